What follows belongs to an exercise in optimizing a design on an open flow for small area; a production flow would make more cautious choices.
At most, simulation tests tie the RTL to the original design; equivalence was not proved.
The runs stand in the order in which they began. Some may have run side by side, so a run need not build on the results above it, and the first need not be the original design.
The series may have gaps, and a smaller design here may also do less where the tests do not look.
Function not checked in run 4: the RTL went through the layout flow alone.

<file path="design/flow/run.sh">
#!/bin/bash
# synth_recipe.tcl (not shown) runs the flow's synth.tcl, then flattens the netlist and writes it again
# the make line also repeats each setting of config.mk as NAME=value (left out here)
make -C /OpenROAD-flow-scripts/flow DESIGN_CONFIG=/design/flow/config.mk WORK_HOME=/design/flow/orfs CLKGATE_MAP_FILE= SYNTH_SCRIPT=/design/flow/synth_recipe.tcl finish
</file>
<file path="design/flow/config.mk">
export PLATFORM = sky130hd
export DESIGN_NAME = ElevatorController
export DESIGN_NICKNAME = ElevatorController
export VERILOG_FILES = /design/flow/design.v
export SDC_FILE = /design/flow/constraint.sdc
export NUM_CORES = 4
export LEC_CHECK = 0
export CAP_MARGIN = 20
export CORE_MARGIN = 2
export CORE_UTILIZATION = 45
export PLACE_DENSITY = 0.6
export SETUP_SLACK_MARGIN = 1.5
export SLEW_MARGIN = 20
</file>
<file path="design/flow/constraint.sdc">
create_clock -name core_clock -period 32.0 [get_ports {clk}]
set_input_delay 6.4000 -clock core_clock [delete_from_list [all_inputs] [get_ports {clk}]]
set_output_delay 6.4000 -clock core_clock [all_outputs]
set_load 0.01 [all_outputs]
</file>
<file path="design/flow/design.v">
`timescale 1ns / 1ps
module ElevatorController#(parameter CLK_PER_OPEN = 5, CLK_PER_MOVE = 10, CLK_PER_HOLD = 10)
   (
    input         clk,
    input         reset,
    input [11:0]  newRealFloorButton,
    input [9:1]   newInternalButton1,
    input [9:1]   newInternalButton2,
    input [9:1]   newInternalButton3,
    output [2:0]  currentFloor1,
    output [2:0]  currentFloor2,
    output [2:0]  currentFloor3,
    output [1:0]  currentDirection1,
    output [1:0]  currentDirection2,
    output [1:0]  currentDirection3,
    output [11:0] currentRealFloorButton,
    output [9:1]  currentInternalButton1,
    output [9:1]  currentInternalButton2,
    output [9:1]  currentInternalButton3,
    output        doorState1,
    output        doorState2,
    output        doorState3
    );
   reg [13:0]     unusedFloorButtonIn;
   wire [13:0]    newExtendedFloorButton = {1'b0, newRealFloorButton, 1'b0};
   wire [13:0]    currentFloorButton1;
   wire [13:0]    currentFloorButton2;
   wire [13:0]    currentFloorButton3;
   wire [13:0]    nextFloorButton1;
   wire [13:0]    nextFloorButton2;
   wire [13:0]    nextFloorButton3;
   wire [13:0]    unusedFloorButtonOut;
   wire [13:0]    currentExtendedFloorButton =
                  currentFloorButton1 |
                  currentFloorButton2 |
                  currentFloorButton3 |
                  unusedFloorButtonIn;
   assign currentRealFloorButton = currentExtendedFloorButton[12:1];
   wire [9:1]     nextInternalButton1;
   wire [9:1]     nextInternalButton2;
   wire [9:1]     nextInternalButton3;
   assign currentInternalButton1 = nextInternalButton1 | newInternalButton1;
   assign currentInternalButton2 = nextInternalButton2 | newInternalButton2;
   assign currentInternalButton3 = nextInternalButton3 | newInternalButton3;
   GiveFloorButton
     gFB(clk, reset,
         currentFloor1, currentFloor2, currentFloor3, newExtendedFloorButton,
         nextFloorButton1, nextFloorButton2, nextFloorButton3, unusedFloorButtonIn,
         currentDirection1, currentDirection2, currentDirection3,
         currentFloorButton1, currentFloorButton2, currentFloorButton3,
         unusedFloorButtonOut);
   Elevator#(CLK_PER_OPEN, CLK_PER_MOVE, CLK_PER_HOLD)
   ele1(clk, reset, currentFloorButton1, currentInternalButton1, currentFloor1,
        currentDirection1, nextFloorButton1, nextInternalButton1, doorState1);
   Elevator#(CLK_PER_OPEN, CLK_PER_MOVE, CLK_PER_HOLD)
   ele2(clk, reset, currentFloorButton2, currentInternalButton2, currentFloor2,
        currentDirection2, nextFloorButton2, nextInternalButton2, doorState2);
   Elevator#(CLK_PER_OPEN, CLK_PER_MOVE, CLK_PER_HOLD)
   ele3(clk, reset, currentFloorButton3, currentInternalButton3, currentFloor3,
        currentDirection3, nextFloorButton3, nextInternalButton3, doorState3);
   always @(posedge clk)
     begin
        unusedFloorButtonIn <= unusedFloorButtonOut;
     end
endmodule  
`timescale 1ns / 1ps
module GiveFloorButton
  (
   input         clk,
   input         reset,
   input [2:0]   currentFloor1,
   input [2:0]   currentFloor2,
   input [2:0]   currentFloor3,
   input [13:0]  newFloorButton,
   input [13:0]  currentFloorButton1,
   input [13:0]  currentFloorButton2,
   input [13:0]  currentFloorButton3,
   input [13:0]  unusedFloorButtonIn,
   input [1:0]   direction1,
   input [1:0]   direction2,
   input [1:0]   direction3,
   output [13:0] nextFloorButton1,
   output [13:0] nextFloorButton2,
   output [13:0] nextFloorButton3,
   output [13:0] unusedFloorButtonOut
   );
   reg [6:1]     LRU;
   wire [6:1]    LRUwire[8:1];
   assign LRUwire[1] = LRU;
   genvar        i;
   generate
      for (i = 0; i < 7; i = i + 1)
        begin : subgen
           SubGive sub(clk, reset, LRUwire[i+1], LRUwire[i+2], i+1,
                       currentFloor1, currentFloor2, currentFloor3,
                       newFloorButton[2*i+1:2*i],
                       currentFloorButton1[2*i+1:2*i],
                       currentFloorButton2[2*i+1:2*i],
                       currentFloorButton3[2*i+1:2*i],
                       unusedFloorButtonIn[2*i+1:2*i],
                       direction1, direction2, direction3,
                       nextFloorButton1[2*i+1:2*i],
                       nextFloorButton2[2*i+1:2*i],
                       nextFloorButton3[2*i+1:2*i],
                       unusedFloorButtonOut[2*i+1:2*i]);
        end  
   endgenerate
   always @(posedge clk)
     begin
        if (reset)
          LRU <= {2'd1, 2'd2, 2'd3};
        else
          LRU <= LRUwire[8];
     end
endmodule  
module SubGive
  (
   input        clk,
   input        reset,
   input [6:1]  LRUIn,
   output [6:1] LRUOut,
   input [2:0]  buttonFloor,
   input [2:0]  currentFloor1,
   input [2:0]  currentFloor2,
   input [2:0]  currentFloor3,
   input [1:0]  newFloorButton,
   input [1:0]  currentFloorButton1,
   input [1:0]  currentFloorButton2,
   input [1:0]  currentFloorButton3,
   input [1:0]  unusedFloorButtonIn,
   input [1:0]  direction1,
   input [1:0]  direction2,
   input [1:0]  direction3,
   output [1:0] nextFloorButton1,
   output [1:0] nextFloorButton2,
   output [1:0] nextFloorButton3,
   output [1:0] unusedFloorButtonOut
   );
   localparam STOP = 2'b00, UP = 2'b10, DOWN = 2'b01, UPDOWN = 2'b11,
     ON = 1'b1, OFF = 1'b0;
   wire [1:0] wholeButton = newFloorButton |
              currentFloorButton1 |
              currentFloorButton2 |
              currentFloorButton3 |
              unusedFloorButtonIn;
   wire [1:0] getButton1, getButton2, getButton3;
   wire       isUp, isDown;
   wire [1:0] upClosest, downClosest;
   wire       upStill, downStill;
   wire [1:0] freeButton = unusedFloorButtonIn | newFloorButton;
   assign LRUOut = LRUControl(LRUIn, getButton1, getButton2, getButton3);
   assign {upClosest, upStill} =
          ToUpClosest(LRUIn,
                      buttonFloor, currentFloor1, currentFloor2, currentFloor3);
   assign isUp = (upStill? wholeButton[1] : freeButton[1]);
   assign {downClosest, downStill} =
          ToDownClosest(LRUIn,
                        buttonFloor, currentFloor1, currentFloor2, currentFloor3);
   assign isDown = isUp? 1'b0 :
                   (downStill? wholeButton[0] : freeButton[0]);
   assign getButton1[1] = (upClosest == 1) & isUp;
   assign getButton2[1] = (upClosest == 2) & isUp;
   assign getButton3[1] = (upClosest == 3) & isUp;
   assign getButton1[0] = (downClosest == 1) & isDown;
   assign getButton2[0] = (downClosest == 2) & isDown;
   assign getButton3[0] = (downClosest == 3) & isDown;
   assign nextFloorButton1 = reset?2'b0:
                             ((currentFloorButton1 | getButton1) &
                              ~(getButton2 | getButton3));
   assign nextFloorButton2 = reset?2'b0:
                             ((currentFloorButton2 | getButton2) &
                              ~(getButton1 | getButton3));
   assign nextFloorButton3 = reset?2'b0:
                             ((currentFloorButton3 | getButton3) &
                              ~(getButton1 | getButton2));
   assign unusedFloorButtonOut = reset?2'b0:
                                 (wholeButton &
                                  ~(nextFloorButton1 |
                                    nextFloorButton2 |
                                    nextFloorButton3));
   function [2:0] ToUpClosest;
      input [6:1] LRU;
      input [2:0] buttonFloor;
      input [2:0] currentFloor1;
      input [2:0] currentFloor2;
      input [2:0] currentFloor3;
      reg [1:0]   closestNum;
      reg         still;
      begin
         case ({currentFloor1 > buttonFloor,
                currentFloor2 > buttonFloor,
                currentFloor3 > buttonFloor,
                currentFloor1 > currentFloor2,
                currentFloor2 > currentFloor3,
                currentFloor3 > currentFloor1,
                currentFloor1 == currentFloor2,
                currentFloor2 == currentFloor3,
                currentFloor3 == currentFloor1})
           9'b000_000_111 : closestNum = (LRU[6:5] == 1 ? 1 :
                                     LRU[4:3] == 1 ? 2 : 3);
           9'b000_001_100, 9'b000_101_000, 9'b010_011_000, 9'b100_100_000,
             9'b110_010_000, 9'b110_010_100, 9'b110_110_000 :
             closestNum = 3;
           9'b000_010_001, 9'b000_011_000, 9'b001_001_000, 9'b100_110_000,
             9'b101_100_000, 9'b101_100_001, 9'b101_101_000 :
             closestNum = 2;
           9'b000_100_010, 9'b000_110_000, 9'b001_101_000, 9'b010_010_000,
             9'b011_001_000, 9'b011_001_010, 9'b011_011_000:
             closestNum = 1;
           9'b000_010_100, 9'b001_001_100 :
             closestNum = (LRU[6:5] < LRU[4:3] ? 1 : 2);
           9'b000_100_001, 9'b010_010_001 :
             closestNum = (LRU[6:5] < LRU[2:1] ? 1 : 3);
           9'b000_001_010, 9'b100_100_010 :
             closestNum = (LRU[4:3] < LRU[2:1] ? 2 : 3);
           default :
             closestNum = 1;
         endcase  
         still = (closestNum == 1? buttonFloor == currentFloor1 :
                  (closestNum == 2? buttonFloor == currentFloor2 :
                   buttonFloor == currentFloor3));
         ToUpClosest = {closestNum, still};
      end
   endfunction  
   function [2:0] ToDownClosest;
      input [6:1] LRU;
      input [2:0] buttonFloor;
      input [2:0] currentFloor1;
      input [2:0] currentFloor2;
      input [2:0] currentFloor3;
      reg [1:0]   closestNum;
      reg         still;
      begin
         case ({currentFloor1 < buttonFloor,
                currentFloor2 < buttonFloor,
                currentFloor3 < buttonFloor,
                currentFloor1 < currentFloor2,
                currentFloor2 < currentFloor3,
                currentFloor3 < currentFloor1,
                currentFloor1 == currentFloor2,
                currentFloor2 == currentFloor3,
                currentFloor3 == currentFloor1})
           9'b000_000_111 : closestNum = (LRU[6:5] == 1 ? 1 :
                                     LRU[4:3] == 1 ? 2 : 3);
           9'b000_001_100, 9'b000_101_000, 9'b010_011_000, 9'b100_100_000,
             9'b110_010_000, 9'b110_010_100, 9'b110_110_000 :
             closestNum = 3;
           9'b000_010_001, 9'b000_011_000, 9'b001_001_000, 9'b100_110_000,
             9'b101_100_000, 9'b101_100_001, 9'b101_101_000 :
             closestNum = 2;
           9'b000_100_010, 9'b000_110_000, 9'b001_101_000, 9'b010_010_000,
             9'b011_001_000, 9'b011_001_010, 9'b011_011_000:
             closestNum = 1;
           9'b000_010_100, 9'b001_001_100 :
             closestNum = (LRU[6:5] < LRU[4:3] ? 1 : 2);
           9'b000_100_001, 9'b010_010_001 :
             closestNum = (LRU[6:5] < LRU[2:1] ? 1 : 3);
           9'b000_001_010, 9'b100_100_010 :
             closestNum = (LRU[4:3] < LRU[2:1] ? 2 : 3);
           default :
             closestNum = 1;
         endcase  
         still = (closestNum == 1? buttonFloor == currentFloor1 :
                  (closestNum == 2? buttonFloor == currentFloor2 :
                   buttonFloor == currentFloor3));
         ToDownClosest = {closestNum, still};
      end
   endfunction  
   function [6:1] LRUControl;
      input [6:1] LRUIn;
      input [1:0] getButton1, getButton2, getButton3;
      begin
         case (LRUIn)
           {2'd1, 2'd2, 2'd3} :
             if (getButton1)
               LRUControl = {2'd3, 2'd1, 2'd2};
             else if (getButton2)
               LRUControl = {2'd1, 2'd3, 2'd2};
             else
               LRUControl = LRUIn;
           {2'd1, 2'd3, 2'd2} :
             if (getButton1)
               LRUControl = {2'd3, 2'd2, 2'd1};
             else if (getButton3)
               LRUControl = {2'd1, 2'd2, 2'd3};
             else
               LRUControl = LRUIn;
           {2'd2, 2'd1, 2'd3} :
             if (getButton1)
               LRUControl = {2'd3, 2'd1, 2'd2};
             else if (getButton2)
               LRUControl = {2'd1, 2'd3, 2'd2};
             else
               LRUControl = LRUIn;
           {2'd2, 2'd3, 2'd1} :
             if (getButton1)
               LRUControl = {2'd3, 2'd2, 2'd1};
             else if (getButton3)
               LRUControl = {2'd1, 2'd2, 2'd3};
             else
               LRUControl = LRUIn;
           {2'd3, 2'd1, 2'd2} :
             if (getButton2)
               LRUControl = {2'd2, 2'd3, 2'd1};
             else if (getButton3)
               LRUControl = {2'd2, 2'd1, 2'd3};
             else
               LRUControl = LRUIn;
           {2'd3, 2'd2, 2'd1} :
             if (getButton2)
               LRUControl = {2'd2, 2'd3, 2'd1};
             else if (getButton3)
               LRUControl = {2'd2, 2'd1, 2'd3};
             else
               LRUControl = LRUIn;
           default :
             LRUControl = LRUIn;
         endcase  
      end
   endfunction  
endmodule  
`timescale 1ns / 1ps
module Elevator#(parameter CLK_PER_OPEN = 5, CLK_PER_MOVE = 10, CLK_PER_HOLD = 10)
   (
    input         clk,
    input         reset,
    input [13:0]  floorButton,
    input [9:1]   internalButton,
    output [2:0]  nextFloor,
    output [1:0]  nextDirection,
    output [13:0] nextFloorButton,
    output [9:1]  nextInternalButton,
    output        doorState
    );
   localparam ON = 1'b1, OFF = 1'b0,
     STOP = 2'b00, UP = 2'b10, DOWN = 2'b01, UPDOWN = 2'b11,
     OPEN = 1'b1, CLOSE = 1'b0,
     MOVE = 1'b1, HOLD = 1'b0,
     DIREC_STAGE = 2'b00, DOOR_STAGE = 2'b01, BUTTON_STAGE = 2'b10, LIFT_STAGE = 2'b11;
   reg [1:0]      sequenceChecker;
   wire           move;
   Director
     director(clk, (sequenceChecker == DIREC_STAGE), reset,
              nextFloor, nextDirection, floorButton, internalButton[7:1],
              doorState, move,
              nextDirection);
   Door#(CLK_PER_OPEN)
   door(clk, (sequenceChecker == DOOR_STAGE), reset, move,
        nextFloor, nextDirection,
        getCurrent(floorButton, nextFloor), internalButton,
        doorState);
   Button
     button(clk, (sequenceChecker == BUTTON_STAGE), reset,
            nextFloor, nextDirection,
            floorButton, internalButton, doorState, move,
            nextFloorButton, nextInternalButton);
   Lift#(CLK_PER_MOVE, CLK_PER_HOLD)
   lift(clk, (sequenceChecker == LIFT_STAGE), reset,
        doorState, nextFloor, nextDirection,
        nextFloor, move);
   always @(posedge clk or posedge reset)
     begin
        if (reset == ON)
          begin
             sequenceChecker <= DIREC_STAGE;
          end
        else
          begin
             sequenceChecker <= sequenceChecker + 1;
          end
     end  
   function [1:0] getCurrent;
      input [13:0] floorButton;
      input [2:0]  currentFloor;
      begin
         getCurrent = (currentFloor == 1) ? floorButton[1:0] :
                      (currentFloor == 2) ? floorButton[3:2] :
                      (currentFloor == 3) ? floorButton[5:4] :
                      (currentFloor == 4) ? floorButton[7:6] :
                      (currentFloor == 5) ? floorButton[9:8] :
                      (currentFloor == 6) ? floorButton[11:10] :
                      (currentFloor == 7) ? floorButton[13:12] : 2'b00;
      end
   endfunction  
endmodule
`timescale 1ns / 1ps
module Director
  (  
    input            clk,
    input            enable,
    input            reset,
    input [2:0]      currentFloor,
    input [1:0]      currentDirection,
    input [13:0]     floorButton,
    input [7:1]      internalButton,
    input            doorState,
    input            move,
    output reg [1:0] nextDirection
    );
   localparam ON = 1'b1, OFF = 1'b0,
     MOVE = 1'b1, HOLD = 1'b0,
     OPEN = 1'b1, CLOSE = 1'b0,
     STOP = 2'b00, UP = 2'b10, DOWN = 2'b01, UPDOWN = 2'b11;
   wire              anyUpper = upper(currentFloor, floorButton, internalButton);
   wire              anyLower = lower(currentFloor, floorButton, internalButton);
   always @(posedge clk or posedge reset)
     begin
        if (reset == ON)
          begin
             nextDirection <= STOP;
          end
        else if (enable == ON)
          begin
             if (move == HOLD)
               begin
                  if (doorState == CLOSE)
                    case (currentDirection)
                      STOP :
                        begin
                           if (anyUpper == ON)
                             nextDirection <= UP;
                           else if (anyLower == ON)
                             nextDirection <= DOWN;
                        end
                      UP :
                        begin
                           if (anyUpper == OFF)
                             begin
                                if (anyLower == ON)
                                  nextDirection <= DOWN;
                                else
                                  nextDirection <= STOP;
                             end
                        end
                      DOWN :
                        begin
                           if (anyLower == OFF)
                             begin
                                if (anyUpper == ON)
                                  nextDirection <= UP;
                                else
                                  nextDirection <= STOP;
                             end
                        end
                      UPDOWN :
                        $display("ERROR in Director\n");
                    endcase  
               end  
          end  
        else
          begin
             nextDirection <= currentDirection;
          end  
     end  
   function upper;
      input [2:0]  currentFloor;
      input [13:0] floorButton;
      input [9:1]  internalButton;
      begin
         upper = (currentFloor < 2 &&
                  (internalButton[2] == ON ||
                   !isIn(STOP, floorButton[3:2]))) ||
                 (currentFloor < 3 &&
                  (internalButton[3] == ON ||
                   !isIn(STOP, floorButton[5:4]))) ||
                 (currentFloor < 4 &&
                  (internalButton[4] == ON ||
                   !isIn(STOP, floorButton[7:6]))) ||
                 (currentFloor < 5 &&
                  (internalButton[5] == ON ||
                   !isIn(STOP, floorButton[9:8]))) ||
                 (currentFloor < 6 &&
                  (internalButton[6] == ON ||
                   !isIn(STOP, floorButton[11:10]))) ||
                 (currentFloor < 7 &&
                  (internalButton[7] == ON ||
                   !isIn(STOP, floorButton[13:12])));
      end
   endfunction  
   function lower;
      input [2:0]  currentFloor;
      input [13:0] floorButton;
      input [9:1]  internalButton;
      begin
         lower = (currentFloor > 1 &&
                  (internalButton[1] == ON ||
                   !isIn(STOP, floorButton[1:0]))) ||
                 (currentFloor > 2 &&
                  (internalButton[2] == ON ||
                   !isIn(STOP, floorButton[3:2]))) ||
                 (currentFloor > 3 &&
                  (internalButton[3] == ON ||
                   !isIn(STOP, floorButton[5:4]))) ||
                 (currentFloor > 4 &&
                  (internalButton[4] == ON ||
                   !isIn(STOP, floorButton[7:6]))) ||
                 (currentFloor > 5 &&
                  (internalButton[5] == ON ||
                   !isIn(STOP, floorButton[9:8]))) ||
                 (currentFloor > 6 &&
                  (internalButton[6] == ON ||
                   !isIn(STOP, floorButton[11:10])));
      end
   endfunction  
   function isIn;
      input [1:0] currentDirection;
      input [1:0] currentFloorButton;
      begin
         case (currentDirection)
           STOP   : isIn = (currentFloorButton == STOP);
           UP     : isIn = (currentFloorButton == UP
                            || currentFloorButton == UPDOWN);
           DOWN   : isIn = (currentFloorButton == DOWN
                            || currentFloorButton == UPDOWN);
           UPDOWN : $display("ERROR in Door!");
         endcase  
      end
   endfunction  
endmodule  
`timescale 1ns / 1ps
module Door#(parameter CLK_PER_OPEN=5)
   (  
     input       clk,
     input       enable,
     input       reset,
     input       hold,
     input [2:0] currentFloor,
     input [1:0] currentDirection,
     input [1:0] currentFloorButton,
     input [9:1] internalButton,
     output reg  doorState
     );
   localparam OPEN_B = 9, CLOSE_B = 8,
     ON = 1'b1, OFF = 1'b0,
     OPEN = 1'b1, CLOSE = 1'b0,
     INIT = 32'b0,
     STOP = 2'b00, UP = 2'b10, DOWN = 2'b01, UPDOWN = 2'b11;
   reg [31:0]    counter;
   always @(posedge clk or posedge reset)
     begin
        if (reset == ON)
          begin
             doorState <= CLOSE;
             counter  <= INIT;
          end
        else if (hold == ON)
          begin
             doorState <= CLOSE;
             counter  <= INIT;
          end
        else if (enable == ON)
          begin
             if (internalButton[currentFloor] == ON ||
                 (currentDirection != STOP &&
                  isIn(currentDirection, currentFloorButton)) ||
                 (currentDirection == STOP &&
                  !isIn(STOP, currentFloorButton)))
               begin
                  doorState <= OPEN;
                  counter <= CLK_PER_OPEN;
               end
             else if (counter == INIT)
               begin
                  if (doorState == OPEN)
                    doorState <= CLOSE;
               end
             else
               begin
                  if (internalButton[OPEN_B] == ON)
                    counter <= CLK_PER_OPEN;
                  else if (internalButton[CLOSE_B] == ON)
                    counter <= INIT;
                  else
                    counter <= counter - 1;
               end  
          end  
     end  
   function isIn;
      input [1:0] currentDirection;
      input [1:0] currentFloorButton;
      begin
         case (currentDirection)
           STOP   : isIn = (currentFloorButton == STOP);
           UP     : isIn = (currentFloorButton == UP
                            || currentFloorButton == UPDOWN);
           DOWN   : isIn = (currentFloorButton == DOWN
                            || currentFloorButton == UPDOWN);
           UPDOWN :
             begin
                isIn = 0;
                $display("ERROR in Door!");
             end
         endcase  
      end
   endfunction  
endmodule  
`timescale 1ns / 1ps
module Button
  (  
    input wire        clk,
    input wire        enable,
    input wire        reset,
    input wire [2:0]  currentFloor,
    input wire [1:0]  currentDirection,
    input wire [13:0] currentFloorButton,
    input wire [9:1]  internalButton,
    input wire        doorState,
    input wire        move,
    output reg [13:0] nextFloorButton,
    output reg [9:1]  nextInternalButton
    );
   localparam NO_FB = 14'b0, NO_B = 9'b0,
     OPEN = 1'b1, CLOSE = 1'b0,
     ON = 1'b1, OFF = 1'b0,
     MOVE = 1'b1, HOLD = 1'b0,
     STOP = 2'b00, UP = 2'b10, DOWN = 2'b01, UPDOWN = 2'b11;
   integer            ind0, ind1, ind2;
   always @(posedge clk or posedge reset)
     begin
        if (reset == ON)
          begin
             nextFloorButton <= NO_FB;
             nextInternalButton <= NO_B;
          end
        else if (enable == ON)
          begin
             if (doorState == OPEN)
               begin
                  if (currentDirection & UPDOWN)
                    begin
                       for (ind0 = 0; ind0 < 14; ind0 = ind0 + 1)
                        begin
                           nextFloorButton[ind0] <= (ind0/2 == currentFloor-1)?
                                   currentFloorButton[ind0] &
                                   ~currentDirection[ind0-ind0/2*2] :
                                   currentFloorButton[ind0];
                        end
                    end
                  else
                    begin
                       for (ind0 = 0; ind0 < 14; ind0 = ind0 + 1)
                         begin
                            nextFloorButton[ind0] <= (ind0/2 == currentFloor-1)?
                                   currentFloorButton[ind0] &
                                   ((ind0-ind0/2*2)?
                                    currentFloorButton[ind0-1]:
                                    OFF):
                                   currentFloorButton[ind0];
                         end
                    end  
                  for (ind1 = 1; ind1 < 10; ind1 = ind1 + 1)
                    begin
                       nextInternalButton[ind1] <= (ind1 == currentFloor ||
                                                    ind1 == 9)?
                              OFF : internalButton[ind1];
                    end
               end  
             else if (move == HOLD)
               begin
                  nextFloorButton <= currentFloorButton;
                  for (ind2 = 1; ind2 < 10; ind2 = ind2 + 1)
                    begin
                       nextInternalButton[ind2] <= (ind2 == currentFloor ||
                                                    ind2 == 8)?
                              OFF : internalButton[ind2];
                    end
               end
             else
               begin
                  nextFloorButton <= currentFloorButton;
                  nextInternalButton[7:1] <= internalButton[7:1];
                  nextInternalButton[9:8] <= 0;
               end  
          end  
        else
          begin
             nextFloorButton <= currentFloorButton;
             nextInternalButton <= internalButton;
          end  
     end  
endmodule  
`timescale 1ns / 1ps
module Lift#(parameter CLK_PER_MOVE = 10, CLK_PER_HOLD = 10)
   (  
     input            clk,
     input            enable,
     input            reset,
     input            doorState,
     input [2:0]      currentFloor,
     input [1:0]      currentDirection,
     output reg [2:0] nextFloor,
     output reg       move
     );
   localparam ON = 1'b1, OFF = 1'b0,
     STOP = 2'b00, UP = 2'b10, DOWN = 2'b01, UPDOWN = 2'b11,
     MOVE = 1'b1, HOLD = 1'b0,
     INIT = 32'b0,
     F_FST = 3'b1;
   reg [31:0]         counter;
   always @(posedge clk or posedge reset)
     begin
        if (reset == ON)
          begin
             nextFloor <= F_FST;
             move <= OFF;
             counter <= INIT;
          end
        else if (enable == ON)
          begin
             if (counter == INIT)
               begin
                  if (doorState == ON || move == MOVE)
                    begin
                       nextFloor <= currentFloor;
                       move <= HOLD;
                       counter <= CLK_PER_HOLD;
                    end
                  else
                    begin
                       case (currentDirection)
                         STOP :
                           begin
                              nextFloor <= currentFloor;
                              move <= HOLD;
                           end
                         UP :
                           begin
                              if (currentFloor < 7)
                                begin
                                   nextFloor <= currentFloor + 1;
                                   move <= MOVE;
                                   counter <= CLK_PER_MOVE;
                                end
                              else
                                $display("ERROR in Lift!(UP)\n");
                           end  
                         DOWN :
                           begin
                              if (currentFloor > 1)
                                begin
                                   nextFloor <= currentFloor - 1;
                                   move <= MOVE;
                                   counter <= CLK_PER_MOVE;
                                end
                              else
                                $display("ERROR in Lift!(DOWN)\n");
                           end  
                         UPDOWN :
                           begin
                              $display("ERROR in Lift!(UPDOWN)\n");
                           end
                       endcase  
                    end  
               end  
             else
               begin
                  counter <= counter - 1;
               end  
          end  
        else
          begin
             nextFloor <= currentFloor;
          end  
     end  
endmodule  
</file>
==> flow_summary.ini, run 1 <==
[drt]
finalWirelength_um = 120000
ant_nets = 0
vias = 29700
drc = 0
vias_per_cell = 6.92
first_pass_iters = 9
avgRoutedWirePerCell_um = 27.9
drt-initial-drc-count = 3753

[synth]
synth_edf_count = 0
synth.avg_cell_area_sq_um = 7.81
async_flop_share_pct = 93.5
synth_flop_cell = dfrtp_1
yosys_register_bits = 308
yosys.area_share.xor_xnor_pct = 2.17
netlist-cell-type-count = 124
syn-cell-area_sq_mm = 0.0262
synth_mux_area_share_pct = 2.03
yosysWarnings = 8
synth-compound-area-share_pct = 29.8
ys_seq_area_share_pct = 29.0
synth_cells = 3359
synth-simple-area-share_pct = 28.6
synth-adder-area-share_pct = 4.15
synth_top_family_by_area = compound AO/OA/AOI/OAI gates

[critical_path]
crit_family = compound AO/OA/AOI/OAI gates
r2r_cells = 85
path_buf_inv = 9
path_class = input port to output pin
slowest_stage = a311oi_4
critPathMaxStageDelay_ps = 550
cpMostUsedCell = nor2_1
worstSetupStartpointType = input port
r2r_end = ele3.director.nextDirection[0]
regToRegSetupSlack_ps = 9850
arrival_ps = 23510
path_max_fanout = 9
timing.rr.start = ele2.lift.nextFloor[2]
cp-end-kind = output pin
worstPathRequired_ps = 25600

[clock_tree]
ctsHoldBuffers = 0
ctsHtreeMaxLevel = 2
cts_tree = yes
clkTransAtPathRegs_ps = 50
clock_sinks = 308
root_buffer = clkbuf_16
cts_buffer_depth = 3
clk_latency_ps = 590
cts_inserted_buffers = 39

[floorplanning]
die_area_sq_mm = 0.0603
rows = 88
die_height_um = 246
core-area_sq_mm = 0.0577
initial_utilization_pct = 45.5
die_w_um = 246
io_pins = 98

[global_routing]
grt_max_degree = 150
grt_pass1_wl_um = 177000
antenna_found_initial = 5
grt_pass1_vias = 28100
grtUsageTotal_pct = 38.6
grt-ovfl-total = 0

[sta]
slew_viol_final = 0
setup_slack_ps = 2090
finClkSkew_ps = 31.0
rsz0062_at_grt = no
slew-limit-headroom_pct = 20.0
hold_viol_final = 0
fin_setup_tns_ps = 0
worst_pin_slew_ps = 1190
max_freq_ghz = 0.0334
period_needed_ps = 29910
layout_worst_path_cycle_share_pct = 93.5
setup_viol = 0

[min_path]
hp-class = flip-flop to flip-flop
min_to = ele3.door.counter[31]
whs_path_depth = 1
hp-start = ele3.door.counter[31]

[final_layout]
final_layout_size_suffix_gt1_share_pct = 12.1
final_cell_mix = 402 x nor2_1, 294 x nand2_1, 285 x dfrtp_1, 195 x o21ai_0, 188 x a21oi_1
area.growth.synth_to_final_pct = 16.9
nNetsFinal = 3633
final_common_cell = nor2_1

[outcome]
status = finished clean

[placement]
pre_cts_slack_ps = 24.2
port_buffers = 97
place_hpwl_um = 90200
gp_congestion = 1.11

[job]
drv_cap = 0
-- per-stage QoR --
stage | std cells | hold WS [ps] | utilization [%] | cell area [sq um]
after detailed placement | 4167 | 461 | 49.0 | 28200
after CTS | 4251 | 469 | 51.8 | 29900
after global placement | 4167 | 453 | 49.0 | 28200
after floorplan | 3365 | 441 | - | 26300
after global routing | 4299 | 503 | 53.2 | 30700
final | 4300 | 471 | 53.2 | 30700
-- sequential cells by signal, indices dropped and copies added, names as in the netlist, 32 cells and up --
signal and flops:
ele1.lift.counter 32, ele3.door.counter 32, ele2.lift.counter 32, ele2.door.counter 32
ele3.lift.counter 32, ele1.door.counter 32
-- per-layer routing --
layer,wire (um),track usage (%),part of all wire [%],vias to the layer above
met5,8,0,0.0067,-
met4,8290,21.9,6.9,2
met3,12900,9.91,11,463
met2,51600,58.5,43,1775
met1,47200,50.0,39,14500
li1,-,-,-,13000
-- cell type report --
| class | instances | area (sq um) |
|---|---|---|
| timing repair buffer | 229 | 1980 |
| inverter | 148 | 563 |
| antenna | 1 | 2.50 |
| multi-input combinational | 2779 | 18200 |
| clock inverter | 16 | 265 |
| tap | 765 | 957 |
| sequential | 308 | 7610 |
| clock buffer | 54 | 1070 |
| fill | 5497 | 27000 |
-- cell families after synthesis --
| logic type | count (synthesis) |
|---|---|
| and+or+nand+nor | 1487 |
| DFF | 308 |
| AOI/OAI and AO/OA | 1089 |
| muxes | 43 |
| xor gates and xnor gates | 65 |
| adders and majority gates | 87 |
| other | 1 |
| buffers and inverters | 279 |
-- worst max path at each step --
stage                     slack, ps  cells after the start                  start                          to
after floorplan                2900                     75  newRealFloorButton[0]  currentRealFloorButton[11]
after global placement          650                     75  newRealFloorButton[0]  currentRealFloorButton[11]
after detailed placement         20                     76  newRealFloorButton[0]  currentRealFloorButton[11]
after CTS                      1510                     76  newRealFloorButton[0]  currentRealFloorButton[11]
after global routing           1410                     79  newRealFloorButton[0]  currentRealFloorButton[11]
final                          2090                     78  newRealFloorButton[0]  currentRealFloorButton[11]
-- cells in the mapped netlist (13+ instances only) --
master    instances  area share, %
nor2_1          407            5.8
nand2_1         294            4.2
dfrtp_1         285             27
o21ai_0         200            3.8
a21oi_1         194            3.7
nor3_1          177            3.4
inv_1           140            2.0
nand3_1         100            1.9
clkbuf_1         93            1.3
ha_1             87            4.1
or3_1            87            2.1
nor4_1           69            1.6
nand2b_1         59            1.4
a31oi_1          58            1.4
or4_1            57            1.6
xnor2_1          52            1.7
a211oi_1         47            1.3
o211ai_1         44            1.3
o31ai_1          44            1.3
a21o_1           42            1.2
a22oi_1          40            1.1
nand4_1          37           0.88
or2_2            36           0.86
and2_1           32           0.76
and3_1           30           0.72
o21ai_1          28           0.53
o22ai_1          27           0.64
mux2i_1          25           0.95
a21boi_0         24           0.69
nor2b_1          23           0.55
a32o_1           21           0.80
buf_2            21           0.40
o21a_1           21           0.60
a22o_1           20           0.67
dfxtp_1          20            1.5
o221ai_1         17           0.57
nand3b_1         13           0.37
xor2_1           13           0.43
-- what timing repair did --
item	4_1_cts	5_1_grt
buffers inserted	14	46
resized for setup	39	78
pin swaps	10	37
setup endpoints to repair	1	2
gates cloned	0	1
Power of run 1 is not shown: the default activity estimate is doubtful for this run.
==> inputs of run 2 (changes only) <==
==> design/flow/design.v (replaced) <==
`timescale 1ns / 1ps
module ElevatorController
  (
   input         clk,
   input         reset,
   input [11:0]  newRealFloorButton,
   input [9:1]   newInternalButton1,
   input [9:1]   newInternalButton2,
   input [9:1]   newInternalButton3,
   output [2:0]  currentFloor1,
   output [2:0]  currentFloor2,
   output [2:0]  currentFloor3,
   output [1:0]  currentDirection1,
   output [1:0]  currentDirection2,
   output [1:0]  currentDirection3,
   output [11:0] currentRealFloorButton,
   output [9:1]  currentInternalButton1,
   output [9:1]  currentInternalButton2,
   output [9:1]  currentInternalButton3,
   output        doorState1,
   output        doorState2,
   output        doorState3
   );
   reg [1:0]     stage;
   always @(posedge clk or posedge reset)
     if (reset) stage <= 2'd0;
     else       stage <= stage + 2'd1;
   wire          enDir  = (stage == 2'd0);
   wire          enDoor = (stage == 2'd1);
   wire          enBtn  = (stage == 2'd2);
   wire          enLift = (stage == 2'd3);
   reg [12:1]    unused;
   reg           p12, p13, p23;
   wire [13:0]   B1, B2, B3;
   wire [2:0]    F1 = currentFloor1, F2 = currentFloor2, F3 = currentFloor3;
   wire [13:0]   newExt = {1'b0, newRealFloorButton, 1'b0};
   wire [13:0]   U = {1'b0, unused, 1'b0};
   wire          gt12 = F1 > F2, gt23 = F2 > F3, gt31 = F3 > F1;
   wire          eq12 = F1 == F2, eq23 = F2 == F3, eq31 = F3 == F1;
   wire          gt21 = ~gt12 & ~eq12, gt32 = ~gt23 & ~eq23, gt13 = ~gt31 & ~eq31;
   wire          distinct = ~eq12 & ~eq23 & ~eq31;
   wire          cyc = distinct & (gt12 ^ gt23 ^ gt31);
   reg [13:0]    n1, n2, n3, uo;
   reg           q12, q13, q23;
   reg           c1, c2, c3, w1u, w2u, w3u, w1d, w2d, w3d;
   reg           aU, aD, g1u, g2u, g3u, g1d, g2d, g3d, g1, g2, g3;
   reg           sU, sD, wh, fr;
   integer       b;
   always @* begin
      q12 = p12; q13 = p13; q23 = p23;
      n1 = 14'b0; n2 = 14'b0; n3 = 14'b0; uo = 14'b0;
      for (b = 1; b <= 7; b = b + 1) begin
         c1 = F1 <= b; c2 = F2 <= b; c3 = F3 <= b;
         w1u = c1 & (~c2 | gt12 | (eq12 & q12)) & (~c3 | gt13 | (eq31 & q13));
         w2u = c2 & (~c1 | gt21 | (eq12 & ~q12)) & (~c3 | gt23 | (eq23 & q23));
         w3u = c3 & (~c1 | gt31 | (eq31 & ~q13)) & (~c2 | gt32 | (eq23 & ~q23));
         if ((~c1 & ~c2 & ~c3) | (cyc & c1 & c2 & c3)) begin
            w1u = 1'b1; w2u = 1'b0; w3u = 1'b0;
         end
         c1 = F1 >= b; c2 = F2 >= b; c3 = F3 >= b;
         w1d = c1 & (~c2 | gt21 | (eq12 & q12)) & (~c3 | gt31 | (eq31 & q13));
         w2d = c2 & (~c1 | gt12 | (eq12 & ~q12)) & (~c3 | gt32 | (eq23 & q23));
         w3d = c3 & (~c1 | gt13 | (eq31 & ~q13)) & (~c2 | gt23 | (eq23 & ~q23));
         if ((~c1 & ~c2 & ~c3) | (~cyc & distinct & c1 & c2 & c3)) begin
            w1d = 1'b1; w2d = 1'b0; w3d = 1'b0;
         end
         sU = (w1u & (F1 == b)) | (w2u & (F2 == b)) | (w3u & (F3 == b));
         sD = (w1d & (F1 == b)) | (w2d & (F2 == b)) | (w3d & (F3 == b));
         aU = 1'b0;
         if (b < 7) begin
            wh = newExt[2*b-1] | B1[2*b-1] | B2[2*b-1] | B3[2*b-1] | U[2*b-1];
            fr = newExt[2*b-1] | U[2*b-1];
            aU = sU ? wh : fr;
         end
         g1u = w1u & aU; g2u = w2u & aU; g3u = w3u & aU;
         aD = 1'b0;
         if (b > 1) begin
            wh = newExt[2*b-2] | B1[2*b-2] | B2[2*b-2] | B3[2*b-2] | U[2*b-2];
            fr = newExt[2*b-2] | U[2*b-2];
            aD = ~aU & (sD ? wh : fr);
         end
         g1d = w1d & aD; g2d = w2d & aD; g3d = w3d & aD;
         if (b < 7) begin
            n1[2*b-1] = (B1[2*b-1] | g1u) & ~(g2u | g3u);
            n2[2*b-1] = (B2[2*b-1] | g2u) & ~(g1u | g3u);
            n3[2*b-1] = (B3[2*b-1] | g3u) & ~(g1u | g2u);
            uo[2*b-1] = (newExt[2*b-1] | U[2*b-1] | B1[2*b-1] | B2[2*b-1] | B3[2*b-1]) &
                        ~(n1[2*b-1] | n2[2*b-1] | n3[2*b-1]);
         end
         if (b > 1) begin
            n1[2*b-2] = (B1[2*b-2] | g1d) & ~(g2d | g3d);
            n2[2*b-2] = (B2[2*b-2] | g2d) & ~(g1d | g3d);
            n3[2*b-2] = (B3[2*b-2] | g3d) & ~(g1d | g2d);
            uo[2*b-2] = (newExt[2*b-2] | U[2*b-2] | B1[2*b-2] | B2[2*b-2] | B3[2*b-2]) &
                        ~(n1[2*b-2] | n2[2*b-2] | n3[2*b-2]);
         end
         g1 = g1u | g1d; g2 = g2u | g2d; g3 = g3u | g3d;
         q12 = g1 ? 1'b0 : (g2 ? 1'b1 : q12);
         q13 = g1 ? 1'b0 : (g3 ? 1'b1 : q13);
         q23 = g2 ? 1'b0 : (g3 ? 1'b1 : q23);
      end
   end
   always @(posedge clk) begin
      if (reset) begin
         unused <= 12'b0;
         p12 <= 1'b1; p13 <= 1'b1; p23 <= 1'b1;
      end else begin
         unused <= uo[12:1];
         p12 <= q12; p13 <= q13; p23 <= q23;
      end
   end
   assign currentRealFloorButton = n1[12:1] | n2[12:1] | n3[12:1] | unused;
   Car car1(clk, reset, enDir, enDoor, enBtn, enLift, n1, newInternalButton1,
            currentFloor1, currentDirection1, doorState1, B1, currentInternalButton1);
   Car car2(clk, reset, enDir, enDoor, enBtn, enLift, n2, newInternalButton2,
            currentFloor2, currentDirection2, doorState2, B2, currentInternalButton2);
   Car car3(clk, reset, enDir, enDoor, enBtn, enLift, n3, newInternalButton3,
            currentFloor3, currentDirection3, doorState3, B3, currentInternalButton3);
endmodule  
module Car
  (
   input             clk,
   input             reset,
   input             enDir,
   input             enDoor,
   input             enBtn,
   input             enLift,
   input [13:0]      fb,         
   input [9:1]       newInt,
   output reg [2:0]  floor,
   output reg [1:0]  dir,        
   output reg        door,
   output [13:0]     hallReg,
   output [9:1]      ibCur
   );
   reg [12:1]        hall;
   reg [9:1]         ib;
   reg [2:0]         dcnt;
   reg [3:0]         lcnt;
   reg               move;
   assign hallReg = {1'b0, hall, 1'b0};
   assign ibCur = ib | newInt;
   wire [7:1]        fbUp = {1'b0, fb[11], fb[9], fb[7], fb[5], fb[3], fb[1]};
   wire [7:1]        fbDn = {fb[12], fb[10], fb[8], fb[6], fb[4], fb[2], 1'b0};
   wire [7:1]        calls = ibCur[7:1] | fbUp | fbDn;
   reg [7:1]         here, above, below;
   integer           f;
   always @* begin
      for (f = 1; f <= 7; f = f + 1) begin
         here[f] = floor == f;
         above[f] = floor < f;
         below[f] = floor > f;
      end
   end
   wire              upper = |(calls & above);
   wire              lower = |(calls & below);
   wire              hUp = |(fbUp & here);
   wire              hDn = |(fbDn & here);
   wire              ibHere = |(ibCur[7:1] & here);
   always @(posedge clk or posedge reset)
     if (reset)
       dir <= 2'b00;
     else if (enDir & ~move & ~door)
       dir <= {upper & ~(dir[0] & lower), lower & (dir[0] | ~upper)};
   wire              openReq = ibHere | (hUp & ~dir[0]) | (hDn & ~dir[1]);
   always @(posedge clk or posedge reset)
     if (reset) begin
        door <= 1'b0;
        dcnt <= 3'd0;
     end else if (move) begin
        door <= 1'b0;
        dcnt <= 3'd0;
     end else if (enDoor) begin
        if (openReq) begin
           door <= 1'b1;
           dcnt <= 3'd5;
        end else if (dcnt == 3'd0)
          door <= 1'b0;
        else if (ibCur[9])
          dcnt <= 3'd5;
        else if (ibCur[8])
          dcnt <= 3'd0;
        else
          dcnt <= dcnt - 3'd1;
     end
   wire              bOpen = enBtn & door;
   wire [7:1]        clrDn = {7{bOpen & ~dir[1]}} & here;
   wire [7:1]        clrUp = {7{bOpen}} & here & ({7{dir[1]}} | ({7{~dir[0]}} & ~fbDn));
   wire [7:1]        clrI = {7{enBtn & (door | ~move)}} & here;
   wire [12:1]       clrH = {clrDn[7], clrUp[6], clrDn[6], clrUp[5], clrDn[5], clrUp[4],
                             clrDn[4], clrUp[3], clrDn[3], clrUp[2], clrDn[2], clrUp[1]};
   always @(posedge clk or posedge reset)
     if (reset) begin
        hall <= 12'b0;
        ib <= 9'b0;
     end else begin
        hall <= fb[12:1] & ~clrH;
        ib <= ibCur & ~{enBtn & (door | move), enBtn & ~door, clrI};
     end
   always @(posedge clk or posedge reset)
     if (reset) begin
        floor <= 3'd1;
        move <= 1'b0;
        lcnt <= 4'd0;
     end else if (enLift) begin
        if (lcnt == 4'd0) begin
           if (door | move) begin
              move <= 1'b0;
              lcnt <= 4'd10;
           end else if (dir[1] & (floor != 3'd7)) begin
              floor <= floor + 3'd1;
              move <= 1'b1;
              lcnt <= 4'd10;
           end else if (dir[0] & (floor != 3'd1)) begin
              floor <= floor - 3'd1;
              move <= 1'b1;
              lcnt <= 4'd10;
           end
        end else
          lcnt <= lcnt - 4'd1;
     end
endmodule  
==> flow_summary.ini, run 2 <==
[floorplanning]
die_w_um = 159
die_height_um = 159
initial_utilization_pct = 45.9
die_area_sq_mm = 0.0252
rows = 56
io_pins = 98
core-area_sq_mm = 0.0235

[global_routing]
antenna_found_initial = 0
grt_pass1_vias = 11800
grt-ovfl-total = 0
grt_max_degree = 59
grt_pass1_wl_um = 72400
grtUsageTotal_pct = 37.5

[final_layout]
final_layout_size_suffix_gt1_share_pct = 10.9
final_common_cell = nor2_1
final_cell_mix = 167 x nor2_1, 143 x nand2_1, 119 x a21oi_1, 104 x dfrtp_1, 97 x clkdlybuf4s50_1
nFillCells = 2277
fin_area_sq_mm = 0.0127
n_antenna_cell = 0
area.growth.synth_to_final_pct = 18.2
nNetsFinal = 1568
final_util_pct = 54.3

[drt]
first_pass_iters = 6
drc = 0
ant_nets = 0
vias = 12400
avgRoutedWirePerCell_um = 26.4
drt-initial-drc-count = 1600
vias_per_cell = 6.81
finalWirelength_um = 48100

[sta]
setup_viol = 0
hold_viol_final = 0
finClkSkew_ps = 22.7
max_freq_ghz = 0.0416
layout_worst_path_cycle_share_pct = 75.1
period_needed_ps = 24050
worst_pin_slew_ps = 1190
fin_setup_tns_ps = 0
slew_viol_final = 0
rsz0062_at_grt = no
slew-limit-headroom_pct = 20.7

[synth]
syn-cell-area_sq_mm = 0.0108
synth_cells = 1388
yosys.area_share.xor_xnor_pct = 0.975
synth-adder-area-share_pct = 4.64
synth_mux_area_share_pct = 0.232
synth-simple-area-share_pct = 25.1
synth.top_cells.by_area = dfrtp_1 24%, nor2_1 5.8%, a21oi_1 5.5%, nand2_1 5.0%, ha_1 4.6%
synth_flop_cell = dfrtp_1
synth_common_cells = 167 x nor2_1, 143 x nand2_1, 119 x a21oi_1
yosys_register_bits = 122
synth_edf_count = 0
yosysWarnings = 2
ys_seq_area_share_pct = 27.7
synth_top_area_share_pct = 24.1
synth_top_area_cell = dfrtp_1
async_flop_share_pct = 87.7
synth-compound-area-share_pct = 36.7
synth.avg_cell_area_sq_um = 7.77
synth_top_family_by_area = compound AO/OA/AOI/OAI gates
netlist-cell-type-count = 112
synth_most_common_cell = nor2_1

[job]
drv_cap = 0

[min_path]
hp-class = flip-flop to flip-flop

[clock_tree]
root_buffer = clkbuf_16
ctsHoldBuffers = 0
clkTransAtPathRegs_ps = 60
cts_setup_buffers = 0
clk_latency_ps = 450
cts_buffer_depth = 2
cts_tree = yes
ctsHtreeMaxLevel = 4
clock_sinks = 122
cts_resized = 0
cts_inserted_buffers = 17

[critical_path]
cp-end-kind = output pin
path_class = input port to output pin
critPathMaxStageDelay_ps = 610
worstPathRequired_ps = 25600
path_max_fanout = 8
slowest_stage = o31ai_2
arrival_ps = 17650
worstSetupStartpointType = input port

[placement]
gp_congestion = 1.04
place_hpwl_um = 36400
placement.cell_area_sq_mm = 0.0122
port_buffers = 97

[outcome]
status = finished clean
## run 2: logic make-up after synthesis
group / count (synthesis)
AO/OA/AOI/OAI: 537
multiplexers: 2
buffers and inverters: 127
adder cells (fa/ha/maj): 40
XOR/XNOR: 9
AND/OR/NAND/NOR: 551
flip-flops: 122
## run 2: layout make-up
class | count | area [sq um] | area share (%)
flip-flops and latches | 122 | 2980 | 23.4
inverters | 84 | 318 | 2.49
well taps | 319 | 399 | 3.13
clock buffers | 19 | 443 | 3.48
repair buffers | 123 | 1170 | 9.15
multi-input cells | 1139 | 7290 | 57.2
clock inverters | 13 | 144 | 1.13
## run 2: per-stage QoR
step,setup slack [ps],std cells,hold slack [ps]
3_5_place_dp,8330,1787,493
4_1_cts,8240,1819,508
5_1_grt,7210,1819,534
3_3_place_gp,8330,1787,482
6_report,7950,1819,505
2_1_floorplan,10600,1388,465
## run 2: worst max-delay path, delay by kind of cell
family                 cells  cell delay [ps]
AO/OA/AOI/OAI             26             8100
buffers and inverters      2              920
AND/OR/NAND/NOR            7             2220
## run 2: routing by layer
metal	GRT usage (%)	vias to the layer above	wire length, um
met5	0	-	0
met4	20.6	0	3020
met3	9.04	162	5280
met2	55.8	816	20100
met1	50.1	5975	19600
li1	-	5439	-
## run 2: worst paths after layout
| path | slack (ps) | depth (start not counted) | endpoint | startpoint |
|---|---|---|---|---|
| max in group asynchronous | 24020 | 4 | car1.hall[6] | reset |
| worst min-delay path | 500 | 2 | car3.lcnt[1] | car3.lcnt[1] |
| min in group asynchronous | 6690 | 3 | car3.ib[2] | reset |
| worst min register to register | 500 | 2 | car3.lcnt[1] | car3.lcnt[1] |
| worst max-delay path | 7950 | 35 | currentRealFloorButton[11] | newRealFloorButton[0] |
| worst max register to register | 18760 | 38 | car1.dcnt[0] | car2.floor[0] |
Power of run 2 is not shown: the default activity estimate is doubtful for this run.
==> inputs of run 3 (changes only) <==
--- a/design/flow/design.v
+++ b/design/flow/design.v
@@ -24,77 +24,89 @@
    reg [1:0]     stage;
    always @(posedge clk or posedge reset)
      if (reset) stage <= 2'd0;
-     else       stage <= stage + 2'd1;
+     else       stage <= {stage[1] ^ stage[0], ~stage[0]};
    wire          enDir  = (stage == 2'd0);
    wire          enDoor = (stage == 2'd1);
    wire          enBtn  = (stage == 2'd2);
    wire          enLift = (stage == 2'd3);
-   reg [12:1]    unused;
+   function fgt(input [2:0] a, input [2:0] c);
+      fgt = (a[2] & ~c[2]) |
+            (~(a[2] ^ c[2]) & ((a[1] & ~c[1]) | (~(a[1] ^ c[1]) & a[0] & ~c[0])));
+   endfunction
+   function fle(input [2:0] a, input integer k);
+      reg [2:0] kk;
+      begin
+         kk = k;
+         fle = (k >= 7) | ~fgt(a, kk);
+      end
+   endfunction
+   function feq(input [2:0] a, input integer k);
+      reg [2:0] kk;
+      begin
+         kk = k;
+         feq = &(a ~^ kk);
+      end
+   endfunction
+   reg [6:2]     ud;
    reg           p12, p13, p23;
    wire [13:0]   B1, B2, B3;
    wire [2:0]    F1 = currentFloor1, F2 = currentFloor2, F3 = currentFloor3;
    wire [13:0]   newExt = {1'b0, newRealFloorButton, 1'b0};
-   wire [13:0]   U = {1'b0, unused, 1'b0};
-   wire          gt12 = F1 > F2, gt23 = F2 > F3, gt31 = F3 > F1;
-   wire          eq12 = F1 == F2, eq23 = F2 == F3, eq31 = F3 == F1;
+   wire          gt12 = fgt(F1, F2), gt23 = fgt(F2, F3), gt31 = fgt(F3, F1);
+   wire          eq12 = &(F1 ~^ F2), eq23 = &(F2 ~^ F3), eq31 = &(F3 ~^ F1);
    wire          gt21 = ~gt12 & ~eq12, gt32 = ~gt23 & ~eq23, gt13 = ~gt31 & ~eq31;
    wire          distinct = ~eq12 & ~eq23 & ~eq31;
    wire          cyc = distinct & (gt12 ^ gt23 ^ gt31);
-   reg [13:0]    n1, n2, n3, uo;
+   reg [13:0]    n1, n2, n3;
+   reg [6:2]     udn;
    reg           q12, q13, q23;
    reg           c1, c2, c3, w1u, w2u, w3u, w1d, w2d, w3d;
-   reg           aU, aD, g1u, g2u, g3u, g1d, g2d, g3d, g1, g2, g3;
-   reg           sU, sD, wh, fr;
+   reg           aU, aD, g1, g2, g3;
+   reg           sU, sD, qU, qD, at, ub;
    integer       b;
    always @* begin
       q12 = p12; q13 = p13; q23 = p23;
-      n1 = 14'b0; n2 = 14'b0; n3 = 14'b0; uo = 14'b0;
+      n1 = 14'b0; n2 = 14'b0; n3 = 14'b0; udn = 5'b0;
       for (b = 1; b <= 7; b = b + 1) begin
-         c1 = F1 <= b; c2 = F2 <= b; c3 = F3 <= b;
+         c1 = fle(F1, b); c2 = fle(F2, b); c3 = fle(F3, b);
          w1u = c1 & (~c2 | gt12 | (eq12 & q12)) & (~c3 | gt13 | (eq31 & q13));
          w2u = c2 & (~c1 | gt21 | (eq12 & ~q12)) & (~c3 | gt23 | (eq23 & q23));
          w3u = c3 & (~c1 | gt31 | (eq31 & ~q13)) & (~c2 | gt32 | (eq23 & ~q23));
-         if ((~c1 & ~c2 & ~c3) | (cyc & c1 & c2 & c3)) begin
+         qU = cyc & ~gt12 & c1 & c2 & c3;
+         if ((~c1 & ~c2 & ~c3) | qU) begin
             w1u = 1'b1; w2u = 1'b0; w3u = 1'b0;
          end
-         c1 = F1 >= b; c2 = F2 >= b; c3 = F3 >= b;
+         c1 = ~fle(F1, b-1); c2 = ~fle(F2, b-1); c3 = ~fle(F3, b-1);
          w1d = c1 & (~c2 | gt21 | (eq12 & q12)) & (~c3 | gt31 | (eq31 & q13));
          w2d = c2 & (~c1 | gt12 | (eq12 & ~q12)) & (~c3 | gt32 | (eq23 & q23));
          w3d = c3 & (~c1 | gt13 | (eq31 & ~q13)) & (~c2 | gt23 | (eq23 & ~q23));
-         if ((~c1 & ~c2 & ~c3) | (~cyc & distinct & c1 & c2 & c3)) begin
+         qD = ~cyc & distinct & gt12 & c1 & c2 & c3;
+         if ((~c1 & ~c2 & ~c3) | qD) begin
             w1d = 1'b1; w2d = 1'b0; w3d = 1'b0;
          end
-         sU = (w1u & (F1 == b)) | (w2u & (F2 == b)) | (w3u & (F3 == b));
-         sD = (w1d & (F1 == b)) | (w2d & (F2 == b)) | (w3d & (F3 == b));
+         at = feq(F1, b) | feq(F2, b) | feq(F3, b);
+         sU = at & ~qU;
+         sD = at & ~qD;
          aU = 1'b0;
          if (b < 7) begin
-            wh = newExt[2*b-1] | B1[2*b-1] | B2[2*b-1] | B3[2*b-1] | U[2*b-1];
-            fr = newExt[2*b-1] | U[2*b-1];
-            aU = sU ? wh : fr;
-         end
-         g1u = w1u & aU; g2u = w2u & aU; g3u = w3u & aU;
+            aU = newExt[2*b-1] | (sU & (B1[2*b-1] | B2[2*b-1] | B3[2*b-1]));
+            n1[2*b-1] = aU ? w1u : B1[2*b-1];
+            n2[2*b-1] = aU ? w2u : B2[2*b-1];
+            n3[2*b-1] = aU ? w3u : B3[2*b-1];
+         end
          aD = 1'b0;
          if (b > 1) begin
-            wh = newExt[2*b-2] | B1[2*b-2] | B2[2*b-2] | B3[2*b-2] | U[2*b-2];
-            fr = newExt[2*b-2] | U[2*b-2];
-            aD = ~aU & (sD ? wh : fr);
-         end
-         g1d = w1d & aD; g2d = w2d & aD; g3d = w3d & aD;
-         if (b < 7) begin
-            n1[2*b-1] = (B1[2*b-1] | g1u) & ~(g2u | g3u);
-            n2[2*b-1] = (B2[2*b-1] | g2u) & ~(g1u | g3u);
-            n3[2*b-1] = (B3[2*b-1] | g3u) & ~(g1u | g2u);
-            uo[2*b-1] = (newExt[2*b-1] | U[2*b-1] | B1[2*b-1] | B2[2*b-1] | B3[2*b-1]) &
-                        ~(n1[2*b-1] | n2[2*b-1] | n3[2*b-1]);
-         end
-         if (b > 1) begin
-            n1[2*b-2] = (B1[2*b-2] | g1d) & ~(g2d | g3d);
-            n2[2*b-2] = (B2[2*b-2] | g2d) & ~(g1d | g3d);
-            n3[2*b-2] = (B3[2*b-2] | g3d) & ~(g1d | g2d);
-            uo[2*b-2] = (newExt[2*b-2] | U[2*b-2] | B1[2*b-2] | B2[2*b-2] | B3[2*b-2]) &
-                        ~(n1[2*b-2] | n2[2*b-2] | n3[2*b-2]);
-         end
-         g1 = g1u | g1d; g2 = g2u | g2d; g3 = g3u | g3d;
+            ub = (b < 7) ? ud[b] : 1'b0;
+            aD = ~aU & (newExt[2*b-2] | ub | (sD & (B1[2*b-2] | B2[2*b-2] | B3[2*b-2])));
+            n1[2*b-2] = aD ? w1d : B1[2*b-2];
+            n2[2*b-2] = aD ? w2d : B2[2*b-2];
+            n3[2*b-2] = aD ? w3d : B3[2*b-2];
+            if (b < 7)
+              udn[b] = aU & (ub | (newExt[2*b-2] & ~(B1[2*b-2] | B2[2*b-2] | B3[2*b-2])));
+         end
+         g1 = (w1u & aU) | (w1d & aD);
+         g2 = (w2u & aU) | (w2d & aD);
+         g3 = (w3u & aU) | (w3d & aD);
          q12 = g1 ? 1'b0 : (g2 ? 1'b1 : q12);
          q13 = g1 ? 1'b0 : (g3 ? 1'b1 : q13);
          q23 = g2 ? 1'b0 : (g3 ? 1'b1 : q23);
@@ -102,14 +114,15 @@
    end
    always @(posedge clk) begin
       if (reset) begin
-         unused <= 12'b0;
+         ud <= 5'b0;
          p12 <= 1'b1; p13 <= 1'b1; p23 <= 1'b1;
       end else begin
-         unused <= uo[12:1];
+         ud <= udn;
          p12 <= q12; p13 <= q13; p23 <= q23;
       end
    end
-   assign currentRealFloorButton = n1[12:1] | n2[12:1] | n3[12:1] | unused;
+   assign currentRealFloorButton = n1[12:1] | n2[12:1] | n3[12:1] |
+                                   {2'b0, ud[6], 1'b0, ud[5], 1'b0, ud[4], 1'b0, ud[3], 1'b0, ud[2], 1'b0};
    Car car1(clk, reset, enDir, enDoor, enBtn, enLift, n1, newInternalButton1,
             currentFloor1, currentDirection1, doorState1, B1, currentInternalButton1);
    Car car2(clk, reset, enDir, enDoor, enBtn, enLift, n2, newInternalButton2,
@@ -143,13 +156,26 @@
    wire [7:1]        fbUp = {1'b0, fb[11], fb[9], fb[7], fb[5], fb[3], fb[1]};
    wire [7:1]        fbDn = {fb[12], fb[10], fb[8], fb[6], fb[4], fb[2], 1'b0};
    wire [7:1]        calls = ibCur[7:1] | fbUp | fbDn;
+   function fgt(input [2:0] a, input [2:0] c);
+      fgt = (a[2] & ~c[2]) |
+            (~(a[2] ^ c[2]) & ((a[1] & ~c[1]) | (~(a[1] ^ c[1]) & a[0] & ~c[0])));
+   endfunction
+   function [2:0] dec3(input [2:0] a);
+      dec3 = {a[2] & (a[1] | a[0]), a[1] ~^ a[0], ~a[0]};
+   endfunction
+   function [2:0] inc3(input [2:0] a);
+      inc3 = {a[2] ^ (a[1] & a[0]), a[1] ^ a[0], ~a[0]};
+   endfunction
+   function [3:0] dec4(input [3:0] a);
+      dec4 = {a[3] & (a[2] | a[1] | a[0]), a[2] ^ ~(a[1] | a[0]), a[1] ~^ a[0], ~a[0]};
+   endfunction
    reg [7:1]         here, above, below;
    integer           f;
    always @* begin
       for (f = 1; f <= 7; f = f + 1) begin
-         here[f] = floor == f;
-         above[f] = floor < f;
-         below[f] = floor > f;
+         here[f] = &(floor ~^ f[2:0]);
+         above[f] = fgt(f[2:0], floor);
+         below[f] = fgt(floor, f[2:0]);
       end
    end
    wire              upper = |(calls & above);
@@ -181,7 +207,7 @@
         else if (ibCur[8])
           dcnt <= 3'd0;
         else
-          dcnt <= dcnt - 3'd1;
+          dcnt <= dec3(dcnt);
      end
    wire              bOpen = enBtn & door;
    wire [7:1]        clrDn = {7{bOpen & ~dir[1]}} & here;
@@ -208,15 +234,15 @@
               move <= 1'b0;
               lcnt <= 4'd10;
            end else if (dir[1] & (floor != 3'd7)) begin
-              floor <= floor + 3'd1;
+              floor <= inc3(floor);
               move <= 1'b1;
               lcnt <= 4'd10;
            end else if (dir[0] & (floor != 3'd1)) begin
-              floor <= floor - 3'd1;
+              floor <= dec3(floor);
               move <= 1'b1;
               lcnt <= 4'd10;
            end
         end else
-          lcnt <= lcnt - 4'd1;
+          lcnt <= dec4(lcnt);
      end
 endmodule  
==> design/flow/flow/run.sh (new file) <==
#!/bin/bash
# Standard ORFS layout (standard.sh) with these changes:
#  - ABC maps the logic for area (deepsyn + area mapping) instead of ORFS's script
#  - no half/full-adder extraction before ABC (ABC maps that logic itself)
#  - the port buffers are the smallest buffer cell
# All tool output goes to standard.log and ORFS's own logs under orfs/logs.
set -euo pipefail
here=$(pwd)
mkdir -p scripts_area
for f in "$FLOW_HOME"/scripts/*; do ln -sf "$f" scripts_area/; done
rm -f scripts_area/abc_area.script scripts_area/abc_speed.script
cp flow/abc.script scripts_area/abc_area.script
cp flow/abc.script scripts_area/abc_speed.script
export SCRIPTS_DIR=$here/scripts_area
export ADDER_MAP_FILE=
export BUFFER_PORTS_ARGS="-buffer_cell sky130_fd_sc_hd__buf_1"
bash standard.sh > standard.log 2>&1
==> design/flow/flow/abc.script (new file) <==
strash
&get -n
&deepsyn -T 30
&put
dch -f
map -a
topo
==> design/flow/standard.sh (new file) <==
#!/bin/bash
# synth_recipe.tcl (not shown) runs the flow's synth.tcl, then flattens the netlist and writes it again
# the make line also repeats each setting of config.mk as NAME=value (left out here)
make -C /OpenROAD-flow-scripts/flow DESIGN_CONFIG=/design/flow/config.mk WORK_HOME=/design/flow/orfs CLKGATE_MAP_FILE= SYNTH_SCRIPT=/design/flow/synth_recipe.tcl "${@:-finish}"
--- a/design/flow/config.mk
+++ b/design/flow/config.mk
@@ -5,9 +5,11 @@
 export SDC_FILE = /design/flow/constraint.sdc
 export NUM_CORES = 4
 export LEC_CHECK = 0
+export ABC_AREA = 1
 export CAP_MARGIN = 20
 export CORE_MARGIN = 2
 export CORE_UTILIZATION = 45
+export CTS_BUF_LIST = sky130_fd_sc_hd__clkbuf_8
 export PLACE_DENSITY = 0.6
 export SETUP_SLACK_MARGIN = 1.5
 export SLEW_MARGIN = 20
removed: design/flow/run.sh
==> flow_summary.ini, run 3 <==
[placement]
port_buffers = 97
place_hpwl_um = 23600
gp_congestion = 1.04

[floorplanning]
die_height_um = 131
core-area_sq_mm = 0.0159
io_pins = 98
die_area_sq_mm = 0.0172
initial_utilization_pct = 45.9
die_w_um = 131
rows = 46

[clock_tree]
cts_setup_buffers = 0
clkTransAtPathRegs_ps = 70
cts_resized = 0
clk_latency_ps = 470
root_buffer = clkbuf_8
clock_sinks = 115
ctsHtreeMaxLevel = 4
cts_buffer_depth = 2
ctsHoldBuffers = 0
cts_tree = yes
cts_inserted_buffers = 17

[critical_path]
worstPathRequired_ps = 25600
worstSetupStartpointType = input port
cp-end-kind = output pin
slowest_stage = or3_2
path_max_fanout = 4
critPathMaxStageDelay_ps = 510
cpMostUsedCell = nand2_1
arrival_ps = 12900
path_class = input port to output pin

[min_path]
hp-class = flip-flop to flip-flop

[final_layout]
nFillCells = 1678
final_layout_size_suffix_gt1_share_pct = 5.77
final_cell_mix = 196 x clkinv_1, 179 x nand2_1, 165 x nor2_1, 121 x a21oi_1, 104 x dfrtp_1
nNetsFinal = 1242
regArea_sq_mm = 0.00284
largestRegisters = car1.hall: 12 flops, car2.hall: 12 flops, car3.hall: 12 flops
n_antenna_cell = 0
multi_input_area_sq_mm = 0.00371
final_common_cell = clkinv_1
area.growth.synth_to_final_pct = 15.0

[drt]
vias_per_cell = 5.83
ant_nets = 0
finalWirelength_um = 29900
drc = 0
first_pass_iters = 8
drt-initial-drc-count = 805
vias = 8331
avgRoutedWirePerCell_um = 20.9

[synth]
async_flop_share_pct = 93.0
synth_edf_count = 0
synth.avg_cell_area_sq_um = 6.78
synth_most_common_cell = clkinv_1
yosysWarnings = 2
ys_seq_area_share_pct = 39.0
synth_flop_cell = dfrtp_1
synth_common_cells = 197 x clkinv_1, 179 x nand2_1, 165 x nor2_1
synth_cells = 1075
synth.top_cells.by_area = dfrtp_1 36%, clkinv_1 10%, nand2_1 9.2%, nor2_1 8.5%, a21oi_1 8.3%
synth_top_area_share_pct = 35.7
netlist-cell-type-count = 35
syn-cell-area_sq_mm = 0.00729
yosys_register_bits = 115
synth_top_area_cell = dfrtp_1

[global_routing]
grt_pass1_wl_um = 45900
grtUsageTotal_pct = 34.9
use_met3_pct = 7.29
grt_max_degree = 63
busiest_layer = met2
antenna_found_initial = 0
met2_usage_pct = 56.0
met1_usage_pct = 46.0
grt-ovfl-total = 0
grt_pass1_vias = 7968

[sta]
layout_worst_path_cycle_share_pct = 60.3
rsz0062_at_grt = no
slew_viol_final = 0
worst_pin_slew_ps = 1320
finClkSkew_ps = 18.2
fin_setup_tns_ps = 0
setup_viol = 0
slew-limit-headroom_pct = 11.9
period_needed_ps = 19300
max_freq_ghz = 0.0518
hold_viol_final = 0

[job]
drv_cap = 0

[outcome]
status = finished clean
-- run 3: cell types whose count changed after synthesis, moves of 14 or more --
cell      before  now
clkinv_1       0  197
a211o_1       14    0
o21ai_0       85   57
clkbuf_1      32    0
nand2b_1      18    0
ha_1          40    0
nand3_1       32   55
or2_2         28    5
inv_1         82    0
a211oi_1      35    1
nand2_1      143  179
o21ai_1       19    0
-- run 3: worst paths after layout --
kind                                        from                         end  slack, ps  cells after the start
min reg2reg                         car3.lcnt[0]                car3.lcnt[0]        500                      2
min                                 car3.lcnt[0]                car3.lcnt[0]        500                      2
min in group asynchronous                  reset                car3.hall[5]       6310                      2
max reg2reg                        car2.floor[2]                car1.dcnt[1]      20920                     56
max in group asynchronous                  reset               car1.hall[11]      24450                      3
max                        newRealFloorButton[0]  currentRealFloorButton[11]      12700                     42
-- run 3: per-layer routing --
| metal | vias up | share of wire (%) |
|---|---|---|
| li1 | 3900 | - |
| met1 | 3920 | 42 |
| met2 | 425 | 45 |
| met3 | 86 | 8.0 |
| met4 | 0 | 4.7 |
| met5 | - | 0 |
-- run 3: layout make-up --
class	instances	area share, %
inverters	197	8.85
clock inverters	15	1.75
flip-flops and latches	115	33.9
clock buffers	17	2.79
repair buffers	107	5.24
well taps	216	3.22
multi-input cells	763	44.2
-- run 3: cells by family after synthesis --
group | synth area share [%]
AO/OA/AOI/OAI | 22.6
buffers and inverters | 10.1
XOR/XNOR | 0.961
AND/OR/NAND/NOR | 27.3
flip-flops | 39.0
-- run 3: critical path, delay by kind of cell --
| family | cells | cell delay [ps] |
|---|---|---|
| and+or+nand+nor | 23 | 3050 |
| AOI/OAI and AO/OA | 15 | 2950 |
| buffers and inverters | 4 | 490 |
-- run 3: stage by stage --
| step | cells | worst slack, ps | hold WS, ps | util (%) | cell area (sq um) |
|---|---|---|---|---|---|
| after floorplan | 1075 | 14090 | 454 | - | 7290 |
| after global placement | 1398 | 12890 | 470 | 50.4 | 8000 |
| after detailed placement | 1398 | 12870 | 482 | 50.4 | 8000 |
| after CTS | 1430 | 12870 | 500 | 52.8 | 8380 |
| after global routing | 1430 | 12050 | 533 | 52.8 | 8380 |
| final | 1430 | 12700 | 502 | 52.8 | 8380 |
Power of run 3 is not shown: the default activity estimate is doubtful for this run.
==> inputs of run 4 (changes only) <==
--- a/design/flow/design.v
+++ b/design/flow/design.v
@@ -142,14 +142,13 @@
    input [9:1]       newInt,
    output reg [2:0]  floor,
    output reg [1:0]  dir,        
-   output reg        door,
+   output reg        door,       
    output [13:0]     hallReg,
    output [9:1]      ibCur
    );
    reg [12:1]        hall;
    reg [9:1]         ib;
-   reg [2:0]         dcnt;
-   reg [3:0]         lcnt;
+   reg [3:0]         lcnt;       
    reg               move;
    assign hallReg = {1'b0, hall, 1'b0};
    assign ibCur = ib | newInt;
@@ -188,26 +187,25 @@
        dir <= 2'b00;
      else if (enDir & ~move & ~door)
        dir <= {upper & ~(dir[0] & lower), lower & (dir[0] | ~upper)};
+   reg [2:0]         dq;
    wire              openReq = ibHere | (hUp & ~dir[0]) | (hDn & ~dir[1]);
-   always @(posedge clk or posedge reset)
-     if (reset) begin
-        door <= 1'b0;
-        dcnt <= 3'd0;
-     end else if (move) begin
-        door <= 1'b0;
-        dcnt <= 3'd0;
-     end else if (enDoor) begin
-        if (openReq) begin
-           door <= 1'b1;
-           dcnt <= 3'd5;
-        end else if (dcnt == 3'd0)
-          door <= 1'b0;
+   always @* door = |dq;
+   always @(posedge clk or posedge reset)
+     if (reset)
+       dq <= 3'd0;
+     else if (move)
+       dq <= 3'd0;
+     else if (enDoor) begin
+        if (openReq)
+          dq <= 3'd6;
+        else if (~dq[2] & ~dq[1])
+          dq <= 3'd0;
         else if (ibCur[9])
-          dcnt <= 3'd5;
+          dq <= 3'd6;
         else if (ibCur[8])
-          dcnt <= 3'd0;
+          dq <= 3'd1;
         else
-          dcnt <= dec3(dcnt);
+          dq <= dec3(dq);
      end
    wire              bOpen = enBtn & door;
    wire [7:1]        clrDn = {7{bOpen & ~dir[1]}} & here;
@@ -232,17 +230,17 @@
         if (lcnt == 4'd0) begin
            if (door | move) begin
               move <= 1'b0;
-              lcnt <= 4'd10;
+              lcnt <= 4'b1101;
            end else if (dir[1] & (floor != 3'd7)) begin
               floor <= inc3(floor);
               move <= 1'b1;
-              lcnt <= 4'd10;
+              lcnt <= 4'b1101;
            end else if (dir[0] & (floor != 3'd1)) begin
               floor <= dec3(floor);
               move <= 1'b1;
-              lcnt <= 4'd10;
+              lcnt <= 4'b1101;
            end
         end else
-          lcnt <= dec4(lcnt);
+          lcnt <= {lcnt[2:0], ~(lcnt[3] ^ lcnt[2])};
      end
 endmodule  
--- a/design/flow/flow/run.sh
+++ b/design/flow/flow/run.sh
@@ -3,6 +3,7 @@
 #  - ABC maps the logic for area (deepsyn + area mapping) instead of ORFS's script
 #  - no half/full-adder extraction before ABC (ABC maps that logic itself)
 #  - the port buffers are the smallest buffer cell
+#  - clock tree: larger sink clusters, no dummy balancing loads
 # All tool output goes to standard.log and ORFS's own logs under orfs/logs.
 set -euo pipefail
 here=$(pwd)
@@ -14,4 +15,5 @@
 export SCRIPTS_DIR=$here/scripts_area
 export ADDER_MAP_FILE=
 export BUFFER_PORTS_ARGS="-buffer_cell sky130_fd_sc_hd__buf_1"
+export CTS_ARGS="-sink_clustering_enable -repair_clock_nets -buf_list sky130_fd_sc_hd__clkbuf_8 -sink_clustering_size 40 -sink_clustering_max_diameter 150 -dont_use_dummy_load"
 bash standard.sh > standard.log 2>&1
==> design/flow/flow/abc.script (replaced) <==
strash
&get -n
&deepsyn -T 30
&dch -f
&nf -R 1000
&st
&dch -f
&nf -R 1000
&put
topo
==> flow_summary.ini, run 4 <==
[synth]
yosys_register_bits = 112
async_flop_share_pct = 92.9
netlist-cell-type-count = 48
syn-cell-area_sq_mm = 0.00698
synth.top_cells.by_area = dfrtp_1 36%, a21oi_1 8.7%, nor2_1 6.8%, nand2_1 5.8%, nor3_1 5.0%
synth_flop_cell = dfrtp_1
synth_most_common_cell = nor2_1
ys_seq_area_share_pct = 39.6
synth_common_cells = 126 x nor2_1, 121 x a21oi_1, 108 x nand2_1
yosysWarnings = 2
synth.avg_cell_area_sq_um = 7.59
synth_top_area_share_pct = 36.2
synth_edf_count = 0
synth_cells = 919
synth_top_area_cell = dfrtp_1

[floorplanning]
io_pins = 98
die_height_um = 129
die_area_sq_mm = 0.0165
rows = 45
initial_utilization_pct = 45.9
die_w_um = 129
core-area_sq_mm = 0.0152

[sta]
slew-limit-headroom_pct = 33.5
fin_setup_tns_ps = 0
setup_viol = 0
rsz0062_at_grt = no
period_needed_ps = 20420
worst_pin_slew_ps = 984
finClkSkew_ps = 34.2
hold_viol_final = 0
max_freq_ghz = 0.0490
slew_viol_final = 0
layout_worst_path_cycle_share_pct = 63.8

[final_layout]
fin_cells = 1230
final_layout_size_suffix_gt1_share_pct = 2.88
n_antenna_cell = 0
final_cell_mix = 126 x nor2_1, 121 x a21oi_1, 108 x nand2_1, 101 x dfrtp_1, 97 x buf_1
fin_area_sq_mm = 0.00783
final_util_pct = 51.5
nNetsFinal = 1085
final_common_cell = nor2_1
area.growth.synth_to_final_pct = 12.2
largestRegisters = car1.hall: 12 flops, car2.hall: 12 flops, car3.hall: 12 flops

[global_routing]
grt_max_degree = 61
grt-ovfl-total = 0
grtUsageTotal_pct = 32.5
antenna_found_initial = 0
grt_pass1_wl_um = 40400
grt_pass1_vias = 7019

[drt]
first_pass_iters = 5
drc = 0
ant_nets = 0
drt-initial-drc-count = 744
avgRoutedWirePerCell_um = 21.5
vias = 7680
vias_per_cell = 6.24
finalWirelength_um = 26500

[placement]
numPlacedInstances = 1221
place_hpwl_um = 20400
placement.cell_area_sq_mm = 0.00771
gp_congestion = 0.997
port_buffers = 97

[clock_tree]
clock_sinks = 112
cts_setup_buffers = 0
root_buffer = clkbuf_8
cts_tree = yes
clkTransAtPathRegs_ps = 110
cts_inserted_buffers = 9
cts_resized = 0
cts_buffer_depth = 2
ctsHoldBuffers = 0
ctsHtreeMaxLevel = 3
clk_latency_ps = 410

[critical_path]
path_max_fanout = 8
cpMostUsedCell = nor2_1
critPathMaxStageDelay_ps = 490
worstPathRequired_ps = 25600
worstSetupStartpointType = input port
path_class = input port to output pin
arrival_ps = 14020
cp-end-kind = output pin
slowest_stage = a21boi_0

[job]
drv_cap = 0

[min_path]
hp-class = flip-flop to flip-flop

[outcome]
status = finished clean
[run 4: cell types whose count changed after synthesis, moves of 8 or more]
cell / change
a21boi_0: +12
a21o_1: +8
and2_0: +8
and2_2: -9
clkinv_1: -148
nand2_1: -71
nand2b_1: +23
nand3_1: -19
nor2_1: -39
nor3_1: +25
o21ai_0: -11
o31ai_1: +10
or2_0: +31
[run 4: per-stage QoR]
| stage | setup WS [ps] | hold slack [ps] |
|---|---|---|
| finish | 11580 | 509 |
| global route | 10890 | 556 |
| CTS | 11730 | 511 |
| detailed placement | 11770 | 482 |
| global placement | 11460 | 479 |
| floorplan | 13550 | 454 |
[run 4: final timing paths]
kind	startpoint	to	slack [ps]	depth (start not counted)
hold reg to reg	car1.lcnt[1]	car1.lcnt[1]	510	2
max in group asynchronous	reset	car2.hall[12]	24440	3
setup reg to reg	car3.floor[1]	car1.dir[1]	20540	47
setup / recovery	newRealFloorButton[2]	currentRealFloorButton[11]	11580	38
hold / removal	car1.lcnt[1]	car1.lcnt[1]	510	2
min in group asynchronous	reset	car1.ib[3]	6330	2
[run 4: metal layers]
| metal | vias up | global-route usage (%) | part of all wire [%] |
|---|---|---|---|
| li1 | 3615 | - | - |
| met1 | 3603 | 45.7 | 43 |
| met2 | 397 | 46.9 | 43 |
| met3 | 65 | 7.78 | 9.1 |
| met4 | 0 | 16.1 | 4.9 |
| met5 | - | 0 | 0 |
[run 4: cells by family after synthesis]
logic type | Yosys count | share of synthesized area (%)
flops | 112 | 39.6
compound gates | 312 | 27.4
buf+inv | 49 | 2.64
xor+xnor | 11 | 1.38
simple gates | 435 | 29.0
[run 4: final cells by class]
| cell class | count | area, sq um |
|---|---|---|
| clock buffer | 9 | 124 |
| tap | 188 | 235 |
| fill | 1565 | 7370 |
| sequential | 112 | 2770 |
| inverter | 49 | 186 |
| multi-input combinational | 758 | 4030 |
| timing repair buffer | 114 | 492 |
[run 4: worst max-delay path: cells and delay by family]
| kind | cells | cell delay [ps] |
|---|---|---|
| compound gates | 13 | 3680 |
| buf+inv | 3 | 380 |
| simple gates | 22 | 3540 |
Power of run 4 is not shown: the default activity estimate is doubtful for this run.
==> inputs of run 5 (changes only) <==
--- a/design/flow/design.v
+++ b/design/flow/design.v
@@ -69,21 +69,15 @@
       n1 = 14'b0; n2 = 14'b0; n3 = 14'b0; udn = 5'b0;
       for (b = 1; b <= 7; b = b + 1) begin
          c1 = fle(F1, b); c2 = fle(F2, b); c3 = fle(F3, b);
-         w1u = c1 & (~c2 | gt12 | (eq12 & q12)) & (~c3 | gt13 | (eq31 & q13));
-         w2u = c2 & (~c1 | gt21 | (eq12 & ~q12)) & (~c3 | gt23 | (eq23 & q23));
-         w3u = c3 & (~c1 | gt31 | (eq31 & ~q13)) & (~c2 | gt32 | (eq23 & ~q23));
          qU = cyc & ~gt12 & c1 & c2 & c3;
-         if ((~c1 & ~c2 & ~c3) | qU) begin
-            w1u = 1'b1; w2u = 1'b0; w3u = 1'b0;
-         end
+         w2u = ~qU & c2 & (~c1 | gt21 | (eq12 & ~q12)) & (~c3 | gt23 | (eq23 & q23));
+         w3u = ~qU & c3 & (~c1 | gt31 | (eq31 & ~q13)) & (~c2 | gt32 | (eq23 & ~q23));
+         w1u = ~w2u & ~w3u;
          c1 = ~fle(F1, b-1); c2 = ~fle(F2, b-1); c3 = ~fle(F3, b-1);
-         w1d = c1 & (~c2 | gt21 | (eq12 & q12)) & (~c3 | gt31 | (eq31 & q13));
-         w2d = c2 & (~c1 | gt12 | (eq12 & ~q12)) & (~c3 | gt32 | (eq23 & q23));
-         w3d = c3 & (~c1 | gt13 | (eq31 & ~q13)) & (~c2 | gt23 | (eq23 & ~q23));
          qD = ~cyc & distinct & gt12 & c1 & c2 & c3;
-         if ((~c1 & ~c2 & ~c3) | qD) begin
-            w1d = 1'b1; w2d = 1'b0; w3d = 1'b0;
-         end
+         w2d = ~qD & c2 & (~c1 | gt12 | (eq12 & ~q12)) & (~c3 | gt32 | (eq23 & q23));
+         w3d = ~qD & c3 & (~c1 | gt13 | (eq31 & ~q13)) & (~c2 | gt23 | (eq23 & ~q23));
+         w1d = ~w2d & ~w3d;
          at = feq(F1, b) | feq(F2, b) | feq(F3, b);
          sU = at & ~qU;
          sD = at & ~qD;
--- a/design/flow/flow/run.sh
+++ b/design/flow/flow/run.sh
@@ -15,5 +15,5 @@
 export SCRIPTS_DIR=$here/scripts_area
 export ADDER_MAP_FILE=
 export BUFFER_PORTS_ARGS="-buffer_cell sky130_fd_sc_hd__buf_1"
-export CTS_ARGS="-sink_clustering_enable -repair_clock_nets -buf_list sky130_fd_sc_hd__clkbuf_8 -sink_clustering_size 40 -sink_clustering_max_diameter 150 -dont_use_dummy_load"
+export CTS_ARGS="-sink_clustering_enable -repair_clock_nets -buf_list sky130_fd_sc_hd__clkbuf_16 -sink_clustering_size 40 -sink_clustering_max_diameter 150 -dont_use_dummy_load"
 bash standard.sh > standard.log 2>&1
--- a/design/flow/config.mk
+++ b/design/flow/config.mk
@@ -9,7 +9,7 @@
 export CAP_MARGIN = 20
 export CORE_MARGIN = 2
 export CORE_UTILIZATION = 45
-export CTS_BUF_LIST = sky130_fd_sc_hd__clkbuf_8
+export GPL_TIMING_DRIVEN = 0
 export PLACE_DENSITY = 0.6
 export SETUP_SLACK_MARGIN = 1.5
 export SLEW_MARGIN = 20
==> flow_summary.ini, run 5 <==
[clock_tree]
clock_sinks = 112
cts_inserted_buffers = 9
clk_latency_ps = 360
root_buffer = clkbuf_16
cts_buffer_depth = 2
ctsHtreeMaxLevel = 3
cts_resized = 0
clkTransAtPathRegs_ps = 70
ctsHoldBuffers = 0
cts_tree = yes
cts_setup_buffers = 0

[sta]
setup_viol = 0
period_needed_ps = 14990
max_freq_ghz = 0.0667
finClkSkew_ps = 20.8
slew_viol_final = 0
slew-limit-headroom_pct = 30.3
fin_setup_tns_ps = 0
hold_viol_final = 0
worst_pin_slew_ps = 1040
rsz0062_at_grt = no
layout_worst_path_cycle_share_pct = 46.8

[global_routing]
antenna_found_initial = 0
grt_pass1_wl_um = 38400
grtUsageTotal_pct = 31.2
grt_pass1_vias = 6773
grt_max_degree = 72
grt-ovfl-total = 0

[drt]
avgRoutedWirePerCell_um = 20.9
vias = 7328
first_pass_iters = 7
ant_nets = 0
drt-initial-drc-count = 624
vias_per_cell = 6.13
drc = 0
finalWirelength_um = 25000

[critical_path]
r2r_end = car1.dq[2]
timing.rr.start = car2.floor[2]
cp-end-kind = flip-flop
regToRegSetupSlack_ps = 20050
path_max_fanout = 6
worstSetupStartpointType = input port
slowest_stage = a2111oi_0
cp-startpoint = newRealFloorButton[0]
path_class = input port to flip-flop
r2r_cells = 47
cpMostUsedCell = o21ai_0
worstPathRequired_ps = 32280
arrival_ps = 15270
critPathMaxStageDelay_ps = 610

[min_path]
hp-class = flip-flop to flip-flop
hp-start = car2.lcnt[1]
whs_path_depth = 2
min_to = car2.lcnt[1]

[placement]
gp_congestion = 1.00
port_buffers = 97
place_hpwl_um = 19200

[synth]
synth_edf_count = 0
synth.top_cells.by_area = dfrtp_1 37%, a21oi_1 8.5%, nor2_1 8.2%, nand2_1 5.8%, o21ai_0 4.2%
async_flop_share_pct = 92.9
yosysWarnings = 2
syn-cell-area_sq_mm = 0.00684
synth_top_area_cell = dfrtp_1
ys_seq_area_share_pct = 40.5
synth.avg_cell_area_sq_um = 7.59
synth_flop_cell = dfrtp_1
synth_common_cells = 150 x nor2_1, 116 x a21oi_1, 106 x nand2_1
netlist-cell-type-count = 50
yosys_register_bits = 112
synth_top_area_share_pct = 37.0
synth_most_common_cell = nor2_1
synth_cells = 901

[final_layout]
largestRegisters = car1.hall: 12 flops, car2.hall: 12 flops, car3.hall: 12 flops
area.growth.synth_to_final_pct = 12.5
final_layout_size_suffix_gt1_share_pct = 1.39
final_cell_mix = 150 x nor2_1, 116 x a21oi_1, 106 x nand2_1, 101 x dfrtp_1, 97 x buf_1
nNetsFinal = 1051
nFillCells = 1541
final_common_cell = nor2_1
n_antenna_cell = 0

[floorplanning]
io_pins = 98
die_w_um = 127
die_height_um = 127
core-area_sq_mm = 0.0150
die_area_sq_mm = 0.0162
initial_utilization_pct = 45.5
rows = 45

[outcome]
status = finished clean

[job]
drv_cap = 0
[run 5: how the worst max path moves through the flow]
| stage | end | slack (ps) | cells past startpoint |
|---|---|---|---|
| 2_1_floorplan | currentRealFloorButton[7] | 18100 | 4 |
| 3_3_place_gp | car1.dq[2] | 16930 | 46 |
| 3_5_place_dp | car1.dq[2] | 17020 | 46 |
| 4_1_cts | car1.dq[2] | 17360 | 46 |
| 5_1_grt | car1.dq[2] | 16200 | 46 |
| 6_report | car1.dq[2] | 17010 | 46 |
[run 5: logic make-up after synthesis]
kind of cell	Yosys count	share of synthesized area, %
AND/OR/NAND/NOR	437	29.6
AO/OA/AOI/OAI	287	25.3
flip-flops	112	40.5
buffers and inverters	51	2.80
XOR/XNOR	11	1.41
multiplexers	3	0.476
[run 5: layout make-up]
| type | instances | area (sq um) | share of cell area (%) |
|---|---|---|---|
| Timing Repair Buffer | 98 | 392 | 5.09 |
| Multi-Input combinational cell | 738 | 3880 | 50.4 |
| Tap cell | 188 | 235 | 3.06 |
| Sequential cell | 112 | 2770 | 36.0 |
| Clock buffer | 9 | 225 | 2.93 |
| Inverter | 51 | 196 | 2.55 |
[run 5: layer usage]
metal	vias up	GRT usage [%]	wire, um
li1	3482	-	-
met1	3464	43.6	11100
met2	332	46.3	10800
met3	50	8.42	2160
met4	0	12.0	937
met5	-	0	0
[run 5: stage by stage]
| step | instance area, sq um | cells | setup slack [ps] | hold WS, ps | util (%) |
|---|---|---|---|---|---|
| final | 7690 | 1196 | 17010 | 507 | 51.2 |
| after CTS | 7690 | 1196 | 17360 | 504 | 51.2 |
| after global routing | 7690 | 1196 | 16200 | 537 | 51.2 |
| after global placement | 7440 | 1186 | 16930 | 478 | 49.5 |
| after floorplan | 6840 | 901 | 18100 | 461 | - |
| after detailed placement | 7470 | 1187 | 17020 | 486 | 49.7 |
[run 5: critical path, delay by kind of cell]
family          cells  cell delay [ps]
compound gates     19             3790
buf+inv             1              100
simple gates       26             4990
Power of run 5 is not shown: the default activity estimate is doubtful for this run.
==> inputs of run 6 (changes only) <==
--- a/design/flow/flow/run.sh
+++ b/design/flow/flow/run.sh
@@ -15,5 +15,5 @@
 export SCRIPTS_DIR=$here/scripts_area
 export ADDER_MAP_FILE=
 export BUFFER_PORTS_ARGS="-buffer_cell sky130_fd_sc_hd__buf_1"
-export CTS_ARGS="-sink_clustering_enable -repair_clock_nets -buf_list sky130_fd_sc_hd__clkbuf_16 -sink_clustering_size 40 -sink_clustering_max_diameter 150 -dont_use_dummy_load"
+export CTS_ARGS="-sink_clustering_enable -repair_clock_nets -buf_list sky130_fd_sc_hd__clkbuf_8 -sink_clustering_size 30 -sink_clustering_max_diameter 100 -dont_use_dummy_load"
 bash standard.sh > standard.log 2>&1
==> flow_summary.ini, run 6 <==
[final_layout]
nNetsFinal = 1051
regArea_sq_mm = 0.00277
largestRegisters = car1.hall: 12 flops, car2.hall: 12 flops, car3.hall: 12 flops
n_antenna_cell = 0
fin_area_sq_mm = 0.00759
nFillCells = 1556
final_layout_size_suffix_gt1_share_pct = 1.39
final_common_cell = nor2_1
multi_input_area_sq_mm = 0.00388
final_cell_mix = 150 x nor2_1, 116 x a21oi_1, 106 x nand2_1, 101 x dfrtp_1, 97 x buf_1
area.growth.synth_to_final_pct = 11.1

[floorplanning]
die_w_um = 127
core-area_sq_mm = 0.0150
io_pins = 98
die_height_um = 127
die_area_sq_mm = 0.0162
rows = 45
initial_utilization_pct = 45.5

[global_routing]
grt_max_degree = 72
grt_pass1_vias = 6818
grt-ovfl-total = 0
grtUsageTotal_pct = 31.2
grt_pass1_wl_um = 38500
antenna_found_initial = 0

[clock_tree]
cts_setup_buffers = 0
cts_tree = yes
cts_inserted_buffers = 9
ctsHtreeMaxLevel = 3
clk_latency_ps = 410
clock_sinks = 112
cts_resized = 0
root_buffer = clkbuf_8
ctsHoldBuffers = 0
cts_buffer_depth = 2
clkTransAtPathRegs_ps = 100

[sta]
fin_setup_tns_ps = 0
finClkSkew_ps = 35.1
slew_viol_final = 0
rsz0062_at_grt = no
layout_worst_path_cycle_share_pct = 46.5
slew-limit-headroom_pct = 29.1
holdWs_ps = 514
worst_pin_slew_ps = 1060
setup_viol = 0
max_freq_ghz = 0.0672
hold_viol_final = 0
setup_slack_ps = 17110
period_needed_ps = 14890

[synth]
synth_flop_cell = dfrtp_1
syn-cell-area_sq_mm = 0.00684
synth_top_family_by_area = simple AND/OR/NAND/NOR gates
synth-adder-area-share_pct = 0
synth_cells = 901
synth.top_cells.by_area = dfrtp_1 37%, a21oi_1 8.5%, nor2_1 8.2%, nand2_1 5.8%, o21ai_0 4.2%
yosys.area_share.xor_xnor_pct = 1.41
synth_mux_area_share_pct = 0.476
synth-compound-area-share_pct = 25.3
ys_seq_area_share_pct = 40.5
yosys_register_bits = 112
synth_common_cells = 150 x nor2_1, 116 x a21oi_1, 106 x nand2_1
synth_most_common_cell = nor2_1
netlist-cell-type-count = 50
synth.avg_cell_area_sq_um = 7.59
synth-simple-area-share_pct = 29.6
async_flop_share_pct = 92.9
synth_top_area_cell = dfrtp_1
synth_top_area_share_pct = 37.0
yosysWarnings = 2
synth_edf_count = 0

[drt]
avgRoutedWirePerCell_um = 20.7
drc = 0
finalWirelength_um = 24800
drt-initial-drc-count = 564
ant_nets = 0
vias_per_cell = 6.12
first_pass_iters = 6
vias = 7325

[critical_path]
critPathMaxStageDelay_ps = 600
worstPathRequired_ps = 32330
regToRegSetupSlack_ps = 20050
cp-end-kind = flip-flop
cp-startpoint = newRealFloorButton[0]
worstSetupStartpointType = input port
path_max_fanout = 6
cpMostUsedCell = o21ai_0
cp-endpoint = car1.dq[2]
r2r_cells = 47
arrival_ps = 15210
path_class = input port to flip-flop
slowest_stage = a2111oi_0
timing.rr.start = car2.floor[2]
r2r_end = car1.dq[2]

[placement]
pre_cts_slack_ps = 17020
placement.cell_area_sq_mm = 0.00747
gp_congestion = 1.00
place_hpwl_um = 19200
port_buffers = 97

[job]
drv_cap = 0

[min_path]
hp-class = flip-flop to flip-flop
whs_path_depth = 2

[outcome]
status = finished clean
run 6: cell counts after synthesis:
Identical to the previous run, type by type.
run 6: cell families after synthesis:
family,after synthesis
buffers and inverters,51
xor gates and xnor gates,11
AOI/OAI and AO/OA,287
and+or+nand+nor,437
DFF,112
muxes,3
run 6: worst max-delay path, delay by kind of cell:
family	cells	cell delay, ps
compound gates	19	3730
buf+inv	1	100
simple gates	26	4960
run 6: worst min path at each step:
stage                          endpoint  slack [ps]     startpoint
after detailed placement   car2.lcnt[1]         490   car2.lcnt[1]
after global routing      car3.hall[12]         550  car3.hall[12]
after global placement     car2.lcnt[1]         480   car2.lcnt[1]
after CTS                  car2.lcnt[1]         510   car2.lcnt[1]
after floorplan           car2.hall[12]         460  car2.hall[12]
final                      car2.lcnt[1]         510   car2.lcnt[1]
run 6: layout make-up:
type / count / area share [%]
clock buffers: 9 / 1.63
inverters: 51 / 2.59
multi-input cells: 738 / 51.1
flip-flops and latches: 112 / 36.4
well taps: 188 / 3.10
repair buffers: 98 / 5.16
run 6: routing by layer:
layer	track usage, %	routed length (um)	vias up
met5	0	0	-
li1	-	-	3484
met2	46.5	10900	319
met4	13.4	990	0
met1	42.6	10800	3472
met3	8.63	2140	50
run 6: through the flow:
step	cells	util, %
6_report	1196	50.5
5_1_grt	1196	50.5
4_1_cts	1196	50.5
3_5_place_dp	1187	49.7
3_3_place_gp	1186	49.5
2_1_floorplan	901	-
Power of run 6 is not shown: the default activity estimate is doubtful for this run.
==> inputs of run 7 (changes only) <==
--- a/design/flow/design.v
+++ b/design/flow/design.v
@@ -143,7 +143,6 @@
    reg [12:1]        hall;
    reg [9:1]         ib;
    reg [3:0]         lcnt;       
-   reg               move;
    assign hallReg = {1'b0, hall, 1'b0};
    assign ibCur = ib | newInt;
    wire [7:1]        fbUp = {1'b0, fb[11], fb[9], fb[7], fb[5], fb[3], fb[1]};
@@ -176,35 +175,41 @@
    wire              hUp = |(fbUp & here);
    wire              hDn = |(fbDn & here);
    wire              ibHere = |(ibCur[7:1] & here);
+   reg [2:0]         dq;
+   wire              move = ~dq[2] & ~dq[1] & dq[0];
+   always @* door = dq[2] | dq[1];
+   wire              idle = ~dq[2] & ~dq[1] & ~dq[0];
    always @(posedge clk or posedge reset)
      if (reset)
        dir <= 2'b00;
-     else if (enDir & ~move & ~door)
+     else if (enDir & idle)
        dir <= {upper & ~(dir[0] & lower), lower & (dir[0] | ~upper)};
-   reg [2:0]         dq;
    wire              openReq = ibHere | (hUp & ~dir[0]) | (hDn & ~dir[1]);
-   always @* door = |dq;
+   wire              lz = (lcnt == 4'd0);
    always @(posedge clk or posedge reset)
      if (reset)
-       dq <= 3'd0;
-     else if (move)
-       dq <= 3'd0;
-     else if (enDoor) begin
+       dq <= 3'b000;
+     else if (enDoor & ~move) begin
         if (openReq)
-          dq <= 3'd6;
-        else if (~dq[2] & ~dq[1])
-          dq <= 3'd0;
+          dq <= 3'b111;
+        else if (~dq[2] & ~dq[0])
+          dq <= 3'b000;
         else if (ibCur[9])
-          dq <= 3'd6;
+          dq <= 3'b111;
         else if (ibCur[8])
-          dq <= 3'd1;
+          dq <= 3'b010;
         else
           dq <= dec3(dq);
+     end else if (enLift & lz) begin
+        if (move)
+          dq <= 3'b000;
+        else if (~door & ((dir[1] & (floor != 3'd7)) | (dir[0] & (floor != 3'd1))))
+          dq <= 3'b001;
      end
    wire              bOpen = enBtn & door;
    wire [7:1]        clrDn = {7{bOpen & ~dir[1]}} & here;
    wire [7:1]        clrUp = {7{bOpen}} & here & ({7{dir[1]}} | ({7{~dir[0]}} & ~fbDn));
-   wire [7:1]        clrI = {7{enBtn & (door | ~move)}} & here;
+   wire [7:1]        clrI = {7{enBtn & ~move}} & here;
    wire [12:1]       clrH = {clrDn[7], clrUp[6], clrDn[6], clrUp[5], clrDn[5], clrUp[4],
                              clrDn[4], clrUp[3], clrDn[3], clrUp[2], clrDn[2], clrUp[1]};
    always @(posedge clk or posedge reset)
@@ -213,25 +218,21 @@
         ib <= 9'b0;
      end else begin
         hall <= fb[12:1] & ~clrH;
-        ib <= ibCur & ~{enBtn & (door | move), enBtn & ~door, clrI};
+        ib <= ibCur & ~{enBtn & ~idle, enBtn & ~door, clrI};
      end
    always @(posedge clk or posedge reset)
      if (reset) begin
         floor <= 3'd1;
-        move <= 1'b0;
         lcnt <= 4'd0;
      end else if (enLift) begin
-        if (lcnt == 4'd0) begin
-           if (door | move) begin
-              move <= 1'b0;
-              lcnt <= 4'b1101;
-           end else if (dir[1] & (floor != 3'd7)) begin
+        if (lz) begin
+           if (door | move)
+             lcnt <= 4'b1101;
+           else if (dir[1] & (floor != 3'd7)) begin
               floor <= inc3(floor);
-              move <= 1'b1;
               lcnt <= 4'b1101;
            end else if (dir[0] & (floor != 3'd1)) begin
               floor <= dec3(floor);
-              move <= 1'b1;
               lcnt <= 4'b1101;
            end
         end else
==> flow_summary.ini, run 7 <==
[sta]
max_freq_ghz = 0.0645
rsz0062_at_grt = no
setup_slack_ps = 16490
period_needed_ps = 15510
fin_setup_tns_ps = 0
slew_viol_final = 0
worst_pin_slew_ps = 1100
slew-limit-headroom_pct = 25.7
layout_worst_path_cycle_share_pct = 48.5
hold_viol_final = 0
finClkSkew_ps = 33.3
setup_viol = 0

[placement]
pre_cts_slack_ps = 16450
gp_congestion = 1.00
place_hpwl_um = 19600
numPlacedInstances = 1166
port_buffers = 97

[critical_path]
path_class = input port to flip-flop
worstPathRequired_ps = 32290
path_max_fanout = 5
timing.rr.start = car2.floor[0]
r2r_cells = 47
regToRegSetupSlack_ps = 20460
crit_family = simple AND/OR/NAND/NOR gates
cp-end-kind = flip-flop
slowest_stage = nor4_1
critPathMaxStageDelay_ps = 940
cpMostUsedCell = nor2_1
worstSetupStartpointType = input port
path_buf_inv = 2
arrival_ps = 15800
r2r_end = car1.dq[0]

[min_path]
min_to = ud[4]
hp-start = ud[4]
hp-class = flip-flop to flip-flop
whs_path_depth = 2

[synth]
syn-cell-area_sq_mm = 0.00676
yosysWarnings = 2
synth_flop_cell = dfrtp_1
synth.avg_cell_area_sq_um = 7.66
async_flop_share_pct = 92.7
synth_top_area_cell = dfrtp_1
synth_most_common_cell = nor2_1
synth_top_area_share_pct = 36.3
synth_common_cells = 139 x nor2_1, 123 x a21oi_1, 98 x dfrtp_1
synth_cells = 883
yosys_register_bits = 109
synth.top_cells.by_area = dfrtp_1 36%, a21oi_1 9.1%, nor2_1 7.7%, nand2_1 5.2%, o21ai_0 3.8%
ys_seq_area_share_pct = 39.8
synth_edf_count = 0
netlist-cell-type-count = 54

[floorplanning]
die_w_um = 127
initial_utilization_pct = 46.4
core-area_sq_mm = 0.0146
io_pins = 98
die_area_sq_mm = 0.0160
rows = 44
die_height_um = 127

[drt]
drc = 0
drt-initial-drc-count = 620
avgRoutedWirePerCell_um = 21.3
finalWirelength_um = 25000
vias = 7402
vias_per_cell = 6.30
first_pass_iters = 7
ant_nets = 0

[clock_tree]
ctsHtreeMaxLevel = 3
cts_tree = yes
cts_resized = 0
ctsHoldBuffers = 0
cts_inserted_buffers = 9
cts_buffer_depth = 2
root_buffer = clkbuf_8
clk_latency_ps = 390
cts_setup_buffers = 0
clock_sinks = 109
clkTransAtPathRegs_ps = 100

[final_layout]
final_cell_mix = 139 x nor2_1, 123 x a21oi_1, 98 x dfrtp_1, 97 x buf_1, 94 x nand2_1
fin_cells = 1175
largestRegisters = car1.hall: 12 flops, car2.hall: 12 flops, car3.hall: 12 flops
nNetsFinal = 1034
final_util_pct = 51.6
n_antenna_cell = 0
final_common_cell = nor2_1
final_layout_size_suffix_gt1_share_pct = 1.61
area.growth.synth_to_final_pct = 11.3

[global_routing]
grt_max_degree = 59
grt_pass1_vias = 6945
grt_pass1_wl_um = 39000
grtUsageTotal_pct = 31.7
antenna_found_initial = 0
grt-ovfl-total = 0

[outcome]
status = finished clean

[job]
drv_cap = 0
## run 7: logic make-up (layout without fill, tap and decap cells)
| logic type | count (synthesis) | after routing | share of synthesized area (%) |
|---|---|---|---|
| mux | 5 | 5 | 0.814 |
| simple gates | 406 | 406 | 28.1 |
| xor+xnor | 7 | 7 | 0.907 |
| compound gates | 307 | 307 | 27.6 |
| flops | 109 | 109 | 39.8 |
| buf+inv | 49 | 157 | 2.72 |
## run 7: worst max path at each step
stage / start / end / slack (ps) / cells past startpoint
3_5_place_dp: newRealFloorButton[0] / car1.dq[0] / 16450 / 43
3_3_place_gp: newRealFloorButton[0] / car1.dq[0] / 16240 / 43
6_report: newRealFloorButton[0] / car1.dq[0] / 16490 / 43
4_1_cts: newRealFloorButton[0] / car1.dq[0] / 16840 / 43
5_1_grt: newRealFloorButton[0] / car1.dq[0] / 15920 / 43
2_1_floorplan: newRealFloorButton[6] / currentRealFloorButton[5] / 18030 / 4
## run 7: layer usage
metal | global-route usage, % | up-vias | share of wire [%]
li1 | - | 3470 | -
met1 | 43.9 | 3513 | 44
met2 | 46.5 | 365 | 43
met3 | 7.89 | 54 | 8.4
met4 | 15.1 | 0 | 4.6
met5 | 0 | - | 0
## run 7: final cells by class
class,count,area (sq um)
sequential,109,2690
multi-input combinational,725,3890
clock buffer,9,124
fill,1509,7060
tap,184,230
timing repair buffer,99,399
inverter,49,189
## run 7: worst register-to-register path: cells and delay by family (launching register included)
family          cells  cell delay [ps]
flops               1              740
buf+inv             2              590
simple gates       26             4550
compound gates     19             5560
## run 7: through the flow
stage / hold WS, ps / area, sq um
after floorplan: 457 / 6760
after global placement: 500 / 7360
after detailed placement: 508 / 7400
after CTS: 525 / 7530
after global routing: 558 / 7530
final: 523 / 7530
Power of run 7 is not shown: the default activity estimate is doubtful for this run.
==> inputs of run 8 (changes only) <==
--- a/design/flow/flow/run.sh
+++ b/design/flow/flow/run.sh
@@ -1,6 +1,6 @@
 #!/bin/bash
 # Standard ORFS layout (standard.sh) with these changes:
-#  - ABC maps the logic for area (deepsyn + area mapping) instead of ORFS's script
+#  - ABC maps the logic for area (deepsyn, mfs, area mapping) instead of ORFS's script
 #  - no half/full-adder extraction before ABC (ABC maps that logic itself)
 #  - the port buffers are the smallest buffer cell
 #  - clock tree: larger sink clusters, no dummy balancing loads
==> design/flow/flow/abc.script (replaced) <==
strash
&get -n
&deepsyn -T 30
&if -K 4 -a
&mfs
&st
&dch -f
&nf -R 1000
&st
&dch -f
&nf -R 1000
&put
topo
==> flow_summary.ini, run 8 <==
[floorplanning]
rows = 44
io_pins = 98
initial_utilization_pct = 46.2
die_height_um = 126
core-area_sq_mm = 0.0146
die_w_um = 126
die_area_sq_mm = 0.0160

[sta]
max_freq_ghz = 0.0619
slew-limit-headroom_pct = 27.3
setup_viol = 0
layout_worst_path_cycle_share_pct = 50.5
hold_viol_final = 0
finClkSkew_ps = 33.8
period_needed_ps = 16170
holdWs_ps = 529
fin_setup_tns_ps = 0
worst_pin_slew_ps = 1080
slew_viol_final = 0
rsz0062_at_grt = no

[placement]
gp_congestion = 1.01
place_hpwl_um = 19000
port_buffers = 97

[global_routing]
grtUsageTotal_pct = 31.2
antenna_found_initial = 1
grt_pass1_vias = 6826
grt_pass1_wl_um = 38500
grt_max_degree = 65
grt-ovfl-total = 0

[critical_path]
arrival_ps = 16450
worstSetupStartpointType = input port
critPathMaxStageDelay_ps = 920
worstPathRequired_ps = 32290
slowest_stage = nor4_1
cp-end-kind = flip-flop
cpMostUsedCell = nor2_1
path_class = input port to flip-flop
r2r_cells = 47
path_max_fanout = 5

[clock_tree]
cts_setup_buffers = 0
root_buffer = clkbuf_8
ctsHtreeMaxLevel = 3
clkTransAtPathRegs_ps = 110
cts_buffer_depth = 2
ctsHoldBuffers = 0
cts_resized = 0
cts_inserted_buffers = 9
clk_latency_ps = 400
clock_sinks = 109
cts_tree = yes

[final_layout]
largestRegisters = car1.hall: 12 flops, car2.hall: 12 flops, car3.hall: 12 flops
multi_input_area_sq_mm = 0.00388
n_antenna_cell = 0
final_layout_size_suffix_gt1_share_pct = 1.83
regArea_sq_mm = 0.00269
nNetsFinal = 1027
final_common_cell = nor2_1
nFillCells = 1496
final_util_pct = 51.4
final_cell_mix = 140 x nor2_1, 116 x a21oi_1, 98 x dfrtp_1, 97 x buf_1, 93 x nand2_1
area.growth.synth_to_final_pct = 11.3

[synth]
yosysWarnings = 2
synth.avg_cell_area_sq_um = 7.68
async_flop_share_pct = 92.7
synth_top_area_share_pct = 36.4
synth_top_area_cell = dfrtp_1
synth.top_cells.by_area = dfrtp_1 36%, a21oi_1 8.6%, nor2_1 7.8%, nand2_1 5.2%, o21ai_0 3.8%
synth_most_common_cell = nor2_1
synth_edf_count = 0
synth_cells = 877
synth_flop_cell = dfrtp_1
ys_seq_area_share_pct = 40.0
syn-cell-area_sq_mm = 0.00674
yosys_register_bits = 109
synth_common_cells = 140 x nor2_1, 116 x a21oi_1, 98 x dfrtp_1
netlist-cell-type-count = 54

[outcome]
status = finished clean

[drt]
vias = 7373
ant_nets = 0
vias_per_cell = 6.31
drc = 0
avgRoutedWirePerCell_um = 21.2
finalWirelength_um = 24800
first_pass_iters = 5
drt-initial-drc-count = 680

[min_path]
whs_path_depth = 2
hp-class = flip-flop to flip-flop

[job]
drv_cap = 0
-- run 8: cell types whose count changed in the layout (fill, tap and decap cells not counted), moves of 4 or more --
cell	delta
a31oi_1	-4
a211oi_1	+8
nand2b_1	+5
a21boi_0	-4
o21bai_1	-4
a22oi_1	+5
a21oi_1	-7
-- run 8: cells by family (layout without fill, tap and decap cells) --
kind of cell,count (synthesis),after routing,synth area share (%)
AOI/OAI and AO/OA,302,302,27.6
xor gates and xnor gates,7,7,0.910
buffers and inverters,49,156,2.73
DFF,109,109,40.0
muxes,3,3,0.483
and+or+nand+nor,407,407,28.3
-- run 8: cell type report --
type | instances | share of cell area, %
multi-input combinational | 719 | 51.7
sequential | 109 | 35.9
timing repair buffer | 98 | 5.12
tap | 184 | 3.07
inverter | 49 | 2.52
clock buffer | 9 | 1.65
-- run 8: critical path, delay by kind of cell --
family | cells | cell delay, ps
simple gates | 22 | 4290
compound gates | 23 | 5570
buf+inv | 2 | 170
-- run 8: stage by stage --
step                instances  area [sq um]  worst slack [ps]
floorplan                 877          6740             17960
global placement         1158          7330             15680
detailed placement       1159          7370             15880
CTS                      1168          7500             16240
global route             1168          7500             14740
finish                   1168          7500             15830
-- run 8: metal layers --
layer | vias to the layer above | wire length (um) | GRT usage, %
met3 | 59 | 1800 | 6.33
met4 | 0 | 1020 | 12.0
met5 | - | 0 | 0
met1 | 3545 | 10900 | 43.2
li1 | 3435 | - | -
met2 | 334 | 11100 | 48.3
-- run 8: worst paths after layout --
kind	startpoint	endpoint	slack, ps
worst max-delay path	newRealFloorButton[0]	car1.dir[1]	15830
worst min-delay path	car2.lcnt[1]	car2.lcnt[1]	530
worst max register to register	car2.floor[2]	car1.dir[1]	19970
worst min register to register	car2.lcnt[1]	car2.lcnt[1]	530
max in group asynchronous	reset	car2.floor[0]	24930
min in group asynchronous	reset	car3.dir[1]	6410
Power of run 8 is not shown: the default activity estimate is doubtful for this run.
==> inputs of run 9 (changes only) <==
--- a/design/flow/config.mk
+++ b/design/flow/config.mk
@@ -6,10 +6,10 @@
 export NUM_CORES = 4
 export LEC_CHECK = 0
 export ABC_AREA = 1
-export CAP_MARGIN = 20
+export CAP_MARGIN = 5
 export CORE_MARGIN = 2
 export CORE_UTILIZATION = 45
 export GPL_TIMING_DRIVEN = 0
 export PLACE_DENSITY = 0.6
 export SETUP_SLACK_MARGIN = 1.5
-export SLEW_MARGIN = 20
+export SLEW_MARGIN = 5
==> flow_summary.ini, run 9 <==
[critical_path]
cpMostUsedCell = nor2_1
worstSetupStartpointType = input port
critPathMaxStageDelay_ps = 940
r2r_cells = 47
slowest_stage = nor4_1
cp-end-kind = flip-flop
worstPathRequired_ps = 32290
timing.rr.start = car2.floor[2]
path_class = input port to flip-flop
regToRegSetupSlack_ps = 19920
arrival_ps = 16540
r2r_end = car1.dir[1]
path_max_fanout = 5

[clock_tree]
root_buffer = clkbuf_8
ctsHoldBuffers = 0
cts_tree = yes
clock_sinks = 109
cts_inserted_buffers = 9
cts_resized = 0
cts_buffer_depth = 2
ctsHtreeMaxLevel = 3
cts_setup_buffers = 0
clkTransAtPathRegs_ps = 110
clk_latency_ps = 400

[placement]
pre_cts_slack_ps = 15770
gp_congestion = 1.01
port_buffers = 97
place_hpwl_um = 19000

[drt]
avgRoutedWirePerCell_um = 21.1
vias_per_cell = 6.26
finalWirelength_um = 24700
drc = 0
drt-initial-drc-count = 629
ant_nets = 0
vias = 7320
first_pass_iters = 5

[synth]
synth_edf_count = 0
synth_flop_cell = dfrtp_1
async_flop_share_pct = 92.7
yosysWarnings = 2
netlist-cell-type-count = 54
syn-cell-area_sq_mm = 0.00674
synth_cells = 877
yosys_register_bits = 109
ys_seq_area_share_pct = 40.0
synth_most_common_cell = nor2_1
synth.avg_cell_area_sq_um = 7.68
synth.top_cells.by_area = dfrtp_1 36%, a21oi_1 8.6%, nor2_1 7.8%, nand2_1 5.2%, o21ai_0 3.8%
synth_top_area_share_pct = 36.4
synth_common_cells = 140 x nor2_1, 116 x a21oi_1, 98 x dfrtp_1
synth_top_area_cell = dfrtp_1

[sta]
period_needed_ps = 16250
setup_slack_ps = 15750
hold_viol_final = 0
rsz0062_at_grt = no
finClkSkew_ps = 36.9
setup_viol = 0
slew-limit-headroom_pct = 9.12
fin_setup_tns_ps = 0
worst_pin_slew_ps = 1350
max_freq_ghz = 0.0615
layout_worst_path_cycle_share_pct = 50.8
slew_viol_final = 0

[min_path]
whs_path_depth = 2
hp-class = flip-flop to flip-flop
hp-start = car2.ib[9]
min_to = car2.ib[9]

[final_layout]
final_common_cell = nor2_1
n_antenna_cell = 0
largestRegisters = car1.hall: 12 flops, car2.hall: 12 flops, car3.hall: 12 flops
final_layout_size_suffix_gt1_share_pct = 1.62
final_cell_mix = 140 x nor2_1, 116 x a21oi_1, 98 x dfrtp_1, 97 x buf_1, 93 x nand2_1
nFillCells = 1521
area.growth.synth_to_final_pct = 11.3
nNetsFinal = 1028

[job]
drv_cap = 0

[floorplanning]
io_pins = 98
die_w_um = 126
core-area_sq_mm = 0.0146
initial_utilization_pct = 46.2
die_height_um = 126
rows = 44
die_area_sq_mm = 0.0160

[global_routing]
grt-ovfl-total = 0
grt_pass1_vias = 6781
antenna_found_initial = 0
grt_max_degree = 80
grtUsageTotal_pct = 31.2
grt_pass1_wl_um = 38400

[outcome]
status = finished clean
==> run 9: kinds of logic (layout without fill, tap and decap cells) <==
| kind of cell | after synthesis | count (layout) | synth area share, % |
|---|---|---|---|
| multiplexers | 3 | 3 | 0.483 |
| buffers and inverters | 49 | 157 | 2.73 |
| AND/OR/NAND/NOR | 407 | 407 | 28.3 |
| AO/OA/AOI/OAI | 302 | 302 | 27.6 |
| XOR/XNOR | 7 | 7 | 0.910 |
| flip-flops | 109 | 109 | 40.0 |
==> run 9: worst max-delay path: cells and delay by family <==
kind            cells  cell delay [ps]
buf+inv             2              180
compound gates     23             5630
simple gates       22             4350
==> run 9: cell type report <==
cell class / count / area, sq um / area share, %
Sequential cell: 109 / 2690 / 35.9
Timing Repair Buffer: 99 / 397 / 5.29
Clock buffer: 9 / 124 / 1.65
Multi-Input combinational cell: 719 / 3860 / 51.6
Inverter: 49 / 189 / 2.52
Tap cell: 184 / 230 / 3.07
==> run 9: worst max-delay path by stage <==
stage / end / slack [ps] / start / cells past startpoint
after floorplan: car1.dir[1] / 17960 / newRealFloorButton[0] / 47
final: car1.dir[1] / 15750 / newRealFloorButton[0] / 47
after global routing: car1.dir[1] / 14750 / newRealFloorButton[0] / 47
after CTS: car1.dir[1] / 16110 / newRealFloorButton[0] / 47
after global placement: car1.dir[1] / 15680 / newRealFloorButton[0] / 47
after detailed placement: car1.dir[1] / 15770 / newRealFloorButton[0] / 47
==> run 9: layer usage <==
metal	GRT usage [%]	part of all wire (%)	vias to the layer above
met1	43.6	44	3498
met2	47.6	44	310
met3	6.16	7.3	61
met5	0	0	-
li1	-	-	3451
met4	12.7	4.0	0
==> run 9: metrics by stage <==
stage          area, sq um  hold slack (ps)  utilization [%]  std cells
6_report              7500              524             51.4       1169
5_1_grt               7500              561             51.4       1169
4_1_cts               7490              524             51.3       1169
3_5_place_dp          7370              498             50.5       1160
3_3_place_gp          7330              500             50.2       1158
2_1_floorplan         6740              460                -        877
Power of run 9 is not shown: the default activity estimate is doubtful for this run.

## what the ideal ports hide
The flow's constraints put no driver on any port. The routed layouts listed below were extracted and timed again, unchanged, in two steps. Step 1 assumes that a clkbuf_16 drives the clock port and a buf_2 every other input. Step 2 adds t to the input delays and takes it off the output delays; t is the mean of the earliest and latest rising clock arrival at the registers after step 1. Input paths then give back, and output paths get back, about the clock's delay inside the block. Three values: ideal ports, drivers, drivers and shift; two values: the first two.
run	t, ns	setup WS [ns]	hold slack, ns	worst setup path at the end	latest minus earliest clock arrival (ns)
run 1	0.635	2.091 / 2.064 / 2.064	0.471 / 0.471 / 0.471	input to output	0.031 / 0.032
run 2	0.486	7.952 / 7.927 / 7.927	0.505 / 0.505 / 0.505	input to output	0.023 / 0.023
run 3	0.498	12.704 / 12.684 / 12.684	0.502 / 0.502 / 0.502	input to output	0.018 / 0.018
run 4	0.429	11.579 / 11.546 / 11.546	0.509 / 0.509 / 0.509	input to output	0.035 / 0.035
run 5	0.396	17.013 / 17.031 / 16.636	0.507 / 0.507 / 0.507	input to register	0.021 / 0.021
run 6	0.432	17.114 / 17.130 / 16.697	0.514 / 0.514 / 0.514	input to register	0.035 / 0.035
run 7	0.417	16.487 / 16.498 / 16.081	0.523 / 0.523 / 0.523	input to register	0.033 / 0.033
run 8	0.423	15.834 / 15.846 / 15.423	0.529 / 0.529 / 0.529	input to register	0.034 / 0.034
run 9	0.424	15.753 / 15.767 / 15.342	0.524 / 0.524 / 0.524	input to register	0.037 / 0.037
After both steps setup and hold are still met in every run listed. The setup slack of run 6, which loses most, moves by +0.016 ns with the drivers and by -0.417 ns with both steps.
